From an optimization exercise on the open Yosys and OpenROAD flow, aimed at small area; shortcuts taken in it are not production practice. Function was checked by simulation only, so behaviour that the tests miss may differ from the original. The runs stand in the order in which they began. Some may have run side by side, so a run need not build on the results above it, and the first need not be the original design. Some runs may be left out. An edit can pass the tests and still lose a function that they never use. In runs 5 to 12 the design's own scripts or RTL, not TritonCTS, make the clock network. The clock input has no modelled driver; a real chip could not lean on it and would need a root buffer or a full tree.

## design.v

```verilog
`timescale 10ns / 1ns
module SpiController #(
    parameter CLOCK_DIVIDE = 2,   
    parameter FRAME_WIDTH = 32   
) (
    input clk_i,   
    input reset_i,   
    input start_i,   
    output is_idle_o,   
    output spi_sclk_o,   
    output spi_mosi_o,   
    input spi_miso_i,   
    output spi_cs_o,   
    output unsigned [FRAME_WIDTH-1:0] data_o,   
    input unsigned [FRAME_WIDTH-1:0] data_i   
);
    parameter COUNTER_WIDTH = $clog2(FRAME_WIDTH) + 1;
    typedef enum logic [4:0] {
        IDLE,   
        CS_DOWN,   
        CLK_LEAD,   
        CLK_TRAIL,   
        DONE   
    } state_e;
    typedef struct packed {
        state_e state;
        logic [COUNTER_WIDTH-1:0] bit_counter;   
        logic [5:0] clk_divider;
        logic [FRAME_WIDTH-1:0] data_rx;
        logic [FRAME_WIDTH-1:0] data_tx;
        logic signed [FRAME_WIDTH-1:0] data_rx_final;
    } state_t;
    state_t state_d;
    state_t state_q;
    always_ff @(posedge clk_i) begin
        if (reset_i) begin
            state_q.state <= IDLE;
            state_q.bit_counter <= 0;
            state_q.clk_divider <= 0;
            state_q.data_rx <= 0;
            state_q.data_tx <= 0;
            state_q.data_rx_final <= 0;
        end
        else begin
            state_q <= state_d;
        end
    end   
    always_comb begin
        state_d = state_q;
        case (state_q.state)
            IDLE: begin
                state_d.bit_counter = COUNTER_WIDTH'(FRAME_WIDTH);
                state_d.clk_divider = CLOCK_DIVIDE;
                state_d.data_tx = data_i;   
                if (start_i) state_d.state = CS_DOWN;
            end
            CS_DOWN: begin
                if (state_q.clk_divider > 0) begin   
                    state_d.clk_divider = state_q.clk_divider - 1;
                end
                else begin   
                    state_d.clk_divider = CLOCK_DIVIDE;
                    state_d.state = CLK_LEAD;
                end
            end
            CLK_LEAD: begin
                state_d.data_rx[state_q.bit_counter-1] = spi_miso_i;   
                if (state_q.clk_divider > 0) begin   
                    state_d.clk_divider = state_q.clk_divider - 1;
                end
                else begin   
                    state_d.clk_divider = CLOCK_DIVIDE;
                    state_d.state = CLK_TRAIL;
                    state_d.bit_counter = state_q.bit_counter - 1;   
                end
            end
            CLK_TRAIL: begin
                if (state_q.bit_counter == 0) begin
                    state_d.state = DONE;
                end
                else if (state_q.clk_divider == 0) begin   
                    state_d.state = CLK_LEAD;
                    state_d.clk_divider = CLOCK_DIVIDE;
                end
                else begin
                    state_d.clk_divider = state_q.clk_divider - 1;
                end
            end
            DONE: begin
                state_d.data_rx_final = state_q.data_rx;
                state_d.state = IDLE;
            end
            default: begin
                state_d.state = IDLE;
            end
        endcase
    end   
    assign spi_mosi_o = state_q.data_tx[state_q.bit_counter - 1] & (!spi_cs_o) & (state_q.bit_counter > 0);
    assign spi_sclk_o = (state_q.state == CLK_LEAD);
    assign spi_cs_o = ((state_q.state == IDLE) | (state_q.state == DONE));
    assign is_idle_o = (state_q.state == IDLE);
    assign data_o = state_q.data_rx_final;
endmodule
```

## run.sh

```bash
#!/bin/bash
# synth_recipe.tcl (not shown) runs the flow's synth.tcl, then flattens the netlist and writes it again
# the make line also repeats each setting of config.mk as NAME=value (left out here)
make -C /OpenROAD-flow-scripts/flow DESIGN_CONFIG=/design/flow/config.mk WORK_HOME=/design/flow/orfs CLKGATE_MAP_FILE= SYNTH_SCRIPT=/design/flow/synth_recipe.tcl finish
```

## config.mk

```make
export PLATFORM = sky130hd
export DESIGN_NAME = SpiController
export DESIGN_NICKNAME = SpiController
export VERILOG_FILES = /design/flow/design.v
export SDC_FILE = /design/flow/constraint.sdc
export NUM_CORES = 4
export LEC_CHECK = 0
export CAP_MARGIN = 20
export CORE_MARGIN = 2
export CORE_UTILIZATION = 40
export SLEW_MARGIN = 20
```

## constraint.sdc

```tcl
create_clock -name core_clock -period 5.0 [get_ports {clk_i}]
set_input_delay 1.0000 -clock core_clock [delete_from_list [all_inputs] [get_ports {clk_i}]]
set_output_delay 1.0000 -clock core_clock [all_outputs]
set_load 0.01 [all_outputs]
```

==> notes.md, run 1 <==
status no timing/DRC/antenna violations; EDFF count, synth 0; commonest non-fill, non-tap cells in the layout nand2_1 (144), dfxtp_1 (111), a21oi_1 (98); largest net degree at the start of global routing 43; antenna viol nets, final 0; fin area 0.00632 mm²; remaining global-route overflow 0; Slew @ Worst Pin 0.867 ns; clk_skew 0.00585 ns; crit-path most repeated cell mux4_2; maximum clock frequency 229 MHz; fin crit share 87.4%; DRC 0; # clock sinks 111; Initial Utilization 41.4%; drt pass-1 iters 5; CTS Buf Count 9; Reg clk slew, reported paths 0.07 ns; syn_area_per_cell 8.15 µm²; Crit. End Element output port; htree depth 3; critical path class flop to output port; Critical-path top delay cell dfxtp_1; via/cell ratio 5.49; total die area 0.0148 mm²; Max-Cap Viols 0; CP delay by family, top multiplexers; Die Span Y 121 µm; antenna cells 0; worst setup path startpoint state_q[103]$_SDFFE_PP0P_; root buf cell clkbuf_16; sequential fraction of the synthesis area 40.3%; setup bufs post-CTS 0; vias post-DR 4738; worst hold path class flop to flop; layout cells sized above 1 7.86%; setup violators final 0; fin crit period 4.37 ns; Worst slew margin 42.0%; vias in the first global route 4490; first-pass GRT wire length 22100 µm; Final HPWL DP 9050 µm; CP max FO 14; CP arrival 3.37 ns; RSZ-0062 raised after global routing false; Place WS 0.761 ns; post-synthesis register bit count 111; # rows 42; Max Buffers Root-to-Sink 2; final net count 731; CTS tree done; Hold Startpoint state_q[73]$_SDFFE_PP0P_; width of the die 121 µm; drt wl/cell 15.3 µm; clk latency of the worst-skew pair 0.36 ns; Synth cell types 64; non-filler cells, final 863; Synth Cell Area 0.00552 mm²; I/O pin count 72; Regs by FF count state_q x111; hold_buf cts 0; cell count after synthesis 677; Final TNS setup 0 ns; required time of the critical path 4.00 ns; P&R area growth vs syn 14.4%; Post-synth ARST share 0%; ys flop type dfxtp_1; initial antenna violation count 0; post-CTS sizing 0; Final Wtd Congestion 0.882; area of the core 0.0133 mm²; syn nets 725; max-slew violations 0; startpoint types flop; Cell Area, Placed 0.00604 mm²; Cell Chain, Critical Path inv_1 > ha_1 > buf_4 > mux4_2 > mux4_2 > mux2i_1 > nor3_1 > clkdlybuf4s50_1; setup ws final 0.629 ns; Synth warnings 1; Buf/Inv on CP 3; Initial DRC Count 355; number of port buffers 71; Placed Cells 848; commonest non-fill, non-tap cell in the layout nand2_1; Total GRT Usage 18.7%; Largest Register state_q; Hold Fails Final Rpt 0; Worst R2R Start state_q[103]$_SDFFE_PP0P_; WL final 13200 µm; max reg flops 111; slowest cell delay on critical path 0.54 ns
## synth_stat cells (3+ instances only)
| cell | n | area (µm²) |
|---|---|---|
| a21oi_1 | 98 | 490 |
| a22oi_1 | 4 | 30.0 |
| and3_1 | 7 | 43.8 |
| buf_1 | 3 | 11.3 |
| buf_2 | 14 | 70.1 |
| buf_4 | 33 | 248 |
| clkbuf_1 | 34 | 128 |
| dfxtp_1 | 111 | 2220 |
| ha_1 | 12 | 150 |
| inv_1 | 11 | 41.3 |
| mux4_2 | 10 | 225 |
| nand2_1 | 145 | 544 |
| nand3_1 | 5 | 25.0 |
| nand4_1 | 50 | 313 |
| nor2_1 | 21 | 78.8 |
| nor3_1 | 10 | 50.1 |
| nor4b_1 | 3 | 26.3 |
| o21ai_0 | 26 | 130 |
| o21ai_1 | 14 | 70.1 |
| xnor2_1 | 7 | 61.3 |
| xnor2_2 | 3 | 48.8 |
| xor2_1 | 4 | 35.0 |
## final timing paths
check / end / slack (ns) / depth (start not counted)
worst min-delay path: state_q[9]$_SDFFE_PP0P_ / 0.45 / 2
worst max register to register: state_q[71]$_SDFFE_PP0P_ / 0.67 / 13
worst max-delay path: spi_mosi_o / 0.63 / 8
worst min register to register: state_q[9]$_SDFFE_PP0P_ / 0.45 / 2
## logic make-up (layout without fill, tap and decap cells)
group | Yosys count | after routing | share of synthesized area [%]
DFF | 111 | 111 | 40.3
buffers and inverters | 98 | 108 | 9.52
adders and majority gates | 12 | 12 | 2.72
xor gates and xnor gates | 14 | 14 | 2.63
AOI/OAI and AO/OA | 168 | 168 | 17.5
muxes | 12 | 12 | 4.44
and+or+nand+nor | 262 | 262 | 22.9
## final cells by class
type,instances,area (µm²)
timing repair buffer,82,783
sequential,111,2220
clock inverter,3,27.5
fill,1354,7030
clock buffer,12,246
tap,176,220
multi-input combinational,468,2780
inverter,11,41.3
## worst reg2reg max path: stages, from the launching register on
cell      delay (ns)
dfxtp_1         0.54
inv_1           0.16
ha_1            0.34
o41a_1          0.48
nor2_1          0.31
nand3_1         0.18
inv_1           0.10
ha_1            0.32
nor4bb_1        0.34
and3_1          0.23
o21a_1          0.51
and3_1          0.42
nand4_1         0.14
a21oi_1         0.20
## metal layers
metal / part of all wire, % / GRT usage [%] / vias to the layer above
met2: 45 / 28.2 / 119
met3: 5.6 / 4.46 / 21
met4: 2.1 / 8.41 / 0
met5: 0 / 0 / -
li1: - / - / 2371
met1: 48 / 25.4 / 2227
## through the flow
stage | hold WS [ns] | utilization (%)
CTS | 0.455 | 47.3
global placement | 0.440 | 45.3
finish | 0.451 | 47.3
global route | 0.466 | 47.3
floorplan | 0.428 | -
detailed placement | 0.446 | 45.3
Power of run 1 is not shown: the default activity estimate is doubtful for this run.
==> run 2, diff against run 1 <==
==> design.v (replaced) <==
`timescale 10ns / 1ns
module SpiController #(
    parameter CLOCK_DIVIDE = 2,   
    parameter FRAME_WIDTH = 32   
) (
    input clk_i,   
    input reset_i,   
    input start_i,   
    output is_idle_o,   
    output spi_sclk_o,   
    output spi_mosi_o,   
    input spi_miso_i,   
    output spi_cs_o,   
    output unsigned [FRAME_WIDTH-1:0] data_o,   
    input unsigned [FRAME_WIDTH-1:0] data_i   
);
    logic act_q;
    logic [2:0] phase_q;
    logic [5:0] cnt_q;
    logic [FRAME_WIDTH-1:0] shift_q;
    logic [FRAME_WIDTH-1:0] data_q;
    logic run, shift, done;
    assign run = act_q & ~reset_i;
    assign shift = phase_q[2] & ~phase_q[1];   
    assign done = ~act_q & cnt_q[5];
    always_ff @(posedge clk_i) begin
        act_q <= ~reset_i & ~cnt_q[5] & (act_q | start_i);
        phase_q <= run ? {phase_q[1:0], ~phase_q[2]} : 3'b000;
        cnt_q <= run ? (cnt_q + {5'b0, shift}) : 6'b0;
        if (!act_q) shift_q <= data_i;
        else if (shift) shift_q <= {shift_q[FRAME_WIDTH-2:0], spi_miso_i};
        if (reset_i) data_q <= '0;
        else if (done) data_q <= shift_q;
    end
    assign spi_mosi_o = shift_q[FRAME_WIDTH-1] & act_q & ~cnt_q[5];
    assign spi_sclk_o = phase_q[2];
    assign spi_cs_o = ~act_q;
    assign is_idle_o = ~act_q & ~cnt_q[5];
    assign data_o = data_q;
endmodule
==> notes.md, run 2 <==
status no timing/DRC/antenna violations; Placed Cells 402 (-53%); Max Buffers Root-to-Sink 2 (unchanged); # clock sinks 74 (-33%); width of the die 88.3 µm (-27%); largest net degree at the start of global routing 40 (-7.0%); # rows 30 (-29%); Total GRT Usage 15.2% (-3.5 points); area of the core 0.00683 mm² (-49%); syn nets 285 (-61%); Hold Fails Final Rpt 0 (unchanged); setup violators final 0 (unchanged); non-filler cells, final 418 (-52%); Final Wtd Congestion 0.692 (-22%); crit path to spi_mosi_o; Synth area leaders edfxtp_1 (34%), dfxtp_1 (30%), mux2_2 (13%), nand2_1 (8.6%), a21oi_1 (5.8%); Post-synth ARST share 0% (unchanged); Synth cell types 24 (-63%); setup ws final 1.89 ns (+1.26 ns); worst hold path class flop to flop; Cell Chain, Critical Path inv_2 > nor3b_1 > clkdlybuf4s50_1; Critical Path Stages 3 (-5); Regs by FF count data_q x32, shift_q x32, cnt_q x6; Reg clk slew, reported paths 0.07 ns (about the same); Finished Core Util 55.8% (+8.5 points); fin crit period 3.11 ns (-1.26 ns); syn_area_per_cell 11.5 µm² (+41%); commonest non-fill, non-tap cell in the layout clkdlybuf4s50_1; vias in the first global route 1759 (-61%); fin crit share 62.1% (-25 points); vias post-DR 1939 (-59%); post-synthesis register bit count 74 (-33%); EDFF count, synth 32 (+32); via/cell ratio 4.64 (-16%); Crit. End Element output port; CP delay by family, top flip-flops; remaining global-route overflow 0 (unchanged); Final HPWL DP 3570 µm (-61%); maximum clock frequency 322 MHz (+41%); Worst R2R Start act_q$_DFF_P_; CTS Buf Count 9 (unchanged); Buf/Inv on CP 2 (-1); R2R depth 1 (-12); first-pass GRT wire length 8850 µm (-60%); RSZ-0062 raised after global routing false; initial antenna violation count 0 (unchanged); required time of the critical path 4.00 ns (about the same); Layout fillers 642 (-53%); DRC 0 (unchanged); r2r setup slk 2.92 ns (+2.25 ns); clk latency of the worst-skew pair 0.34 ns (-0.02 ns); CTS tree done; final net count 355 (-51%); WL final 5610 µm (-57%); Multi-input gate area 942 µm² (-66%); total die area 0.00780 mm² (-47%); htree depth 3 (unchanged); sequential fraction of the synthesis area 63.3% (+23 points); commonest non-fill, non-tap cells in the layout clkdlybuf4s50_1 (71), nand2_1 (65), dfxtp_1 (41); Critical-path top delay cell dfxtp_2; Initial Utilization 41.6% (+0.29 points); hold_buf cts 0 (unchanged); drt wl/cell 13.4 µm (-12%); Synth Cell Area 0.00285 mm² (-48%); flip-flop and latch area 0.00180 mm² (-19%); Worst slew margin 39.0% (-3.0 points); Commonest cells post-synth nand2_1 (65), dfxtp_1 (42), a21oi_1 (33); Initial DRC Count 119 (-66%); startpoint types flop; ys flop type dfxtp_1; critical path class flop to output port; Synth area leader edfxtp_1; drt pass-1 iters 4 (-1); antenna cells 0 (unchanged); Max-Cap Viols 0 (unchanged); Synth warnings 1 (unchanged); max-slew violations 0 (unchanged); worst setup path startpoint act_q$_DFF_P_; setup bufs post-CTS 0 (unchanged); CP max FO 39 (+25); top-area cell type share of the netlist area 33.8% (-6.5 points); cell count after synthesis 247 (-64%); number of port buffers 71 (unchanged); layout cells sized above 1 16.5% (+8.6 points); slowest cell delay on critical path 0.93 ns (+0.39 ns); Slew @ Worst Pin 0.915 ns (+0.0487 ns); Place WS 2.22 ns (+1.46 ns); post-CTS sizing 0 (unchanged); reg2reg end shift_q[1]$_DFFE_PP_; CP arrival 2.11 ns (-1.26 ns); antenna viol nets, final 0 (unchanged); clk_skew 0.00504 ns (-0.000805 ns); Final TNS setup 0 ns (unchanged); P&R area growth vs syn 33.9%; Die Span Y 88.3 µm (-27%); I/O pin count 72 (unchanged); most common cell in the synthesized netlist nand2_1; root buf cell clkbuf_8
run 2: changes by cell type in the layout (fill, tap and decap cells not counted), sizes merged, moves of 32 or more:
cell,delta
a21oi,-65
dfxtp,-69
edfxtp,+32
mux2,+32
nand2,-80
nand4,-51
o21ai,-39
run 2: worst min path at each step:
stage / depth (start not counted) / start / slack [ns] / end
floorplan: 1 / phase_q[0]$_SDFF_PN0_ / 0.41 / phase_q[1]$_SDFF_PN0_
global placement: 1 / phase_q[0]$_SDFF_PN0_ / 0.42 / phase_q[1]$_SDFF_PN0_
detailed placement: 1 / phase_q[0]$_SDFF_PN0_ / 0.42 / phase_q[1]$_SDFF_PN0_
CTS: 1 / phase_q[0]$_SDFF_PN0_ / 0.44 / phase_q[1]$_SDFF_PN0_
global route: 2 / data_q[18]$_SDFFE_PP0P_ / 0.47 / data_q[18]$_SDFFE_PP0P_
finish: 1 / phase_q[0]$_SDFF_PN0_ / 0.44 / phase_q[1]$_SDFF_PN0_
run 2: through the flow:
stage	cell area (µm²)	hold slack, ns
2_1_floorplan	2850	0.406
3_3_place_gp	3600	0.424
3_5_place_dp	3600	0.420
4_1_cts	3810	0.443
5_1_grt	3810	0.471
6_report	3810	0.437
run 2: metal layers:
| layer | track usage [%] | routed length, µm | vias to the layer above |
|---|---|---|---|
| li1 | - | - | 977 |
| met1 | 21.0 | 2660 | 895 |
| met2 | 22.3 | 2610 | 60 |
| met3 | 3.36 | 254 | 7 |
| met4 | 8.26 | 87 | 0 |
| met5 | 0 | 0 | - |
run 2: area by class of cell:
type | instances | area share [%]
flip-flops and latches | 74 | 47.3
multi-input cells | 157 | 24.7
repair buffers | 74 | 19.2
clock buffers | 10 | 3.35
well taps | 96 | 3.15
clock inverters | 6 | 2.13
inverters | 1 | 0.0985
run 2: kinds of logic (layout without fill, tap and decap cells):
logic type               after synthesis  in the layout  share of synthesized area (%)
multiplexers                          32             32                           12.7
buffers and inverters                 16             91                           3.69
adder cells (fa/ha/maj)                2              2                          0.879
XOR/XNOR                               3              3                          0.924
AO/OA/AOI/OAI                         34             34                           5.98
AND/OR/NAND/NOR                       86             86                           12.5
flip-flops                            74             74                           63.3
Power of run 2 is not shown: the default activity estimate is doubtful for this run.
==> run 3, diff against run 2 <==
==> flow/run.sh (new file) <==
#!/bin/bash
# Standard ORFS layout with small port buffers and no CTS dummy loads.
cp standard.sh standard_sh_copy.log
cat config.mk > config_copy.log
export BUFFER_PORTS_ARGS="-buffer_cell sky130_fd_sc_hd__buf_1"
export CTS_ARGS="-sink_clustering_enable -repair_clock_nets -dont_use_dummy_load"
bash standard.sh > standard.log 2>&1
==> standard.sh (new file) <==
#!/bin/bash
# synth_recipe.tcl (not shown) runs the flow's synth.tcl, then flattens the netlist and writes it again
# the make line also repeats each setting of config.mk as NAME=value (left out here)
make -C /OpenROAD-flow-scripts/flow DESIGN_CONFIG=/design/flow/config.mk WORK_HOME=/design/flow/orfs CLKGATE_MAP_FILE= SYNTH_SCRIPT=/design/flow/synth_recipe.tcl "${@:-finish}"
removed: run.sh
==> notes.md, run 3 <==
worst hold path class flop to flop; setup violators final 0 (unchanged); fin area 0.00327 mm² (-14%); Hold Path Cell Cnt 1 (unchanged); post-synthesis register bit count 74 (unchanged); hold_buf cts 0 (unchanged); fin crit period 2.71 ns (-0.395 ns); RSZ-0062 raised after global routing false; width of the die 88.3 µm (unchanged); CTS Buf Count 9 (unchanged); Synth cell types 24 (unchanged); max-slew violations 0 (unchanged); Place WS 2.58 ns (+0.364 ns); cell count after synthesis 247 (unchanged); fin crit share 54.2% (-7.9 points); required time of the critical path 4.00 ns (about the same); # rows 30 (unchanged); Synth warnings 1 (unchanged); Synth Cell Area 0.00285 mm² (unchanged); Die Span Y 88.3 µm (unchanged); Synth area leader edfxtp_1; post-CTS sizing 0 (unchanged); Hold Startpoint phase_q[0]$_SDFF_PN0_; I/O pin count 72 (unchanged); WL final 5400 µm (-3.8%); clk_skew 0.0193 ns (+0.0142 ns); commonest non-fill, non-tap cells in the layout buf_1 (70), nand2_1 (65), dfxtp_1 (41); Max Buffers Root-to-Sink 2 (unchanged); Final TNS setup 0 ns (unchanged); via/cell ratio 4.58 (-1.3%); critical path class flop to output port; CTS tree done; most common cell in the synthesized netlist nand2_1; htree depth 3 (unchanged); maximum clock frequency 369 MHz (+15%); Hold Fails Final Rpt 0 (unchanged); area of the core 0.00683 mm² (unchanged); Initial DRC Count 71 (-40%); Cell Area, Placed 0.00314 mm² (-13%); Slew @ Worst Pin 0.885 ns (-0.0306 ns); Total GRT Usage 14.7% (-0.52 points); CP max FO 39 (unchanged); vias in the first global route 1758 (-0.057%); DRC 0 (unchanged); reg2reg end shift_q[3]$_DFFE_PP_; drt pass-1 iters 4 (unchanged); top-area cell type share of the netlist area 33.8% (unchanged); vias post-DR 1872 (-3.5%); Regs by FF count data_q x32, shift_q x32, cnt_q x6; EDFF count, synth 32 (unchanged); Reg clk slew, reported paths 0.06 ns (about the same); setup bufs post-CTS 0 (unchanged); syn_area_per_cell 11.5 µm² (unchanged); setup ws final 2.29 ns (+0.395 ns); status no timing/DRC/antenna violations; initial antenna violation count 0 (unchanged); ys flop type dfxtp_1; syn nets 285 (unchanged); Max-Cap Viols 0 (unchanged); CP arrival 1.71 ns (-0.40 ns); P&R area growth vs syn 14.9%; # clock sinks 74 (unchanged); r2r setup slk 2.97 ns (+0.05 ns); Crit. End Element output port; Final Wtd Congestion 0.682 (-1.3%); sequential fraction of the synthesis area 63.3% (unchanged); first-pass GRT wire length 8400 µm (-5.1%); startpoint types flop; Final HPWL DP 3490 µm (-2.2%); final net count 353 (-0.56%); largest net degree at the start of global routing 40 (unchanged); number of port buffers 71 (unchanged); antenna cells 0 (unchanged); total die area 0.00780 mm² (unchanged); Hold Path End phase_q[1]$_SDFF_PN0_; Initial Utilization 41.6% (unchanged); drt wl/cell 13.2 µm (-1.7%); layout cells sized above 1 15.0% (-1.4 points); root buf cell clkbuf_8; Post-synth ARST share 0% (unchanged); commonest non-fill, non-tap cell in the layout buf_1; Worst slew margin 41.0% (+2.0 points); worst setup path startpoint act_q$_DFF_P_; antenna viol nets, final 0 (unchanged); remaining global-route overflow 0 (unchanged); Worst R2R Start act_q$_DFF_P_; R2R depth 1 (unchanged); Commonest cells post-synth nand2_1 (65), dfxtp_1 (42), a21oi_1 (33); Synth area leaders edfxtp_1 (34%), dfxtp_1 (30%), mux2_2 (13%), nand2_1 (8.6%), a21oi_1 (5.8%); clk latency of the worst-skew pair 0.34 ns (about the same)
## run 3: kinds of logic after synthesis
kind of cell / Yosys count / synth area share [%]
adder cells (fa/ha/maj): 2 / 0.879
multiplexers: 32 / 12.7
flip-flops: 74 / 63.3
buffers and inverters: 16 / 3.69
AO/OA/AOI/OAI: 34 / 5.98
XOR/XNOR: 3 / 0.924
AND/OR/NAND/NOR: 86 / 12.5
## run 3: layout make-up
cell class,instances,area (µm²)
Inverter,1,3.75
Timing Repair Buffer,72,275
Clock buffer,9,124
Fill cell,692,3560
Multi-Input combinational cell,157,942
Tap cell,96,120
Sequential cell,74,1800
## run 3: routing by layer
layer	up-vias	global-route usage [%]	routed length (µm)
met5	-	0	0
met1	849	18.0	2520
met2	47	23.8	2520
met3	9	4.01	277
met4	0	7.58	82
li1	967	-	-
## run 3: per-stage QoR
stage / instances / hold WS [ns] / utilization [%]
floorplan: 247 / 0.406 / -
global placement: 400 / 0.410 / 46.0
detailed placement: 400 / 0.416 / 46.0
CTS: 409 / 0.431 / 47.8
global route: 409 / 0.435 / 47.8
finish: 409 / 0.428 / 47.8
## run 3: worst max path at each step
stage          slack (ns)  cells past startpoint         end
6_report             2.29                      3  spi_mosi_o
5_1_grt              2.11                      3  spi_mosi_o
4_1_cts              2.22                      3  spi_mosi_o
3_5_place_dp         2.58                      3  spi_mosi_o
3_3_place_gp         2.64                      3  spi_mosi_o
2_1_floorplan        3.15                      3  spi_mosi_o
## run 3: worst max-delay path: stages, from the launching register on
cell	delay [ns]
dfxtp_2	0.91
inv_2	0.09
nor3b_1	0.21
buf_1	0.17
Power of run 3 is not shown: the default activity estimate is doubtful for this run.
==> run 4, diff against run 3 <==
==> design.v (replaced) <==
`timescale 10ns / 1ns
module SpiController #(
    parameter CLOCK_DIVIDE = 2,   
    parameter FRAME_WIDTH = 32   
) (
    input clk_i,   
    input reset_i,   
    input start_i,   
    output is_idle_o,   
    output spi_sclk_o,   
    output spi_mosi_o,   
    input spi_miso_i,   
    output spi_cs_o,   
    output unsigned [FRAME_WIDTH-1:0] data_o,   
    input unsigned [FRAME_WIDTH-1:0] data_i   
);
    logic act_q;   
    logic [2:0] ph_q;   
    logic [5:0] cnt_q;   
    logic [31:0] shift_q;   
    logic [31:0] data_q;   
    logic fin;   
    logic ld, shr, hdr;   
    logic dn, hn;   
    assign fin = cnt_q[1] & cnt_q[2] & cnt_q[3];
    assign ld = ~act_q;
    assign shr = ph_q[2] & ~ph_q[1] & ~reset_i;   
    assign hdr = act_q & ~reset_i & ~shr;
    assign dn = ~act_q & fin & ~reset_i;
    assign hn = ~((~act_q & fin) | reset_i);
    always_ff @(posedge clk_i) begin
        act_q <= ~reset_i & ~fin & (act_q | start_i);
        ph_q[0] <= act_q & ~ph_q[2];
        ph_q[1] <= act_q & ph_q[0];
        ph_q[2] <= act_q & ~reset_i & ph_q[1];
        cnt_q <= ({6{shr}} & {cnt_q[4:0], ~(cnt_q[0] ^ cnt_q[5])})
               | ({6{hdr}} & cnt_q);
        shift_q <= ({32{ld}} & data_i)
                 | ({32{shr}} & {shift_q[30:0], spi_miso_i})
                 | ({32{hdr}} & shift_q);
        data_q <= ({32{dn}} & shift_q) | ({32{hn}} & data_q);
    end
    assign spi_mosi_o = shift_q[31] & act_q & ~fin;
    assign spi_sclk_o = ph_q[2];
    assign spi_cs_o = ~act_q;
    assign is_idle_o = ~act_q & ~fin;
    assign data_o = data_q;
endmodule
==> flow/run.sh (replaced) <==
#!/bin/bash
# Standard ORFS synthesis, then the combinational logic is replaced by a
# hand-mapped equivalent (flow/remap.py, flip-flops kept as synthesized), then
# the standard ORFS layout with small port buffers and no CTS dummy loads.
set -euo pipefail
export BUFFER_PORTS_ARGS="-buffer_cell sky130_fd_sc_hd__buf_1"
export CTS_ARGS="-sink_clustering_enable -repair_clock_nets -dont_use_dummy_load"
bash standard.sh synth > synth.log 2>&1
R=orfs/results/sky130hd/SpiController/base
cp $R/1_2_yosys.v std_synth_netlist.log
python3 flow/remap.py std_synth_netlist.log $R/1_2_yosys.v > remap.log 2>&1
rm -f $R/1_synth.odb $R/1_synth.sdc
bash standard.sh > layout.log 2>&1
==> flow/remap.py (new file) <==
#!/usr/bin/env python3
"""Replace the combinational logic of the standard synthesis netlist by a
hand-mapped equivalent of rtl/SpiController.sv.  The flip-flops of the
standard synthesis are kept as they are: same instance names, cell types and
output nets.  Usage: remap.py IN.v OUT.v"""
import re, sys

src = open(sys.argv[1]).read()
P = 'sky130_fd_sc_hd__'

# flip-flops of the standard synthesis: name -> (cell, Q net text)
flops = {}
for m in re.finditer(r'(sky130_fd_sc_hd__df\w+)\s+(\\\S+|\w+)\s*\((.*?)\);', src, re.S):
    cell, inst, body = m.group(1), m.group(2), m.group(3)
    q = re.search(r'\.Q\(\s*(\\\S+\s|[\w\[\]]+)\s*\)', body).group(1).strip()
    base = inst.lstrip('\\').split('$')[0]
    flops[base] = (cell, inst, q)

names = ['act_q'] + ['ph_q[%d]' % i for i in range(3)] + ['cnt_q[%d]' % i for i in range(6)] \
    + ['shift_q[%d]' % i for i in range(32)] + ['data_q[%d]' % i for i in range(32)]
assert sorted(flops) == sorted(names), sorted(set(flops) ^ set(names))
for n in names:
    assert flops[n][0] == P + 'dfxtp_1', (n, flops[n][0])

def q(n):
    t = flops[n][2]
    return t + ' ' if t.startswith('\\') else t

out = []
wires = set()
cnt = [0]

def w(n):
    wires.add(n)
    return n

def cell(typ, **pins):
    cnt[0] += 1
    conns = ', '.join('.%s(%s)' % (k, v) for k, v in pins.items())
    out.append('  %s%s rm_%d (%s);' % (P, typ, cnt[0], conns))

act, ph, c, s, d = q('act_q'), [q('ph_q[%d]' % i) for i in range(3)], \
    [q('cnt_q[%d]' % i) for i in range(6)], [q('shift_q[%d]' % i) for i in range(32)], \
    [q('data_q[%d]' % i) for i in range(32)]

# shared control
cell('and3_1', A=c[1], B=c[2], C=c[3], X=w('rm_fin'))
cell('inv_1', A=act, Y='spi_cs_o')                      # ld = ~act
ld = 'spi_cs_o'
cell('nor3b_1', A=ph[1], B='reset_i', C_N=ph[2], Y=w('rm_shr'))
cell('nor3_1', A=ld, B='reset_i', C='rm_shr', Y=w('rm_hdr'))
cell('nor3b_1', A=act, B='reset_i', C_N='rm_fin', Y=w('rm_dn'))
cell('a21oi_1', A1=ld, A2='rm_fin', B1='reset_i', Y=w('rm_hn'))
# outputs
cell('nor3b_1', A=ld, B='rm_fin', C_N=s[31], Y='spi_mosi_o')
cell('nor2_1', A=act, B='rm_fin', Y='is_idle_o')

dnet = {}
def D(n):
    dnet[n] = w('rm_d_' + re.sub(r'\W', '_', n))
    return dnet[n]

# act
cell('nor2_1', A=act, B='start_i', Y=w('rm_as'))
cell('nor3_1', A='reset_i', B='rm_fin', C='rm_as', Y=D('act_q'))
# Johnson phase counter
cell('nor2_1', A=ld, B=ph[2], Y=D('ph_q[0]'))
cell('nor2b_1', A=ld, B_N=ph[0], Y=D('ph_q[1]'))
cell('nor3b_1', A=ld, B='reset_i', C_N=ph[1], Y=D('ph_q[2]'))
# bit counter
cell('xnor2_1', A=c[0], B=c[5], Y=w('rm_cfb'))
for i in range(6):
    cell('a22o_1', A1='rm_shr', A2=(c[i - 1] if i else 'rm_cfb'), B1='rm_hdr', B2=c[i], X=D('cnt_q[%d]' % i))
# shift register
for i in range(32):
    y = w('rm_sy_%d' % i)
    cell('a222oi_1', A1=ld, A2='data_i[%d]' % i, B1='rm_shr', B2=(s[i - 1] if i else 'spi_miso_i'),
         C1='rm_hdr', C2=s[i], Y=y)
    cell('inv_1', A=y, Y=D('shift_q[%d]' % i))
# received word
for i in range(32):
    cell('a22o_1', A1='rm_dn', A2=s[i], B1='rm_hn', B2=d[i], X=D('data_q[%d]' % i))

for n in names:
    cellt, inst, qn = flops[n]
    out.append('  %s %s (.CLK(clk_i), .D(%s), .Q(%s));' % (cellt, inst + ' ' if inst.startswith('\\') else inst, dnet[n], q(n)))

# header: ports exactly as in the standard netlist
hdr = src[:src.index(');', src.index('module')) + 2]
decl = re.findall(r'^\s*(?:input|output)\b[^;]*;', src, re.M)
portnames = set()
for dcl in decl:
    portnames.add(dcl.split()[-1].rstrip(';'))
qnets = set()
for n in names:
    t = q(n).strip()
    base = t.split('[')[0] if not t.startswith('\\') else t
    if base not in portnames and not t.startswith('\\'):
        qnets.add(t)
    elif t.startswith('\\'):
        qnets.add(t)
lines = [hdr] + ['  ' + x.strip() for x in decl]
for n in sorted(qnets):
    lines.append('  wire %s ;' % n)
for n in sorted(wires):
    lines.append('  wire %s;' % n)
lines += out + ['endmodule', '']
open(sys.argv[2], 'w').write('\n'.join(lines))
==> notes.md, run 4 <==
Hold Fails Final Rpt 0 (unchanged); WL final 5430 µm (+0.44%); fin crit period 2.69 ns (-0.0170 ns); Initial DRC Count 232 (+230%); Die Span Y 80.4 µm (-9.0%); worst hold path class flop to flop; clk latency of the worst-skew pair 0.33 ns (about the same); CP max FO 20 (-49%); htree depth 3 (unchanged); post-CTS sizing 0 (unchanged); top sig layer met4; Crit. End Element output port; syn_area_per_cell 12.3 µm² (+6.7%); setup bufs post-CTS 0 (unchanged); Final HPWL DP 3350 µm (-4.0%); Critical-path top delay cell inv_1; status no timing/DRC/antenna violations; Layout fillers 528 (-24%); drt pass-1 iters 8 (+4); P&R area growth vs syn 23.0%; Worst slew margin 31.7% (-9.3 points); critical path class flop to output port; Critical Path Stages 3 (unchanged); via/cell ratio 5.62 (+23%); area of the core 0.00557 mm² (-18%); # clock sinks 74 (unchanged); CTS tree done; Total GRT Usage 17.2% (+2.5 points); vias post-DR 1950 (+4.2%); maximum clock frequency 371 MHz (+0.63%); Synth warnings 1 (unchanged); max-slew violations 0 (unchanged); Final TNS setup 0 ns (unchanged); commonest non-fill, non-tap cell in the layout dfxtp_1; Synth Cell Area 0.00234 mm² (-18%); CTS Buf Count 9 (unchanged); cell count after synthesis 190 (-23%); vias in the first global route 1835 (+4.4%); r2r setup slk 2.96 ns (about the same); width of the die 80.4 µm (-9.0%); slowest cell delay on critical path 0.48 ns (-0.43 ns); CP arrival 1.69 ns (-0.02 ns); CP delay by family, top buffers and inverters; Max-Cap Viols 0 (unchanged); met1 wire length 2550 µm (+1.2%); remaining global-route overflow 0 (unchanged); first-pass GRT wire length 8530 µm (+1.6%); Met3 Wirelength 400 µm (+44%); number of port buffers 71 (unchanged); startpoint types flop; layout cells sized above 1 6.55% (-8.5 points); Cell Chain, Critical Path inv_1 > buf_4 > buf_1; setup violators final 0 (unchanged); drt wl/cell 15.6 µm (+18%); syn nets 226 (-21%); Slew @ Worst Pin 1.02 ns (+0.135 ns); required time of the critical path 4.00 ns (about the same); antenna cells 0 (unchanged); Hold Path Cell Cnt 1 (unchanged); R2R depth 6 (+5); Reg clk slew, reported paths 0.07 ns (about the same); RSZ-0062 raised after global routing false; Worst R2R Start act_q$_DFF_P_; routed wl met2 2400 µm (-4.9%); root buf cell clkbuf_8; commonest non-fill, non-tap cells in the layout dfxtp_1 (74), buf_1 (71), a22o_1 (38); initial antenna violation count 0 (unchanged); total die area 0.00647 mm² (-17%); # rows 27 (-10%); crit path to spi_cs_o; DRC 0 (unchanged); I/O pin count 72 (unchanged); Final Wtd Congestion 0.730 (+7.0%); antenna viol nets, final 0 (unchanged); final net count 313 (-11%); clk_skew 0.0172 ns (-0.00204 ns); hold_buf cts 0 (unchanged); largest net degree at the start of global routing 39 (-2.5%); Regs by FF count data_q x32, shift_q x32, cnt_q x6; worst setup path startpoint act_q$_DFF_P_; reg2reg end shift_q[16]$_DFF_P_; Max Buffers Root-to-Sink 2 (unchanged); Buf/Inv on CP 3 (+1); fin crit share 53.9% (-0.34 points); Initial Utilization 41.9% (+0.26 points)
run 4: cell types whose count changed in the layout (fill, tap and decap cells not counted), sizes merged, moves of 4 or more:
cell / delta
mux2: -32
edfxtp: -32
buf: +5
dfxtp: +32
and2: -4
a21oi: -32
inv: +32
a22o: +38
a222oi: +32
nand2: -65
nor2: -4
run 4: final cells by class:
type | count | area (µm²) | share of cell area [%]
clock buffer | 9 | 124 | 4.31
sequential | 74 | 1480 | 51.6
tap | 72 | 90.1 | 3.14
inverter | 33 | 124 | 4.31
multi-input combinational | 83 | 749 | 26.1
timing repair buffer | 76 | 304 | 10.6
run 4: worst register-to-register path, delay by kind of cell (launching register included):
kind	cells	cell delay, ns
and+or+nand+nor	1	0.08
DFF	1	0.34
buffers and inverters	4	1.21
AOI/OAI and AO/OA	1	0.29
run 4: worst min-delay path by stage:
stage                                 end             from  slack, ns
after floorplan           ph_q[1]$_DFF_P_  ph_q[0]$_DFF_P_       0.41
after global placement    ph_q[1]$_DFF_P_  ph_q[0]$_DFF_P_       0.42
after detailed placement  ph_q[1]$_DFF_P_  ph_q[0]$_DFF_P_       0.43
after CTS                 ph_q[1]$_DFF_P_  ph_q[0]$_DFF_P_       0.44
after global routing      ph_q[1]$_DFF_P_  ph_q[0]$_DFF_P_       0.45
final                     ph_q[1]$_DFF_P_  ph_q[0]$_DFF_P_       0.44
run 4: stage by stage:
step                hold WS, ns  util [%]  cells  cell area (µm²)  setup WS (ns)
floorplan                 0.414         -    190             2340         0.0923
global placement          0.416      49.3    338             2750           2.27
detailed placement        0.426      49.3    338             2750           2.15
CTS                       0.443      51.5    347             2870           2.26
global route              0.451      51.5    347             2870           2.15
finish                    0.438      51.5    347             2870           2.31
run 4: metal layers:
metal | up-vias | track usage (%)
met5 | - | 0
met4 | 0 | 9.32
met3 | 9 | 5.51
met2 | 72 | 24.3
met1 | 939 | 23.2
li1 | 930 | -
Power of run 4 is not shown: the default activity estimate is doubtful for this run.
==> run 5, diff against run 4 <==
==> flow/run.sh (replaced) <==
#!/bin/bash
# Standard ORFS synthesis, then the combinational logic is replaced by a
# hand-mapped equivalent (flow/remap.py, flip-flops kept as synthesized), then
# the standard ORFS layout with small port buffers and a flat clock buffering
# (flow/clkbuf.tcl) in place of ORFS's clock tree synthesis.
set -euo pipefail
export BUFFER_PORTS_ARGS="-buffer_cell sky130_fd_sc_hd__buf_1"
export PRE_CTS_TCL=$PWD/flow/clkbuf.tcl
export CLKBUF_GROUPS=9
export CLKBUF_CELL=sky130_fd_sc_hd__clkbuf_4
export CLKBUF_ROOT=sky130_fd_sc_hd__clkbuf_4
bash standard.sh synth > synth.log 2>&1
R=orfs/results/sky130hd/SpiController/base
cp $R/1_2_yosys.v std_synth_netlist.log
python3 flow/remap.py std_synth_netlist.log $R/1_2_yosys.v > remap.log 2>&1
rm -f $R/1_synth.odb $R/1_synth.sdc
bash standard.sh > layout.log 2>&1
==> flow/clkbuf.tcl (new file) <==
# Replaces ORFS's clock tree synthesis by a flat clock buffering: the
# flip-flops are split into CLKBUF_GROUPS groups by location (k-means) and
# each group is driven by one CLKBUF_CELL buffer placed at the group's
# centroid, fed from the clock port directly or, if CLKBUF_ROOT names a cell,
# through one root buffer of that cell.  All flip-flops thus see the same
# number of buffer stages.  Sourced as PRE_CTS_TCL; it overrides clock_tree_synthesis.
proc flat_clock_buffers { ngroups cellname rootname } {
  set db [ord::get_db]
  set block [ord::get_db_block]
  set portnet [$block findNet clk_i]
  set clknet $portnet
  set master [$db findMaster $cellname]
  set sinks {}
  foreach it [$clknet getITerms] {
    set inst [$it getInst]
    set bb [$inst getBBox]
    lappend sinks [list $it [expr {([$bb xMin] + [$bb xMax]) / 2.0}] [expr {([$bb yMin] + [$bb yMax]) / 2.0}]]
  }
  set n [llength $sinks]
  # k-means, seeded by sinks spread along x
  set sorted [lsort -real -index 1 $sinks]
  set cents {}
  for {set g 0} {$g < $ngroups} {incr g} {
    set s [lindex $sorted [expr {int(($g + 0.5) * $n / $ngroups)}]]
    lappend cents [list [lindex $s 1] [lindex $s 2]]
  }
  # balanced k-means: each group takes at most ceil(n / ngroups) sinks,
  # assigned greedily by increasing distance to the group centres
  set cap [expr {($n + $ngroups - 1) / $ngroups}]
  for {set iter 0} {$iter < 30} {incr iter} {
    set pairs {}
    set i 0
    foreach s $sinks {
      for {set g 0} {$g < $ngroups} {incr g} {
        set c [lindex $cents $g]
        lappend pairs [list [expr {abs([lindex $s 1] - [lindex $c 0]) + abs([lindex $s 2] - [lindex $c 1])}] $i $g]
      }
      incr i
    }
    set pairs [lsort -real -index 0 $pairs]
    set assign [lrepeat $n -1]
    set fill [lrepeat $ngroups 0]
    foreach p $pairs {
      lassign $p d i g
      if {[lindex $assign $i] >= 0 || [lindex $fill $g] >= $cap} continue
      lset assign $i $g
      lset fill $g [expr {[lindex $fill $g] + 1}]
    }
    set newc {}
    for {set g 0} {$g < $ngroups} {incr g} {
      set sx 0; set sy 0; set k 0
      foreach s $sinks a $assign {
        if {$a == $g} { set sx [expr {$sx + [lindex $s 1]}]; set sy [expr {$sy + [lindex $s 2]}]; incr k }
      }
      if {$k > 0} { lappend newc [list [expr {$sx / $k}] [expr {$sy / $k}]] } else { lappend newc [lindex $cents $g] }
    }
    set cents $newc
  }
  if {$rootname != ""} {
    # one root buffer at the centroid of the group buffers
    set rinst [odb::dbInst_create $block [$db findMaster $rootname] "clkbuf_flat_root"]
    set clknet [odb::dbNet_create $block "clknet_flat_root"]
    $clknet setSigType CLOCK
    [$rinst findITerm A] connect $portnet
    [$rinst findITerm X] connect $clknet
    set sx 0; set sy 0
    foreach c $cents { set sx [expr {$sx + [lindex $c 0]}]; set sy [expr {$sy + [lindex $c 1]}] }
    $rinst setLocation [expr {int($sx / $ngroups)}] [expr {int($sy / $ngroups)}]
    $rinst setPlacementStatus PLACED
  }
  for {set g 0} {$g < $ngroups} {incr g} {
    set inst [odb::dbInst_create $block $master "clkbuf_flat_$g"]
    set net [odb::dbNet_create $block "clknet_flat_$g"]
    $net setSigType CLOCK
    [$inst findITerm A] connect $clknet
    [$inst findITerm X] connect $net
    set k 0
    foreach s $sinks a $assign {
      if {$a == $g} {
        set it [lindex $s 0]
        $it disconnect
        $it connect $net
        incr k
      }
    }
    set c [lindex $cents $g]
    $inst setLocation [expr {int([lindex $c 0])}] [expr {int([lindex $c 1])}]
    $inst setPlacementStatus PLACED
    puts "clock buffer clkbuf_flat_$g ($cellname): $k flip-flops"
  }
}

rename clock_tree_synthesis orfs_clock_tree_synthesis
proc clock_tree_synthesis { args } {
  flat_clock_buffers $::env(CLKBUF_GROUPS) $::env(CLKBUF_CELL) $::env(CLKBUF_ROOT)
  set_propagated_clock [all_clocks]
}
--- a/config.mk
+++ b/config.mk
@@ -7,5 +7,6 @@
 export LEC_CHECK = 0
 export CAP_MARGIN = 20
 export CORE_MARGIN = 2
-export CORE_UTILIZATION = 40
+export CORE_UTILIZATION = 60
+export PLACE_DENSITY = 0.8
 export SLEW_MARGIN = 20
==> notes.md, run 5 <==
Worst slew margin 73.7% (+42 points); Final HPWL DP 3140 µm (-6.4%); setup violators final 0 (unchanged); critical path class flop to output port; Critical-path top delay cell buf_4; # rows 22 (-19%); Final TNS setup 0 ns (unchanged); Buf/Inv on CP 3 (unchanged); first-pass GRT wire length 8420 µm (-1.2%); CP max FO 38 (+90%); Reg clk slew, reported paths 0.09 ns (+0.02 ns); Cell Chain, Critical Path inv_1 > buf_4 > buf_1; Crit. End Element output port; vias in the first global route 1764 (-3.9%); WL final 5160 µm (-4.9%); antenna cells 0 (unchanged); fin crit period 2.39 ns (-0.300 ns); drt wl/cell 15.9 µm (+1.8%); largest net degree at the start of global routing 40 (+2.6%); I/O pin count 72 (unchanged); Finished Core Util 75.7% (+24 points); total die area 0.00441 mm² (-32%); initial antenna violation count 0 (unchanged); final net count 314 (+0.32%); Synth warnings 1 (unchanged); clk latency of the worst-skew pair 0.40 ns (+0.07 ns); worst hold path class flop to flop; fin crit share 47.9% (-6.0 points); syn_area_per_cell 12.3 µm² (unchanged); area of the core 0.00369 mm² (-34%); maximum clock frequency 418 MHz (+13%); commonest non-fill, non-tap cells in the layout dfxtp_1 (74), buf_1 (71), a22o_1 (38); Final Wtd Congestion 0.697 (-4.5%); antenna viol nets, final 0 (unchanged); number of port buffers 71 (unchanged); setup bufs post-CTS 0 (unchanged); CP arrival 1.39 ns (-0.30 ns); drt pass-1 iters 8 (unchanged); Total GRT Usage 23.4% (+6.2 points); RSZ-0062 raised after global routing false; post-CTS sizing 0 (unchanged); via/cell ratio 5.98 (+6.5%); Max-Cap Viols 0 (unchanged); max-slew violations 0 (unchanged); syn nets 226 (unchanged); Hold Fails Final Rpt 0 (unchanged); Initial DRC Count 367 (+58%); Regs by FF count data_q x32, shift_q x32, cnt_q x6; width of the die 66.4 µm (-17%); vias post-DR 1939 (-0.56%); slowest cell delay on critical path 0.37 ns (-0.11 ns); Die Span Y 66.4 µm (-17%); remaining global-route overflow 0 (unchanged); DRC 0 (unchanged); Slew @ Worst Pin 0.394 ns (-0.626 ns); Initial Utilization 63.3% (+21 points); startpoint types flop; status no timing/DRC/antenna violations; required time of the critical path 4.00 ns (about the same); cell count after synthesis 190 (unchanged); hold_buf cts 0 (unchanged); CP delay by family, top buffers and inverters; P&R area growth vs syn 19.6%; layout cells sized above 1 6.88% (+0.34 points); clk_skew 0.0145 ns (-0.00267 ns); Synth Cell Area 0.00234 mm² (unchanged); commonest non-fill, non-tap cell in the layout dfxtp_1
run 5: routing by layer:
metal  share of wire (%)  GRT usage [%]  vias up  wire (µm)
met2                  46           37.3       83       2380
li1                    -              -      934          -
met1                  45           34.9      915       2340
met3                 7.4           2.73        7        382
met5                   0              0        -          0
met4                 1.1           3.32        0         57
run 5: final cells by class:
type / instances / area (µm²)
sequential: 74 / 1480
fill: 277 / 895
multi-input combinational: 83 / 749
timing repair buffer: 76 / 304
inverter: 33 / 124
buffer: 10 / 75.1
tap: 48 / 60.1
run 5: path summary, 6_finish.rpt:
kind / depth (start not counted) / to / startpoint / slack, ns
worst max-delay path: 3 / spi_cs_o / act_q$_DFF_P_ / 2.61
worst max register to register: 6 / shift_q[30]$_DFF_P_ / ph_q[2]$_DFF_P_ / 3.27
worst min register to register: 1 / ph_q[0]$_DFF_P_ / ph_q[2]$_DFF_P_ / 0.44
worst min-delay path: 1 / ph_q[0]$_DFF_P_ / ph_q[2]$_DFF_P_ / 0.44
run 5: metrics by stage:
step	cell area, µm²	cells	worst slack (ns)	hold WS, ns
CTS	2790	324	2.59	0.444
detailed placement	2720	314	2.42	0.443
finish	2790	324	2.61	0.440
global route	2790	324	2.50	0.452
floorplan	2340	190	0.0923	0.414
global placement	2720	314	2.51	0.416
run 5: worst reg2reg max path: stages (launching register included):
cell      delay (ns)
dfxtp_1         0.35
nor3b_2         0.18
buf_4           0.39
nor3_2          0.07
buf_4           0.26
a222oi_1        0.29
inv_1           0.08
Power of run 5 is not shown: the default activity estimate is doubtful for this run.
==> run 6, diff against run 5 <==
--- a/config.mk
+++ b/config.mk
@@ -7,6 +7,5 @@
 export LEC_CHECK = 0
 export CAP_MARGIN = 20
 export CORE_MARGIN = 2
-export CORE_UTILIZATION = 60
-export PLACE_DENSITY = 0.8
+export CORE_UTILIZATION = 40
 export SLEW_MARGIN = 20
==> notes.md, run 6 <==
status no timing/DRC/antenna violations; commonest non-fill, non-tap cells in the layout dfxtp_1 (74), buf_1 (71), a22o_1 (38); Layout fillers 530 (+91%); Final Wtd Congestion 0.730 (+4.7%); vias in the first global route 1815 (+2.9%); Initial DRC Count 232 (-37%); WL final 5330 µm (+3.2%); drt pass-1 iters 10 (+2); r2r setup slk 2.96 ns (-0.31 ns); clk_skew 0.0161 ns (+0.00154 ns); fin crit period 2.78 ns (+0.385 ns); startpoint types flop; Regs by FF count data_q x32, shift_q x32, cnt_q x6; Place WS 2.15 ns (-0.264 ns); fin crit share 55.6% (+7.7 points); Crit. End Element output port; Synth warnings 1 (unchanged); commonest non-fill, non-tap cell in the layout dfxtp_1; final net count 314 (unchanged); vias post-DR 1937 (-0.10%); clk latency of the worst-skew pair 0.42 ns (+0.02 ns); Total GRT Usage 15.7% (-7.7 points); DRC 0 (unchanged); Final HPWL DP 3350 µm (+6.8%); max-slew violations 0 (unchanged); largest net degree at the start of global routing 39 (-2.5%); Worst R2R Start act_q$_DFF_P_; Worst slew margin 32.8% (-41 points); first-pass GRT wire length 8480 µm (+0.66%); hold_buf cts 0 (unchanged); number of port buffers 71 (unchanged); width of the die 80.4 µm (+21%); total die area 0.00647 mm² (+47%); CP max FO 20 (-47%); Critical-path top delay cell inv_1; critical path class flop to output port; remaining global-route overflow 0 (unchanged); Initial Utilization 41.9% (-21 points); CP arrival 1.78 ns (+0.39 ns); P&R area growth vs syn 20.9%; initial antenna violation count 0 (unchanged); cell count after synthesis 190 (unchanged); R2R depth 6 (unchanged); Reg clk slew, reported paths 0.07 ns (-0.02 ns); slowest cell delay on critical path 0.48 ns (+0.11 ns); Synth Cell Area 0.00234 mm² (unchanged); area of the core 0.00557 mm² (+51%); antenna cells 0 (unchanged); worst hold path class flop to flop; syn_area_per_cell 12.3 µm² (unchanged); I/O pin count 72 (unchanged); Finished Core Util 50.7% (-25 points); setup bufs post-CTS 0 (unchanged); Final TNS setup 0 ns (unchanged); reg2reg end shift_q[25]$_DFF_P_; Max-Cap Viols 0 (unchanged); Die Span Y 80.4 µm (+21%); # rows 27 (+23%); RSZ-0062 raised after global routing false; Hold Fails Final Rpt 0 (unchanged); via/cell ratio 5.57 (-7.0%); setup ws final 2.22 ns (-0.385 ns); drt wl/cell 15.3 µm (-3.9%); antenna viol nets, final 0 (unchanged); Cell Chain, Critical Path inv_1 > buf_4 > buf_1; crit path to spi_cs_o; layout cells sized above 1 6.88% (unchanged); setup violators final 0 (unchanged); post-CTS sizing 0 (unchanged); Slew @ Worst Pin 1.00 ns (+0.610 ns); syn nets 226 (unchanged); maximum clock frequency 360 MHz (-14%); worst setup path startpoint act_q$_DFF_P_; required time of the critical path 4.00 ns (about the same)
[run 6: critical path: cells and delay by family (launching register included)]
family	cells	cell delay, ns
buffers and inverters	3	1.02
flip-flops	1	0.34
[run 6: layout make-up]
| type | instances | area (µm²) | area share, % |
|---|---|---|---|
| Buffer | 10 | 75.1 | 2.66 |
| Sequential cell | 74 | 1480 | 52.5 |
| Multi-Input combinational cell | 83 | 749 | 26.5 |
| Inverter | 33 | 124 | 4.39 |
| Timing Repair Buffer | 76 | 304 | 10.8 |
| Tap cell | 72 | 90.1 | 3.19 |
[run 6: worst min-delay path by stage]
stage / cells after the start / endpoint / from / slack (ns)
after floorplan: 1 / ph_q[1]$_DFF_P_ / ph_q[0]$_DFF_P_ / 0.41
after global placement: 1 / ph_q[1]$_DFF_P_ / ph_q[0]$_DFF_P_ / 0.42
after detailed placement: 1 / ph_q[1]$_DFF_P_ / ph_q[0]$_DFF_P_ / 0.43
after CTS: 1 / ph_q[1]$_DFF_P_ / ph_q[0]$_DFF_P_ / 0.44
after global routing: 1 / ph_q[1]$_DFF_P_ / ph_q[0]$_DFF_P_ / 0.45
final: 1 / ph_q[1]$_DFF_P_ / ph_q[0]$_DFF_P_ / 0.44
[run 6: stage by stage]
stage	hold slack [ns]	instance area [µm²]	std cells
2_1_floorplan	0.414	2340	190
5_1_grt	0.454	2820	348
3_3_place_gp	0.416	2750	338
4_1_cts	0.444	2820	348
6_report	0.439	2820	348
3_5_place_dp	0.426	2750	338
[run 6: metal layers]
| metal | wire [µm] | GRT usage [%] |
|---|---|---|
| met3 | 412 | 3.03 |
| met5 | 0 | 0 |
| met2 | 2340 | 24.8 |
| met4 | 94 | 3.73 |
| met1 | 2480 | 22.2 |
Power of run 6 is not shown: the default activity estimate is doubtful for this run.
==> run 7, diff against run 6 <==
--- a/flow/remap.py
+++ b/flow/remap.py
@@ -43,14 +43,17 @@
     [q('cnt_q[%d]' % i) for i in range(6)], [q('shift_q[%d]' % i) for i in range(32)], \
     [q('data_q[%d]' % i) for i in range(32)]
 
-# shared control
+# shared control; the select nets each drive 32 or more loads, so they come
+# from gates with an output buffer (and*_2, inv_2)
 cell('and3_1', A=c[1], B=c[2], C=c[3], X=w('rm_fin'))
-cell('inv_1', A=act, Y='spi_cs_o')                      # ld = ~act
+cell('inv_2', A=act, Y='spi_cs_o')                      # ld = ~act
 ld = 'spi_cs_o'
-cell('nor3b_1', A=ph[1], B='reset_i', C_N=ph[2], Y=w('rm_shr'))
-cell('nor3_1', A=ld, B='reset_i', C='rm_shr', Y=w('rm_hdr'))
-cell('nor3b_1', A=act, B='reset_i', C_N='rm_fin', Y=w('rm_dn'))
-cell('a21oi_1', A1=ld, A2='rm_fin', B1='reset_i', Y=w('rm_hn'))
+cell('inv_1', A='reset_i', Y=w('rm_nr'))
+cell('and3b_2', A_N=ph[1], B=ph[2], C='rm_nr', X=w('rm_shr'))
+cell('and3b_2', A_N='rm_shr', B=act, C='rm_nr', X=w('rm_hdr'))
+cell('and3_2', A=ld, B='rm_fin', C='rm_nr', X=w('rm_dn'))
+cell('nand2_1', A=ld, B='rm_fin', Y=w('rm_ldfin_n'))
+cell('and2_2', A='rm_ldfin_n', B='rm_nr', X=w('rm_hn'))
 # outputs
 cell('nor3b_1', A=ld, B='rm_fin', C_N=s[31], Y='spi_mosi_o')
 cell('nor2_1', A=act, B='rm_fin', Y='is_idle_o')
@@ -66,7 +69,7 @@
 # Johnson phase counter
 cell('nor2_1', A=ld, B=ph[2], Y=D('ph_q[0]'))
 cell('nor2b_1', A=ld, B_N=ph[0], Y=D('ph_q[1]'))
-cell('nor3b_1', A=ld, B='reset_i', C_N=ph[1], Y=D('ph_q[2]'))
+cell('and3_1', A=act, B='rm_nr', C=ph[1], X=D('ph_q[2]'))
 # bit counter
 cell('xnor2_1', A=c[0], B=c[5], Y=w('rm_cfb'))
 for i in range(6):
==> notes.md, run 7 <==
final net count 311 (-0.96%); Worst R2R Start ph_q[2]$_DFF_P_; Die Span Y 80.7 µm (+0.33%); CP max FO 39 (+95%); width of the die 80.7 µm (+0.33%); I/O pin count 72 (unchanged); largest net degree at the start of global routing 40 (+2.6%); drt pass-1 iters 9 (-1); hold_buf cts 0 (unchanged); startpoint types input port; Critical-path top delay cell and3b_2; Buf/Inv on CP 3 (unchanged); Cell Chain, Critical Path buf_1 > inv_1 > and3b_2 > and3b_2 > a222oi_1 > inv_1; vias in the first global route 1699 (-6.4%); vias post-DR 1927 (-0.52%); Cell Area, Placed 0.00271 mm² (-1.5%); Max-Cap Viols 0 (unchanged); number of port buffers 71 (unchanged); WL final 5260 µm (-1.3%); critical path class input port to flop; Hold Fails Final Rpt 0 (unchanged); r2r setup slk 2.86 ns (-0.10 ns); RSZ-0062 raised after global routing false; fin crit period 2.54 ns (-0.240 ns); P&R area growth vs syn 18.4%; Regs by FF count data_q x32, shift_q x32, cnt_q x6; crit path to shift_q[19]$_DFF_P_; total die area 0.00651 mm² (+0.66%); CP delay by family, top simple AND/OR/NAND/NOR gates; Final TNS setup 0 ns (unchanged); Final Wtd Congestion 0.684 (-6.4%); R2R depth 4 (-2); Initial DRC Count 192 (-17%); hold slack 0.449 ns (+0.00978 ns); clk latency of the worst-skew pair 0.40 ns (-0.02 ns); initial antenna violation count 0 (unchanged); Slew @ Worst Pin 0.718 ns (-0.285 ns); status no timing/DRC/antenna violations; drt wl/cell 15.2 µm (-0.42%); slowest cell delay on critical path 0.68 ns (+0.20 ns); remaining global-route overflow 0 (unchanged); Synth Cell Area 0.00235 mm² (+0.70%); Initial Utilization 41.9% (about the same); cell count after synthesis 192 (+1.1%); antenna cells 0 (unchanged); DRC 0 (unchanged); Final HPWL DP 3210 µm (-4.3%); non-filler cells, final 345 (-0.86%); syn nets 228 (+0.88%); Synth warnings 1 (unchanged); Placed Cells 335 (-0.89%); first-pass GRT wire length 7960 µm (-6.2%); setup violators final 0 (unchanged); area of the core 0.00561 mm² (+0.61%); max-slew violations 0 (unchanged); commonest non-fill, non-tap cell in the layout dfxtp_1; Reg clk slew, reported paths 0.10 ns (+0.03 ns); worst setup path startpoint reset_i; Total GRT Usage 14.8% (-0.95 points); post-CTS sizing 0 (unchanged); via/cell ratio 5.59 (+0.35%); Crit. End Element flop; worst hold path class flop to flop; required time of the critical path 5.27 ns (+1.27 ns); CP arrival 2.81 ns (+1.03 ns); Layout fillers 554 (+4.5%); setup bufs post-CTS 0 (unchanged); commonest non-fill, non-tap cells in the layout dfxtp_1 (74), buf_1 (71), a22o_1 (38); Worst slew margin 52.1% (+19 points); clk_skew 0.0219 ns (+0.00583 ns); antenna viol nets, final 0 (unchanged); Critical Path Stages 6 (+3); reg2reg end shift_q[19]$_DFF_P_; layout cells sized above 1 5.49% (-1.4 points); # rows 27 (unchanged); fin crit share 50.8% (-4.8 points); syn_area_per_cell 12.3 µm² (-0.35%); maximum clock frequency 394 MHz (+9.4%); fin area 0.00278 mm² (-1.4%)
-- run 7: worst min-delay path by stage --
stage / slack (ns) / cells after the start / endpoint / startpoint
after floorplan: 0.41 / 1 / ph_q[1]$_DFF_P_ / ph_q[0]$_DFF_P_
after global placement: 0.42 / 1 / ph_q[1]$_DFF_P_ / ph_q[0]$_DFF_P_
after detailed placement: 0.43 / 1 / ph_q[1]$_DFF_P_ / ph_q[0]$_DFF_P_
after CTS: 0.45 / 1 / ph_q[0]$_DFF_P_ / ph_q[2]$_DFF_P_
after global routing: 0.46 / 1 / ph_q[1]$_DFF_P_ / ph_q[0]$_DFF_P_
final: 0.45 / 1 / ph_q[1]$_DFF_P_ / ph_q[0]$_DFF_P_
-- run 7: metrics by stage --
step	util, %	setup WS, ns
6_report	49.6	2.46
2_1_floorplan	-	2.59
4_1_cts	49.6	2.44
3_5_place_dp	48.3	2.07
3_3_place_gp	48.3	2.16
5_1_grt	49.6	2.35
-- run 7: layout make-up --
cell class	count	area, µm²	area share (%)
flip-flops and latches	74	1480	53.2
multi-input cells	84	743	26.7
repair buffers	71	267	9.57
inverters	34	128	4.58
well taps	72	90.1	3.24
plain buffers	10	75.1	2.70
-- run 7: per-layer routing --
| metal | up-vias | GRT usage [%] | part of all wire (%) |
|---|---|---|---|
| met5 | - | 0 | 0 |
| li1 | 931 | - | - |
| met3 | 5 | 2.81 | 9.4 |
| met4 | 0 | 2.54 | 0.87 |
| met1 | 906 | 21.1 | 48 |
| met2 | 85 | 23.4 | 42 |
Power of run 7 is not shown: the default activity estimate is doubtful for this run.
==> run 8, diff against run 7 <==
--- a/flow/clkbuf.tcl
+++ b/flow/clkbuf.tcl
@@ -4,6 +4,12 @@
 # centroid, fed from the clock port directly or, if CLKBUF_ROOT names a cell,
 # through one root buffer of that cell.  All flip-flops thus see the same
 # number of buffer stages.  Sourced as PRE_CTS_TCL; it overrides clock_tree_synthesis.
+proc out_iterm { inst } {
+  foreach it [$inst getITerms] {
+    if {[$it isOutputSignal]} { return $it }
+  }
+}
+
 proc flat_clock_buffers { ngroups cellname rootname } {
   set db [ord::get_db]
   set block [ord::get_db_block]
@@ -62,7 +68,7 @@
     set clknet [odb::dbNet_create $block "clknet_flat_root"]
     $clknet setSigType CLOCK
     [$rinst findITerm A] connect $portnet
-    [$rinst findITerm X] connect $clknet
+    [out_iterm $rinst] connect $clknet
     set sx 0; set sy 0
     foreach c $cents { set sx [expr {$sx + [lindex $c 0]}]; set sy [expr {$sy + [lindex $c 1]}] }
     $rinst setLocation [expr {int($sx / $ngroups)}] [expr {int($sy / $ngroups)}]
@@ -73,7 +79,7 @@
     set net [odb::dbNet_create $block "clknet_flat_$g"]
     $net setSigType CLOCK
     [$inst findITerm A] connect $clknet
-    [$inst findITerm X] connect $net
+    [out_iterm $inst] connect $net
     set k 0
     foreach s $sinks a $assign {
       if {$a == $g} {
==> notes.md, run 8 <==
Die Span Y 80.7 µm (unchanged); DRC 0 (unchanged); Final HPWL DP 3210 µm (unchanged); setup violators final 0 (unchanged); post-CTS sizing 0 (unchanged); CP arrival 2.81 ns (about the same); fin crit period 2.54 ns (unchanged); worst hold path class flop to flop; Synth Cell Area 0.00235 mm² (unchanged); first-pass GRT wire length 7960 µm (unchanged); Slew @ Worst Pin 0.718 ns (unchanged); syn nets 228 (unchanged); commonest non-fill, non-tap cell in the layout dfxtp_1; CP max FO 39 (unchanged); cell count after synthesis 192 (unchanged); status no timing/DRC/antenna violations; final net count 311 (unchanged); max-slew violations 0 (unchanged); Regs by FF count data_q x32, shift_q x32, cnt_q x6; drt wl/cell 15.2 µm (unchanged); remaining global-route overflow 0 (unchanged); maximum clock frequency 394 MHz (unchanged); Layout fillers 554 (unchanged); Final Wtd Congestion 0.684 (unchanged); vias post-DR 1927 (unchanged); P&R area growth vs syn 18.4% (unchanged); Hold Fails Final Rpt 0 (unchanged); Initial DRC Count 192 (unchanged); Reg clk slew, reported paths 0.10 ns (about the same); required time of the critical path 5.27 ns (about the same); RSZ-0062 raised after global routing false; clk latency of the worst-skew pair 0.40 ns (about the same); width of the die 80.7 µm (unchanged); hold_buf cts 0 (unchanged); global route hottest layer met2; area of the core 0.00561 mm² (unchanged); antenna cells 0 (unchanged); Initial Utilization 41.9% (unchanged); Synth warnings 1 (unchanged); syn_area_per_cell 12.3 µm² (unchanged); initial antenna violation count 0 (unchanged); via/cell ratio 5.59 (unchanged); number of port buffers 71 (unchanged); Worst slew margin 52.1% (unchanged); vias in the first global route 1699 (unchanged); Total GRT Usage 14.8% (unchanged); flip-flop and latch area 0.00148 mm² (unchanged); Max-Cap Viols 0 (unchanged); drt pass-1 iters 9 (unchanged); commonest non-fill, non-tap cells in the layout dfxtp_1 (74), buf_1 (71), a22o_1 (38); layout cells sized above 1 5.49% (unchanged); Final TNS setup 0 ns (unchanged); setup bufs post-CTS 0 (unchanged); I/O pin count 72 (unchanged); met1 usage in global routing 21.1% (unchanged); Crit. End Element flop; WL final 5260 µm (unchanged); startpoint types input port; grt met2 use 23.4% (unchanged); clk_skew 0.0219 ns (unchanged); antenna viol nets, final 0 (unchanged); largest net degree at the start of global routing 40 (unchanged); total die area 0.00651 mm² (unchanged); # rows 27 (unchanged); fin crit share 50.8% (unchanged); critical path class input port to flop; Multi-input gate area 743 µm² (unchanged); GR Util met3 2.81% (unchanged)
==> run 8: worst paths after layout <==
check                        from                   to  slack (ns)  depth (start not counted)
setup / recovery          reset_i  shift_q[19]$_DFF_P_        2.46                          6
hold / removal    ph_q[0]$_DFF_P_      ph_q[1]$_DFF_P_        0.45                          1
setup reg to reg  ph_q[2]$_DFF_P_  shift_q[19]$_DFF_P_        2.86                          4
hold reg to reg   ph_q[0]$_DFF_P_      ph_q[1]$_DFF_P_        0.45                          1
==> run 8: routing by layer <==
| metal | routed length [µm] | part of all wire (%) |
|---|---|---|
| met5 | 0 | 0 |
| met4 | 46 | 0.87 |
| met3 | 494 | 9.4 |
| met2 | 2200 | 42 |
| met1 | 2520 | 48 |
==> run 8: final cells by class <==
type	instances	share of cell area (%)
Sequential cell	74	53.2
Multi-Input combinational cell	84	26.7
Timing Repair Buffer	71	9.57
Inverter	34	4.58
Tap cell	72	3.24
Buffer	10	2.70
==> run 8: critical path: stages <==
cell,delay [ns]
buf_1,0.08
inv_1,0.09
and3b_2,0.68
and3b_2,0.53
a222oi_1,0.36
inv_1,0.07
==> run 8: per-stage QoR <==
step                instances  setup WS [ns]  util [%]  cell area, µm²  hold WS, ns
floorplan                 192           2.59         -            2350        0.414
global placement          335           2.16      48.3            2710        0.422
detailed placement        335           2.07      48.3            2710        0.432
CTS                       345           2.44      49.6            2780        0.455
global route              345           2.35      49.6            2780        0.463
finish                    345           2.46      49.6            2780        0.449
Power of run 8 is not shown: the default activity estimate is doubtful for this run.
==> run 9, diff against run 8 <==
==> flow/run.sh (replaced) <==
#!/bin/bash
# Standard ORFS synthesis, then the combinational logic is replaced by a
# hand-mapped equivalent (flow/remap.py, flip-flops kept as synthesized), then
# the standard ORFS layout with small port buffers and a flat clock buffering
# (flow/clkbuf.tcl, two levels of inverters) in place of ORFS's clock tree synthesis.
set -euo pipefail
export BUFFER_PORTS_ARGS="-buffer_cell sky130_fd_sc_hd__buf_1"
export PRE_CTS_TCL=$PWD/flow/clkbuf.tcl
export CLKBUF_GROUPS=12
export CLKBUF_CELL=sky130_fd_sc_hd__inv_2
export CLKBUF_ROOT=sky130_fd_sc_hd__inv_4
bash standard.sh synth > synth.log 2>&1
R=orfs/results/sky130hd/SpiController/base
cp $R/1_2_yosys.v std_synth_netlist.log
python3 flow/remap.py std_synth_netlist.log $R/1_2_yosys.v > remap.log 2>&1
rm -f $R/1_synth.odb $R/1_synth.sdc
bash standard.sh > layout.log 2>&1
==> notes.md, run 9 <==
Hold Fails Final Rpt 0 (unchanged); startpoint types input port; fin crit period 2.72 ns (+0.179 ns); cell count after synthesis 192 (unchanged); number of port buffers 71 (unchanged); flip-flop and latch area 0.00148 mm² (unchanged); Max-Cap Viols 0 (unchanged); WL final 5330 µm (+1.4%); max-slew violations 0 (unchanged); Worst slew margin 50.0% (-2.2 points); Slew @ Worst Pin 0.751 ns (+0.0325 ns); setup violators final 0 (unchanged); Initial Utilization 41.9% (unchanged); clk_skew 0.0251 ns (+0.00322 ns); Synth warnings 1 (unchanged); maximum clock frequency 368 MHz (-6.6%); routed wl met2 2200 µm (+0.14%); final net count 314 (+0.96%); commonest non-fill, non-tap cell in the layout dfxtp_1; syn_area_per_cell 12.3 µm² (unchanged); commonest non-fill, non-tap cells in the layout dfxtp_1 (74), buf_1 (71), a22o_1 (38); drt pass-1 iters 9 (unchanged); Final HPWL DP 3210 µm (unchanged); area of the core 0.00561 mm² (unchanged); initial antenna violation count 0 (unchanged); met1 wire length 2570 µm (+2.1%); syn nets 228 (unchanged); vias in the first global route 1720 (+1.2%); Final Wtd Congestion 0.684 (unchanged); Synth Cell Area 0.00235 mm² (unchanged); Reg clk slew, reported paths 0.11 ns (about the same); top sig layer met4; fin crit share 54.4% (+3.6 points); CP max FO 39 (unchanged); status no timing/DRC/antenna violations; antenna cells 0 (unchanged); via/cell ratio 5.61 (+0.42%); post-CTS sizing 0 (unchanged); hold_buf cts 0 (unchanged); P&R area growth vs syn 17.3%; total die area 0.00651 mm² (unchanged); required time of the critical path 5.11 ns (-0.16 ns); worst hold path class flop to flop; Met3 Wirelength 528 µm (+6.9%); # rows 27 (unchanged); setup bufs post-CTS 0 (unchanged); DRC 0 (unchanged); layout cells sized above 1 6.52% (+1.0 points); Die Span Y 80.7 µm (unchanged); remaining global-route overflow 0 (unchanged); RSZ-0062 raised after global routing false; antenna viol nets, final 0 (unchanged); largest net degree at the start of global routing 40 (unchanged); Layout fillers 555 (+0.18%); drt wl/cell 15.3 µm (+0.48%); CP arrival 2.82 ns (about the same); first-pass GRT wire length 7950 µm (about the same); Initial DRC Count 207 (+7.8%); Total GRT Usage 14.7% (-0.024 points); width of the die 80.7 µm (unchanged); critical path class input port to flop; clk latency of the worst-skew pair 0.21 ns (-0.19 ns); Regs by FF count data_q x32, shift_q x32, cnt_q x6; Crit. End Element flop; vias post-DR 1952 (+1.3%); Final TNS setup 0 ns (unchanged); Multi-input gate area 743 µm² (unchanged); I/O pin count 72 (unchanged)
run 9: area by class of cell:
class	count	area share, %
inverter	47	6.48
tap	72	3.26
timing repair buffer	71	9.66
multi-input combinational	84	26.9
sequential	74	53.7
run 9: worst paths after layout:
path / from / to / slack [ns] / depth (start not counted)
max: reset_i / shift_q[19]$_DFF_P_ / 2.28 / 6
min: ph_q[0]$_DFF_P_ / ph_q[1]$_DFF_P_ / 0.43 / 1
max reg2reg: ph_q[2]$_DFF_P_ / shift_q[19]$_DFF_P_ / 2.88 / 4
min reg2reg: ph_q[0]$_DFF_P_ / ph_q[1]$_DFF_P_ / 0.43 / 1
run 9: through the flow:
stage / cells / setup WS (ns) / util, % / instance area (µm²) / hold WS, ns
2_1_floorplan: 192 / 2.59 / - / 2350 / 0.414
3_3_place_gp: 335 / 2.16 / 48.3 / 2710 / 0.422
3_5_place_dp: 335 / 2.07 / 48.3 / 2710 / 0.432
4_1_cts: 348 / 2.33 / 49.2 / 2760 / 0.449
5_1_grt: 348 / 2.19 / 49.2 / 2760 / 0.452
6_report: 348 / 2.28 / 49.2 / 2760 / 0.431
run 9: worst max-delay path, cell delays in order:
cell,delay [ns]
buf_1,0.08
inv_1,0.09
and3b_2,0.70
and3b_2,0.52
a222oi_1,0.35
inv_1,0.06
run 9: routing by layer:
layer	vias up	global-route usage, %
met5	-	0
met4	0	2.71
met3	4	3.71
met2	88	22.5
met1	922	21.2
li1	938	-
Power of run 9 is not shown: the default activity estimate is doubtful for this run.
==> run 10, diff against run 9 <==
--- a/design.v
+++ b/design.v
@@ -30,8 +30,8 @@
     assign hn = ~((~act_q & fin) | reset_i);
     always_ff @(posedge clk_i) begin
         act_q <= ~reset_i & ~fin & (act_q | start_i);
-        ph_q[0] <= act_q & ~ph_q[2];
-        ph_q[1] <= act_q & ph_q[0];
+        ph_q[0] <= act_q & ~reset_i & ~ph_q[2];
+        ph_q[1] <= ph_q[0];
         ph_q[2] <= act_q & ~reset_i & ph_q[1];
         cnt_q <= ({6{shr}} & {cnt_q[4:0], ~(cnt_q[0] ^ cnt_q[5])})
                | ({6{hdr}} & cnt_q);
--- a/flow/run.sh
+++ b/flow/run.sh
@@ -6,7 +6,7 @@
 set -euo pipefail
 export BUFFER_PORTS_ARGS="-buffer_cell sky130_fd_sc_hd__buf_1"
 export PRE_CTS_TCL=$PWD/flow/clkbuf.tcl
-export CLKBUF_GROUPS=12
+export CLKBUF_GROUPS=11
 export CLKBUF_CELL=sky130_fd_sc_hd__inv_2
 export CLKBUF_ROOT=sky130_fd_sc_hd__inv_4
 bash standard.sh synth > synth.log 2>&1
--- a/flow/remap.py
+++ b/flow/remap.py
@@ -67,8 +67,8 @@
 cell('nor2_1', A=act, B='start_i', Y=w('rm_as'))
 cell('nor3_1', A='reset_i', B='rm_fin', C='rm_as', Y=D('act_q'))
 # Johnson phase counter
-cell('nor2_1', A=ld, B=ph[2], Y=D('ph_q[0]'))
-cell('nor2b_1', A=ld, B_N=ph[0], Y=D('ph_q[1]'))
+cell('nor3_1', A=ld, B='reset_i', C=ph[2], Y=D('ph_q[0]'))
+dnet['ph_q[1]'] = ph[0]
 cell('and3_1', A=act, B='rm_nr', C=ph[1], X=D('ph_q[2]'))
 # bit counter
 cell('xnor2_1', A=c[0], B=c[5], Y=w('rm_cfb'))
==> notes.md, run 10 <==
worst hold path class flop to flop; Cell Chain, Critical Path buf_1 > inv_1 > and3b_2 > and3b_2 > a222oi_1 > inv_1; Max-Cap Viols 0 (unchanged); Final Wtd Congestion 0.687 (+0.51%); via/cell ratio 5.60 (-0.25%); met1 usage in global routing 22.3% (+1.1 points); slowest cell delay on critical path 0.69 ns (about the same); Slew @ Worst Pin 0.733 ns (-0.0173 ns); drt pass-1 iters 10 (+1); setup ws final 2.25 ns (-0.0338 ns); post-CTS sizing 0 (unchanged); Worst slew margin 51.1% (+1.2 points); grt met2 use 24.4% (+1.9 points); clk latency of the worst-skew pair 0.21 ns (about the same); CP max FO 39 (unchanged); flip-flop and latch area 0.00148 mm² (unchanged); vias in the first global route 1768 (+2.8%); Crit. End Element flop; final net count 312 (-0.64%); CP arrival 2.84 ns (+0.02 ns); clk_skew 0.0145 ns (-0.0107 ns); Initial Utilization 42.1% (+0.16 points); WL final 5330 µm (about the same); CP delay by family, top simple AND/OR/NAND/NOR gates; I/O pin count 72 (unchanged); status no timing/DRC/antenna violations; first-pass GRT wire length 8330 µm (+4.8%); hold_buf cts 0 (unchanged); Final TNS setup 0 ns (unchanged); # rows 27 (unchanged); width of the die 80.6 µm (about the same); syn nets 227 (-0.44%); antenna cells 0 (unchanged); number of port buffers 71 (unchanged); DRC 0 (unchanged); Total GRT Usage 15.5% (+0.77 points); GR Util met3 2.70% (-1.0 points); antenna viol nets, final 0 (unchanged); setup bufs post-CTS 0 (unchanged); initial antenna violation count 0 (unchanged); total die area 0.00650 mm² (-0.20%); hold slack 0.340 ns (-0.0913 ns); Regs by FF count data_q x32, shift_q x32, cnt_q x6; Place WS 2.06 ns (-0.00869 ns); startpoint types input port; vias post-DR 1936 (-0.82%); Final HPWL DP 3190 µm (-0.50%); Hold Fails Final Rpt 0 (unchanged); area of the core 0.00557 mm² (-0.60%); P&R area growth vs syn 17.2%; global route hottest layer met2; Critical-path top delay cell and3b_2; fin crit share 55.0% (+0.68 points); drt wl/cell 15.4 µm (+0.63%); commonest non-fill, non-tap cell in the layout dfxtp_1; Synth warnings 1 (unchanged); Layout fillers 559 (+0.72%); max-slew violations 0 (unchanged); remaining global-route overflow 0 (unchanged); layout cells sized above 1 6.20% (-0.32 points); RSZ-0062 raised after global routing false; Initial DRC Count 207 (unchanged); required time of the critical path 5.09 ns (-0.02 ns); commonest non-fill, non-tap cells in the layout dfxtp_1 (74), buf_1 (71), a22o_1 (38); Multi-input gate area 738 µm² (-0.67%); fin crit period 2.75 ns (+0.0338 ns); Buf/Inv on CP 3 (unchanged); Die Span Y 80.6 µm (about the same); largest net degree at the start of global routing 40 (unchanged); critical path class input port to flop; Finished Core Util 49.4% (+0.14 points); setup violators final 0 (unchanged); maximum clock frequency 363 MHz (-1.2%); Reg clk slew, reported paths 0.11 ns (about the same); syn_area_per_cell 12.3 µm² (+0.31%); cell count after synthesis 191 (-0.52%); Synth Cell Area 0.00235 mm² (-0.21%)
## run 10: layout make-up
cell class,instances,share of cell area (%)
Inverter,46,6.37
Timing Repair Buffer,71,9.69
Sequential cell,74,53.8
Tap cell,72,3.27
Multi-Input combinational cell,83,26.8
## run 10: path summary, 6_finish.rpt
kind,startpoint,endpoint,slack (ns),cells past startpoint
worst min-delay path,ph_q[0]$_DFF_P_,ph_q[1]$_DFF_P_,0.34,0
worst max register to register,ph_q[2]$_DFF_P_,shift_q[7]$_DFF_P_,2.86,4
worst max-delay path,reset_i,shift_q[7]$_DFF_P_,2.25,6
worst min register to register,ph_q[0]$_DFF_P_,ph_q[1]$_DFF_P_,0.34,0
## run 10: through the flow
step | cell area, µm² | std cells
after global placement | 2700 | 334
after detailed placement | 2700 | 334
final | 2750 | 346
after CTS | 2750 | 346
after floorplan | 2350 | 191
after global routing | 2750 | 346
## run 10: routing by layer
metal | share of wire [%] | routed length, µm
met5 | 0 | 0
met4 | 2.0 | 108
met3 | 8.9 | 473
met2 | 44 | 2350
met1 | 45 | 2400
## run 10: worst reg2reg max path: stages, from the launching register on
cell,delay [ns]
dfxtp_1,0.38
and3b_2,0.69
and3b_2,0.53
a222oi_1,0.36
inv_1,0.07
Power of run 10 is not shown: the default activity estimate is doubtful for this run.
==> run 11, diff against run 10 <==
--- a/flow/run.sh
+++ b/flow/run.sh
@@ -6,8 +6,8 @@
 set -euo pipefail
 export BUFFER_PORTS_ARGS="-buffer_cell sky130_fd_sc_hd__buf_1"
 export PRE_CTS_TCL=$PWD/flow/clkbuf.tcl
-export CLKBUF_GROUPS=11
-export CLKBUF_CELL=sky130_fd_sc_hd__inv_2
+export CLKBUF_GROUPS=6
+export CLKBUF_CELL=sky130_fd_sc_hd__inv_4
 export CLKBUF_ROOT=sky130_fd_sc_hd__inv_4
 bash standard.sh synth > synth.log 2>&1
 R=orfs/results/sky130hd/SpiController/base
==> notes.md, run 11 <==
Hold Fails Final Rpt 0 (unchanged); reg2reg end shift_q[25]$_DFF_P_; Max-Cap Viols 0 (unchanged); fin crit share 54.6% (-0.45 points); fin crit period 2.73 ns (-0.0225 ns); CP arrival 2.80 ns (-0.04 ns); required time of the critical path 5.07 ns (-0.02 ns); vias post-DR 1892 (-2.3%); Synth warnings 1 (unchanged); drt pass-1 iters 10 (unchanged); P&R area growth vs syn 17.1%; Initial DRC Count 191 (-7.7%); status no timing/DRC/antenna violations; clk latency of the worst-skew pair 0.21 ns (about the same); cell count after synthesis 191 (unchanged); Initial Utilization 42.1% (unchanged); I/O pin count 72 (unchanged); syn_area_per_cell 12.3 µm² (unchanged); flip-flop and latch area 0.00148 mm² (unchanged); DRC 0 (unchanged); Worst slew margin 52.5% (+1.4 points); Synth Cell Area 0.00235 mm² (unchanged); R2R depth 4 (unchanged); Crit. End Element flop; vias in the first global route 1740 (-1.6%); clk_skew 0.0257 ns (+0.0112 ns); final net count 307 (-1.6%); antenna viol nets, final 0 (unchanged); post-CTS sizing 0 (unchanged); antenna cells 0 (unchanged); number of port buffers 71 (unchanged); Final Wtd Congestion 0.687 (unchanged); max-slew violations 0 (unchanged); Final TNS setup 0 ns (unchanged); largest net degree at the start of global routing 40 (unchanged); # rows 27 (unchanged); Multi-input gate area 738 µm² (unchanged); commonest non-fill, non-tap cell in the layout dfxtp_1; first-pass GRT wire length 8340 µm (+0.17%); drt wl/cell 15.5 µm (+0.84%); remaining global-route overflow 0 (unchanged); Die Span Y 80.6 µm (unchanged); startpoint types input port; Total GRT Usage 15.5% (unchanged); syn nets 227 (unchanged); width of the die 80.6 µm (unchanged); CP max FO 39 (unchanged); r2r setup slk 2.88 ns (+0.02 ns); total die area 0.00650 mm² (unchanged); Layout fillers 550 (-1.6%); hold_buf cts 0 (unchanged); commonest non-fill, non-tap cells in the layout dfxtp_1 (74), buf_1 (71), a22o_1 (38); RSZ-0062 raised after global routing false; worst hold path class flop to flop; maximum clock frequency 366 MHz (+0.82%); area of the core 0.00557 mm² (unchanged); Worst R2R Start ph_q[2]$_DFF_P_; Regs by FF count data_q x32, shift_q x32, cnt_q x6; via/cell ratio 5.55 (-0.84%); WL final 5300 µm (-0.62%); setup violators final 0 (unchanged); Slew @ Worst Pin 0.713 ns (-0.0203 ns); critical path class input port to flop; Final HPWL DP 3190 µm (unchanged); Hold Path Cell Cnt 0 (unchanged); Hold Path End ph_q[1]$_DFF_P_; Hold Startpoint ph_q[0]$_DFF_P_; Reg clk slew, reported paths 0.12 ns (about the same); layout cells sized above 1 4.46% (-1.7 points); setup bufs post-CTS 0 (unchanged); initial antenna violation count 0 (unchanged)
run 11: cell types whose count changed in the layout (fill, tap and decap cells not counted):
cell / change
inv_4: +6
inv_2: -11
run 11: layout make-up:
cell class	instances	share of cell area (%)
repair buffers	71	9.70
inverters	41	6.24
multi-input cells	83	26.9
well taps	72	3.28
flip-flops and latches	74	53.9
run 11: through the flow:
step                      hold slack (ns)  worst slack, ns  area (µm²)  util, %  std cells
final                               0.344             2.27        2750     49.3        341
after global routing                0.364             2.12        2750     49.3        341
after CTS                           0.346             2.30        2750     49.3        341
after detailed placement            0.319             2.06        2700     48.5        334
after global placement              0.313             2.14        2700     48.5        334
after floorplan                     0.310             2.59        2350        -        191
run 11: critical path: stages:
cell and delay, ns:
buf_1 0.09, inv_1 0.10, and3b_2 0.67, and3b_2 0.53
a222oi_1 0.32, inv_1 0.08
run 11: worst max-delay path by stage:
| stage | start | to | slack (ns) |
|---|---|---|---|
| 3_5_place_dp | reset_i | shift_q[18]$_DFF_P_ | 2.06 |
| 4_1_cts | reset_i | shift_q[18]$_DFF_P_ | 2.30 |
| 5_1_grt | reset_i | shift_q[1]$_DFF_P_ | 2.12 |
| 6_report | reset_i | shift_q[25]$_DFF_P_ | 2.27 |
| 2_1_floorplan | reset_i | shift_q[0]$_DFF_P_ | 2.59 |
| 3_3_place_gp | reset_i | shift_q[23]$_DFF_P_ | 2.14 |
run 11: routing by layer:
metal	GRT usage (%)	wire, µm	vias up
li1	-	-	918
met1	22.6	2450	891
met2	24.5	2390	77
met3	2.92	413	6
met4	2.03	44	0
met5	0	0	-
Power of run 11 is not shown: the default activity estimate is doubtful for this run.
==> run 12, diff against run 11 <==
--- a/flow/clkbuf.tcl
+++ b/flow/clkbuf.tcl
@@ -1,9 +1,11 @@
-# Replaces ORFS's clock tree synthesis by a flat clock buffering: the
-# flip-flops are split into CLKBUF_GROUPS groups by location (k-means) and
-# each group is driven by one CLKBUF_CELL buffer placed at the group's
-# centroid, fed from the clock port directly or, if CLKBUF_ROOT names a cell,
-# through one root buffer of that cell.  All flip-flops thus see the same
-# number of buffer stages.  Sourced as PRE_CTS_TCL; it overrides clock_tree_synthesis.
+# Replaces ORFS's clock tree synthesis by a flat two-level clock network:
+# the flip-flops are split into CLKBUF_GROUPS equal groups by location
+# (balanced k-means) and each group is driven by one CLKBUF_CELL placed at
+# the group's centroid, fed from the clock port directly or, if CLKBUF_ROOT
+# names a cell, through one root cell of that type.  The cells may be
+# buffers or inverters (two levels of inverters keep the clock polarity).
+# All flip-flops thus see the same number of stages.  Sourced as PRE_CTS_TCL;
+# it overrides clock_tree_synthesis.
 proc out_iterm { inst } {
   foreach it [$inst getITerms] {
     if {[$it isOutputSignal]} { return $it }
==> notes.md, run 12 <==
required time of the critical path 5.07 ns (about the same); largest net degree at the start of global routing 40 (unchanged); width of the die 80.6 µm (unchanged); Initial Utilization 42.1% (unchanged); startpoint types input port; fin crit period 2.73 ns (unchanged); DRC 0 (unchanged); number of port buffers 71 (unchanged); critical path class input port to flop; Buf/Inv on CP 3 (unchanged); P&R area growth vs syn 17.1% (unchanged); setup bufs post-CTS 0 (unchanged); CP max FO 39 (unchanged); slowest cell delay on critical path 0.67 ns (about the same); fin area 0.00275 mm² (unchanged); Final HPWL DP 3190 µm (unchanged); final net count 307 (unchanged); CP delay by family, top simple AND/OR/NAND/NOR gates; WL final 5300 µm (unchanged); worst hold path class flop to flop; clk latency of the worst-skew pair 0.21 ns (about the same); maximum clock frequency 366 MHz (unchanged); clk_skew 0.0257 ns (unchanged); Die Span Y 80.6 µm (unchanged); vias post-DR 1892 (unchanged); Initial DRC Count 191 (unchanged); setup ws final 2.27 ns (unchanged); syn nets 227 (unchanged); drt wl/cell 15.5 µm (unchanged); Place WS 2.06 ns (unchanged); CP arrival 2.80 ns (about the same); max-slew violations 0 (unchanged); vias in the first global route 1740 (unchanged); total die area 0.00650 mm² (unchanged); status no timing/DRC/antenna violations; Critical-path top delay cell and3b_2; I/O pin count 72 (unchanged); # rows 27 (unchanged); drt pass-1 iters 10 (unchanged); Crit. End Element flop; Hold Fails Final Rpt 0 (unchanged); Worst slew margin 52.5% (unchanged); Final TNS setup 0 ns (unchanged); via/cell ratio 5.55 (unchanged); Synth Cell Area 0.00235 mm² (unchanged); Regs by FF count data_q x32, shift_q x32, cnt_q x6; Cell Area, Placed 0.00270 mm² (unchanged); antenna cells 0 (unchanged); setup violators final 0 (unchanged); initial antenna violation count 0 (unchanged); syn_area_per_cell 12.3 µm² (unchanged); cell count after synthesis 191 (unchanged); RSZ-0062 raised after global routing false; Reg clk slew, reported paths 0.12 ns (about the same); hold slack 0.344 ns (unchanged); antenna viol nets, final 0 (unchanged); layout cells sized above 1 4.46% (unchanged); Slew @ Worst Pin 0.713 ns (unchanged); Max-Cap Viols 0 (unchanged); fin crit share 54.6% (unchanged); area of the core 0.00557 mm² (unchanged); remaining global-route overflow 0 (unchanged); Total GRT Usage 15.5% (unchanged); commonest non-fill, non-tap cell in the layout dfxtp_1; post-CTS sizing 0 (unchanged); hold_buf cts 0 (unchanged); first-pass GRT wire length 8340 µm (unchanged); Cell Chain, Critical Path buf_1 > inv_1 > and3b_2 > and3b_2 > a222oi_1 > inv_1; commonest non-fill, non-tap cells in the layout dfxtp_1 (74), buf_1 (71), a22o_1 (38); Final Wtd Congestion 0.687 (unchanged); Synth warnings 1 (unchanged)
-- run 12: per-stage QoR --
step	utilization, %	instances
after floorplan	-	191
after global placement	48.5	334
after detailed placement	48.5	334
after CTS	49.3	341
after global routing	49.3	341
final	49.3	341
-- run 12: final cells by class --
class | count | area, µm²
Tap cell | 72 | 90.1
Fill cell | 550 | 2830
Sequential cell | 74 | 1480
Inverter | 41 | 171
Multi-Input combinational cell | 83 | 738
Timing Repair Buffer | 71 | 267
-- run 12: routing by layer --
layer / up-vias / GRT usage (%) / wire length, µm / share of wire [%]
li1: 918 / - / - / -
met1: 891 / 22.6 / 2450 / 46
met2: 77 / 24.5 / 2390 / 45
met3: 6 / 2.92 / 413 / 7.8
met4: 0 / 2.03 / 44 / 0.83
met5: - / 0 / 0 / 0
-- run 12: worst paths after layout --
| path | depth (start not counted) | slack (ns) | endpoint | startpoint |
|---|---|---|---|---|
| max | 6 | 2.27 | shift_q[25]$_DFF_P_ | reset_i |
| min | 0 | 0.34 | ph_q[1]$_DFF_P_ | ph_q[0]$_DFF_P_ |
| max reg2reg | 4 | 2.88 | shift_q[25]$_DFF_P_ | ph_q[2]$_DFF_P_ |
| min reg2reg | 0 | 0.34 | ph_q[1]$_DFF_P_ | ph_q[0]$_DFF_P_ |
-- run 12: worst register-to-register path, delay by kind of cell, from the launching register on --
family                 cells  cell delay (ns)
AND/OR/NAND/NOR            2             1.21
flip-flops                 1             0.38
buffers and inverters      1             0.08
AO/OA/AOI/OAI              1             0.32
Power of run 12 is not shown: the default activity estimate is doubtful for this run.

## static timing again, ports no longer ideal
In the flow no input, the clock included, has a driving cell. The finished layouts below were timed again as built, in two steps. Step 1 (the two cells are an assumption about what drives the block):
set clk [get_ports {clk_i}]
set_driving_cell -lib_cell sky130_fd_sc_hd__clkbuf_16 $clk
set_driving_cell -lib_cell sky130_fd_sc_hd__buf_2 [delete_from_list [all_inputs] $clk]
Step 2 adds t to the input delays and takes it off the output delays; t is the mean of the earliest and latest rising clock arrival at the registers after step 1. Input paths then give back, and output paths get back, about the clock's delay inside the block. Three values: ideal ports, drivers, drivers and shift; two values: the first two.
| run | t (ns) | slack for setup (ns) | worst setup path after step 2 | worst register clock-pin slew, ns | worst slew at a driven data input, ns |
|---|---|---|---|---|---|
| run 1 | 0.396 | 0.629 / 0.590 / 0.674 | register to register | 0.07 / 0.07 | 0.03 |
| run 2 | 0.363 | 1.894 / 1.864 / 2.228 | register to output | 0.08 / 0.08 | 0.04 |
| run 3 | 0.356 | 2.289 / 2.261 / 2.618 | register to output | 0.08 / 0.08 | 0.04 |
| run 4 | 0.353 | 2.306 / 2.279 / 2.116 | input to register | 0.07 / 0.07 | 0.04 |
| run 5 | 0.417 | 2.607 / 2.581 / 2.401 | input to register | 0.09 / 0.09 | 0.03 |
| run 6 | 0.439 | 2.222 / 2.196 / 2.127 | input to register | 0.09 / 0.09 | 0.04 |
| run 7 | 0.418 | 2.462 / 2.446 / 2.047 | input to register | 0.10 / 0.10 | 0.04 |
| run 8 | 0.418 | 2.462 / 2.446 / 2.047 | input to register | 0.10 / 0.10 | 0.04 |
| run 9 | 0.234 | 2.282 / 2.291 / 2.057 | input to register | 0.11 / 0.11 | 0.04 |
| run 10 | 0.236 | 2.248 / 2.263 / 2.027 | input to register | 0.11 / 0.11 | 0.05 |
| run 11 | 0.226 | 2.271 / 2.283 / 2.056 | input to register | 0.12 / 0.12 | 0.05 |
| run 12 | 0.226 | 2.271 / 2.283 / 2.056 | input to register | 0.12 / 0.12 | 0.05 |
After both steps setup and hold are still met in every run listed.
